Source: an optimization exercise on an open RTL-to-GDS flow (aim: small area). Production flows keep margins and buffers that such runs may drop. At most, simulation tests tie the RTL to the original design; equivalence was not proved. Order is by start time. A run may have started before the one above it ended, and the first run may already hold edits. Some runs may be left out. An edit can pass the tests and still lose a function that they never use. No functional check of the RTL was part of runs 7 and 9. The clock cells of runs 5 to 9 come from the design's own scripts or RTL, not from TritonCTS. The clock port is modelled as an ideal driver, which makes a skipped or thinned clock tree look cheaper than it is; a real chip needs a root buffer or a tree. Power is estimated from default activity; no workload was simulated.

## design/flow/config.mk

```make
export PLATFORM = sky130hd
export DESIGN_NAME = remote_top
export DESIGN_NICKNAME = remote_top
export VERILOG_FILES = /design/flow/design.v
export SDC_FILE = /design/flow/constraint.sdc
export NUM_CORES = 4
export LEC_CHECK = 0
export CAP_MARGIN = 20
export CORE_MARGIN = 2
export CORE_UTILIZATION = 40
export SLEW_MARGIN = 20
```

## design/flow/constraint.sdc

```tcl
create_clock -name core_clock -period 20.0 [get_ports {CLOCK_50}]
set_input_delay 4.0000 -clock core_clock [delete_from_list [all_inputs] [get_ports {CLOCK_50}]]
set_output_delay 4.0000 -clock core_clock [all_outputs]
set_load 0.01 [all_outputs]
```

## design/flow/design.v

```verilog
`timescale 1ns/1ns
module clk_38k (	input logic clk_50,
						input logic reset,
						output logic clk_38);
	logic [11:0] counter;
	always_ff @(posedge clk_50)
	begin
		if (reset == 1'b1)
		begin
			counter <= 0;
			clk_38 <= 1;
		end
		else if (counter == 12'd440)
			begin
			clk_38 <= 0;
			counter <= counter + 1;
		end
		else if (counter == 12'd1319)
			begin
			clk_38 <= 1;
			counter <= 0;
		end
		else
			begin
			counter <= counter + 1;
		end
	end
endmodule
`timescale 1ns/1ns
module samsung_command (	input logic clk,
									input logic reset,
									input logic [3:0] KEY,
									output logic [31:0] command);
	logic pressed3;
	logic [22:0] counter3;
	always_ff @(posedge clk)
	begin
		if (reset)
			begin
			pressed3 <= 0;
			counter3 <= 22'd0;
			command <= 32'd0;
		end
		else if (~KEY[3])
			begin
			if (~pressed3)
				begin
				command <= 32'he0e040bf;								 
				pressed3 <= 1;
			end
			else
				begin
				counter3 <= 22'd0;
				command <= 32'd0;
			end
		end
		else
			begin
			if (counter3 == 22'd2_000_000)
				begin
				pressed3 <= 0;
				counter3 <= 22'd0;
			end
			else
				begin
				if (pressed3)
					begin
					counter3 <= counter3 + 1;
				end
			end
		end
	end		 
endmodule
`timescale 1ns/1ns
module samsung_protocol (	input logic clk,
									input logic reset,
									input logic [31:0] command_in,
									output logic ir_mod);
	typedef enum logic[3:0] {BEGIN, 
									LEADUP, 
									LEADDOWN,
									DATAUP,
									BITLOW,
									NEXTBIT,
									END} protocol_state_t;
	parameter leadup 		= 225000;
	parameter leaddown 	= 225000;
	parameter dataup		= 28000;
	parameter data0		= 28000;
	parameter data1		= 84500;
	parameter stop			= 28000;
	protocol_state_t state;
	logic [31:0] cmd;
	logic [31:0] counter;
	logic [31:0] stop_val;
	logic [5:0] num_shifts;
	always_ff@(posedge clk)
	begin
		if (reset)
			begin
			state <= BEGIN;
			cmd <= 0;
			counter <= 0;
			stop_val <= 0;
			num_shifts <= 0;
			ir_mod <= 0;
		end
		else case (state)
			BEGIN: begin
				if (command_in != 0)
					begin
						cmd <= command_in;
						counter <= 0;
						stop_val <= leadup;
						ir_mod <= 1;
						state <= LEADUP;
				end
			end
			LEADUP: begin
				if (counter == stop_val)
					begin
					counter <= 0;
					stop_val <= leaddown;
					ir_mod <= 0;
					state <= LEADDOWN;
				end
				else
					begin
					counter <= counter + 1;
				end
			end
			LEADDOWN: begin
				if (counter == stop_val)
					begin
					counter <= 0;
					stop_val <= dataup;
					ir_mod <= 1;
					state <= DATAUP;
				end
				else
					begin
					counter <= counter + 1;
				end
			end
			DATAUP: begin
				if (counter == stop_val)
					begin
					if (cmd[31] == 1)
						begin
						stop_val <= data1;
					end
					else
						begin
						stop_val <= data0;
					end
					counter <= 0;
					ir_mod <= 0;
					state <= BITLOW;
				end
				else
					begin
					counter <= counter + 1;
				end
			end
			BITLOW: begin
				if (counter == stop_val)
					begin
					cmd <= cmd << 1;
					num_shifts <= num_shifts + 1;
					state <= NEXTBIT;
				end
				else
					begin
					counter <= counter + 1;
				end
			end
			NEXTBIT: begin
				if (num_shifts == 32)
					begin
					stop_val <= stop;
					state <= END;
					num_shifts <= 0;
				end
				else
					begin
					stop_val <= dataup;
					state <= DATAUP;
				end
				counter <= 0;
				ir_mod <= 1;
			end
			END: begin
				if (counter == stop_val)
					begin
					state <= BEGIN;
					counter <= 0;
					ir_mod <= 0;
				end
				else
					begin
					counter <= counter + 1;
				end
			end			
		endcase
	end		 
endmodule
`timescale 1ns/1ns
module ir_drive (	input logic clk,
						input logic mod,
						output logic ir_val);
	always_comb
		begin
		ir_val = clk & mod;
	end
endmodule
`timescale 1ns/1ns
module remote_top (	input logic CLOCK_50,
							input logic reset,
							input logic [3:0] KEY,
							output logic IR_LED);
	logic clk_38, ir_mod;
	logic [31:0] command;
	clk_38k divider (	.clk_50(CLOCK_50), 
							.reset(reset), 
							.clk_38(clk_38));
	samsung_command key_to_cmd (	.clk(CLOCK_50), 
											.reset(reset), 
											.KEY(KEY), 
											.command(command));
	samsung_protocol prot (	.clk(CLOCK_50), 
									.reset(reset), 
									.command_in(command), 
									.ir_mod(ir_mod));
	ir_drive ir_drv (	.clk(clk_38), 
							.mod(ir_mod), 
							.ir_val(IR_LED));
endmodule
```

## design/flow/run.sh

```bash
#!/bin/bash
# synth_recipe.tcl (not shown) runs the flow's synth.tcl, then flattens the netlist and writes it again
# the make line also repeats each setting of config.mk as NAME=value (left out here)
make -C /OpenROAD-flow-scripts/flow DESIGN_CONFIG=/design/flow/config.mk WORK_HOME=/design/flow/orfs CLKGATE_MAP_FILE= SYNTH_SCRIPT=/design/flow/synth_recipe.tcl finish
```

==> results.cfg, run 1 <==
[outcome]
status = no timing/DRC/antenna violations

[clock_network]
cts_max_path_buffers = 2
cts_setup_buffers = 0
cts_buffers = 17
path_clk_slew_ns = 0.05
cts.htree.levels = 4
ctsHoldBuffers = 0
cts.repair.resized = 0
cts_tree = yes
cts-root-buf = clkbuf_16
clkSinkCount = 118
clkLatencyLatePin_ns = 0.42

[synthesis]
yosys.area.top_type_share_pct = 42.4
synthArstFlopShare_pct = 0
synth_edf_count = 0
avgSynthCellArea_um2 = 8.68
ys.flop_type = dfxtp_1
synthCells = 642
synth_top_area_cell = dfxtp_1
syn_area_um2 = 5570
synth_area_leaders = dfxtp_1 42%, nor2_1 4.4%, a22o_1 3.3%
ys_types = 63
seq_area_frac_synth_pct = 42.4
yosysWarnings = 4
syn_nets = 656
synth_seq_cells = 118
synth_common_cells = 118 x dfxtp_1, 66 x nor2_1, 47 x nand2_1
synth_most_common_cell = dfxtp_1

[pwr]
ir_drop_mv = 0.0662
p_per_area_nw_per_um2 = 115
leakagePower_nw = 2.23

[timing]
clock_skew_ns = 0.00959
fin_setup_tns_ns = 0
drv_slew = 0
setup_violations = 0
fin_hold_ws_ns = 0.453
fmax_mhz = 155
layout_setup_ws_ns = 13.54
rsz0062_at_grt = no
max_slew.worst_pin.slew_ns = 1.09
period_needed_ns = 6.46
period_share_pct = 32.3
relSlewSlack_pct = 27.1
hold_viol = 0

[detailed_routing]
vias_per_cell = 5.79
drt_first_pass_iters = 5
drtIter0Drc = 302
routed_wl_um = 12300
routed-via-count = 4786
ant_nets = 0
routedWlPerCell_um = 14.9
drc = 0

[floorplanning]
die_y_um = 122
ios = 7
dieArea_um2 = 14900
die_width_um = 122
initial_core_util_pct = 40.6
rows = 43
core_area_um2 = 13700

[final_layout]
final_util_pct = 46.0
drive_gt1_share_pct = 8.82
antenna_cells = 0
area_delta_synth_final_pct = 13.3
n_fill_cell = 1309
final_area_um2 = 6310
nNetsFinal = 648

[critical_path]
worstSetupEndpointType = flop
critPathLaunchType = primary input
critPathMaxFanout = 31
required_ns = 20.26
path_buf_inv = 3
max_stage_delay_ns = 0.78
crit_arrival_ns = 6.72
reg2reg_from = prot.counter[17]
cp_top_family = buffers and inverters
critPathKind = primary input to flop
cp_slowest_cell = o2111ai_1
rrSetupSlack_ns = 16.24
crit_chain = clkdlybuf4s50_1 -> buf_4 -> clkinv_1 -> o2111ai_1 -> nor2b_1 -> o21ai_0 -> o31ai_1
crit_start = reset

[grt]
antenna_found_initial = 0
grt_use_total_pct = 17.8
grt_pass1_vias = 4445
grt-ovfl-total = 0
grt_first_pass_wirelength_um = 21300
grt_max_degree = 32

[min_path]
hp-class = flop to flop
min-delay-start = divider.clk_38

[placed_design]
dpl-instance-area_um2 = 5690
dp_hpwl_um = 8070
place_congestion = 0.838
post-place-ws_ns = 13.08
io_buffers = 3

[job]
maxCapViolations = 0
## power by group
part	total (mW)	internal (mW)	switching, mW
registers	0.269	0.252	0.0169
logic	0.136	0.0446	0.0914
clock network	0.320	0.217	0.103
total	0.724	0.513	0.211
## metrics by stage
step           std cells  power (mW)
2_1_floorplan        642       0.386
3_3_place_gp         795       0.403
3_5_place_dp         795       0.407
4_1_cts              826       0.730
5_1_grt              826       0.764
6_report             826       0.724
## registers in the layout (all words and copies together) (netlist names)
name                 flops
prot.cmd                32
divider.clk_38           1
prot.stop_val            6
prot.num_shifts          6
prot.state               3
prot.counter            32
divider.counter         12
key_to_cmd.pressed3      1
key_to_cmd.counter3     23
prot.ir_mod              1
key_to_cmd.command       1
## logic make-up after synthesis
kind of cell    after synthesis  share of synthesized area, %
compound gates              165                          21.4
xor+xnor                     25                          3.93
fa+ha+maj                     8                          1.80
buf+inv                      53                          4.20
flops                       118                          42.4
mux                           6                          1.08
simple gates                267                          25.2
## metal layers
metal,track usage [%],up-vias,routed length [um]
met5,0,-,0
met4,7.47,0,197
met3,4.49,19,448
met2,28.2,81,5830
met1,23.1,2303,5830
li1,-,2383,-
## cells in the final DEF (no fill, tap or decap), types with 10 or more instances in the layout
| cell type | instances |
|---|---|
| a211o_1 | 11 |
| a21oi_1 | 36 |
| a22o_1 | 21 |
| and3_1 | 12 |
| and4_1 | 11 |
| clkbuf_16 | 17 |
| dfxtp_1 | 118 |
| inv_1 | 20 |
| nand2_1 | 47 |
| nand3_1 | 31 |
| nand4_1 | 19 |
| nor2_1 | 66 |
| nor3_1 | 21 |
| o21ai_0 | 28 |
| o221a_2 | 13 |
| xnor2_1 | 15 |
| xor2_1 | 10 |
## path summary, 6_finish.rpt
path	end	depth (start not counted)
worst min-delay path	divider.clk_38	1
worst min register to register	divider.clk_38	1
worst max-delay path	key_to_cmd.counter3[17]	7
worst max register to register	prot.counter[23]	6
## cell type report
cell class	instances	area (um2)	area share (%)
multi-input combinational	471	2980	47.1
sequential	118	2360	37.4
clock buffer	23	478	7.57
tap	180	225	3.57
clock inverter	8	146	2.32
inverter	21	78.8	1.25
timing repair buffer	5	45.0	0.714
==> run 2, diff against run 1 <==
==> design/flow/design.v (replaced) <==
`timescale 1ns/1ns
module clk_38k (input  logic clk_50,
                input  logic reset,
                output logic clk_38);
  logic [9:0] lfsr;
  wire term = (lfsr == 10'd92);
  always_ff @(posedge clk_50) begin
    if (reset) begin
      clk_38 <= 1'b1;
      lfsr   <= 10'd536;
    end else if (term) begin
      clk_38 <= ~clk_38;
      lfsr   <= clk_38 ? 10'd664 : 10'd536;
    end else begin
      lfsr   <= {lfsr[8:0], lfsr[9] ^ lfsr[6]};
    end
  end
endmodule
`timescale 1ns/1ns
module samsung_command (input  logic clk,
                        input  logic reset,
                        input  logic key3,
                        output logic cmd);
  logic pressed;
  logic [20:0] lfsr;
  wire term = (lfsr == 21'd2035581);
  always_ff @(posedge clk) begin
    if (!key3) lfsr <= 21'd1;
    else       lfsr <= {lfsr[19:0], lfsr[20] ^ lfsr[18]};
    if (reset) begin
      pressed <= 1'b0;
      cmd     <= 1'b0;
    end else if (!key3) begin
      pressed <= 1'b1;
      cmd     <= ~pressed;
    end else if (term) begin
      pressed <= 1'b0;
    end
  end
endmodule
`timescale 1ns/1ns
module samsung_protocol (input  logic clk,
                         input  logic reset,
                         input  logic cmd,
                         output logic ir_mod);
  localparam logic [31:0] PATTERN = 32'he0e040bf;
  logic busy, lead, stop;
  logic [4:0] idx;
  logic [17:0] lfsr;
  wire term = (lfsr == 18'd142358);
  wire bitv = PATTERN[~idx];
  always_ff @(posedge clk) begin
    lfsr <= {lfsr[16:0], lfsr[17] ^ lfsr[10]};
    if (reset) begin
      busy   <= 1'b0;
      ir_mod <= 1'b0;
    end else if (!busy) begin
      if (cmd) begin
        busy   <= 1'b1;
        ir_mod <= 1'b1;
        lead   <= 1'b1;
        stop   <= 1'b0;
        idx    <= 5'd0;
        lfsr   <= 18'd234266;
      end
    end else if (term) begin
      if (ir_mod) begin
        ir_mod <= 1'b0;
        if (stop) busy <= 1'b0;
        lfsr <= lead ? 18'd234266 : (bitv ? 18'd237336 : 18'd249230);
      end else begin
        ir_mod <= 1'b1;
        lfsr   <= 18'd236316;
        if (lead) lead <= 1'b0;
        else begin
          idx <= idx + 5'd1;
          if (&idx) stop <= 1'b1;
        end
      end
    end
  end
endmodule
`timescale 1ns/1ns
module ir_drive (input  logic clk,
                 input  logic mod,
                 output logic ir_val);
  assign ir_val = clk & mod;
endmodule
`timescale 1ns/1ns
module remote_top (input  logic       CLOCK_50,
                   input  logic       reset,
                   input  logic [3:0] KEY,
                   output logic       IR_LED);
  logic clk_38, cmd, ir_mod;
  clk_38k divider (.clk_50(CLOCK_50), .reset(reset), .clk_38(clk_38));
  samsung_command key_to_cmd (.clk(CLOCK_50), .reset(reset), .key3(KEY[3]), .cmd(cmd));
  samsung_protocol prot (.clk(CLOCK_50), .reset(reset), .cmd(cmd), .ir_mod(ir_mod));
  ir_drive ir_drv (.clk(clk_38), .mod(ir_mod), .ir_val(IR_LED));
endmodule
==> results.cfg, run 2 <==
[clock_network]
cts_buffers = 9
cts_max_path_buffers = 2
clkSinkCount = 61
path_clk_slew_ns = 0.07
cts.htree.levels = 3
clkLatencyLatePin_ns = 0.34
cts.repair.resized = 0
ctsHoldBuffers = 0
cts_tree = yes
cts_setup_buffers = 0
cts-root-buf = clkbuf_8

[timing]
drv_slew = 0
relSlewSlack_pct = 58.8
hold_viol = 0
period_needed_ns = 5.55
clock_skew_ns = 0.00885
fin_setup_tns_ns = 0
fmax_mhz = 180
rsz0062_at_grt = no
setup_violations = 0
max_slew.worst_pin.slew_ns = 0.613
period_share_pct = 27.8

[final_layout]
top_regs = key_to_cmd.lfsr (21), prot.lfsr (18), divider.lfsr (10)
largest_reg_flops = 21
area_delta_synth_final_pct = 12.1
final_cells = 288
n_fill_cell = 517
nNetsFinal = 222
final_util_pct = 45.7
drive_gt1_share_pct = 10.6
top_register = key_to_cmd.lfsr
final_cell_mix = 54 x dfxtp_1, 23 x and2_1, 13 x nor2_1
antenna_cells = 0
mostFrequentLayoutCell = dfxtp_1

[detailed_routing]
routed-via-count = 1388
ant_nets = 0
drt_first_pass_iters = 4
drtIter0Drc = 68
vias_per_cell = 4.82
routed_wl_um = 3620
routedWlPerCell_um = 12.6
drc = 0

[critical_path]
critPathMaxFanout = 10
critPathKind = flop to primary output
worstSetupEndpointType = primary output
cp_top_family = buffers and inverters
critPathLaunchType = flop
crit_chain = and2_1 -> clkdlybuf4s50_1
max_stage_delay_ns = 0.53
required_ns = 16.00
cp_slowest_cell = clkdlybuf4s50_1
crit_arrival_ns = 1.55
path_buf_inv = 1

[synthesis]
syn_area_um2 = 2220
yosys.area.top_type_share_pct = 48.8
synth_top_area_cell = dfxtp_1
synthCells = 205
synth_area_leaders = dfxtp_1 49%, edfxtp_1 9.5%, and2_1 6.5%
syn_nets = 216
synthArstFlopShare_pct = 0
ys.flop_type = dfxtp_1
yosysWarnings = 3
synth_edf_count = 7
avgSynthCellArea_um2 = 10.8
synth_seq_cells = 61
seq_area_frac_synth_pct = 58.2
synth_most_common_cell = dfxtp_1
ys_types = 46
synth_common_cells = 54 x dfxtp_1, 23 x and2_1, 13 x nor2_1

[grt]
grt-ovfl-total = 0
grt_max_degree = 27
grt_pass1_vias = 1393
grt_first_pass_wirelength_um = 6470
grt_use_total_pct = 14.2
antenna_found_initial = 0

[floorplanning]
dieArea_um2 = 6150
core_area_um2 = 5440
rows = 27
ios = 7
die_y_um = 78.5
die_width_um = 78.5
initial_core_util_pct = 40.8

[min_path]
hp-class = flop to flop

[placed_design]
dp.cells = 272
dp_hpwl_um = 2360
io_buffers = 3
place_congestion = 0.749

[pwr]
ir_drop_mv = 0.0527
leakagePower_nw = 0.958
power.total_uw = 279
p_per_area_nw_per_um2 = 112

[job]
maxCapViolations = 0

[outcome]
status = no timing/DRC/antenna violations
-- run 2: path summary, 6_finish.rpt --
path / end / slack [ns] / depth (start not counted) / from
worst max-delay path: IR_LED / 14.45 / 2 / prot.ir_mod
worst min-delay path: prot.lfsr[14] / 0.44 / 1 / prot.lfsr[13]
worst max register to register: prot.idx[1] / 17.70 / 4 / prot.lfsr[3]
worst min register to register: prot.lfsr[14] / 0.44 / 1 / prot.lfsr[13]
-- run 2: worst register-to-register path: stages, from the launching register on --
cell	delay [ns]
dfxtp_1	0.31
nand4b_1	0.16
or4_1	0.61
o31a_2	0.49
nor2_1	0.40
-- run 2: per-stage QoR --
step / hold slack [ns] / cell area [um2] / worst slack, ns
2_1_floorplan: 0.403 / 2220 / 15.00
3_3_place_gp: 0.420 / 2300 / 14.23
3_5_place_dp: 0.422 / 2300 / 14.22
4_1_cts: 0.446 / 2490 / 14.42
5_1_grt: 0.456 / 2490 / 14.38
6_report: 0.436 / 2490 / 14.45
-- run 2: layout make-up --
type | instances | area [um2] | share of cell area, %
Timing Repair Buffer | 4 | 37.5 | 1.51
Clock inverter | 6 | 47.5 | 1.91
Inverter | 7 | 26.3 | 1.06
Multi-Input combinational cell | 128 | 856 | 34.4
Sequential cell | 61 | 1290 | 51.9
Tap cell | 72 | 90.1 | 3.62
Clock buffer | 10 | 138 | 5.54
-- run 2: per-layer routing --
layer | GRT usage (%) | vias to the layer above | share of wire (%)
met2 | 19.9 | 14 | 41
met4 | 8.60 | 0 | 2.7
met3 | 6.55 | 12 | 4.2
li1 | - | 722 | -
met1 | 17.7 | 640 | 52
met5 | 0 | - | 0
-- run 2: cell families (layout without fill, tap and decap cells) --
kind of cell / count (synthesis) / after routing / synth area share, %
buf+inv: 16 / 27 / 3.16
flops: 61 / 61 / 58.2
fa+ha+maj: 5 / 5 / 2.82
mux: 1 / 1 / 0.451
simple gates: 89 / 89 / 23.8
compound gates: 28 / 28 / 9.59
xor+xnor: 5 / 5 / 1.98
-- run 2: power by group --
part	internal, mW	switching, mW
Combinational	0.0147	0.0112
Sequential	0.142	0.0108
Clock	0.0490	0.0508
==> run 3, diff against run 2 <==
--- a/design/flow/config.mk
+++ b/design/flow/config.mk
@@ -8,4 +8,7 @@
 export CAP_MARGIN = 20
 export CORE_MARGIN = 2
 export CORE_UTILIZATION = 40
+export CTS_BUF_LIST = sky130_fd_sc_hd__clkbuf_4
+export CTS_CLUSTER_DIAMETER = 200
+export CTS_CLUSTER_SIZE = 30
 export SLEW_MARGIN = 20
==> results.cfg, run 3 <==
[clock_network]
cts.repair.resized = 0
cts_max_path_buffers = 2
cts_buffers = 9
cts.htree.levels = 3
cts_setup_buffers = 0
path_clk_slew_ns = 0.10
ctsHoldBuffers = 0
clkLatencyLatePin_ns = 0.40
cts-root-buf = clkbuf_4
clkSinkCount = 61
cts_tree = yes

[synthesis]
yosys.area.top_type_share_pct = 48.8
synth_most_common_cell = dfxtp_1
synth_seq_cells = 61
synth_edf_count = 7
syn_area_um2 = 2220
seq_area_frac_synth_pct = 58.2
avgSynthCellArea_um2 = 10.8
synth_top_area_cell = dfxtp_1
yosysWarnings = 3
synthArstFlopShare_pct = 0
ys_types = 46
ys.flop_type = dfxtp_1
synthCells = 205
synth_common_cells = 54 x dfxtp_1, 23 x and2_1, 13 x nor2_1
syn_nets = 216
synth_area_leaders = dfxtp_1 49%, edfxtp_1 9.5%, and2_1 6.5%

[final_layout]
top_register = key_to_cmd.lfsr
nNetsFinal = 222
top_regs = key_to_cmd.lfsr (21), prot.lfsr (18), divider.lfsr (10)
final_cell_mix = 54 x dfxtp_1, 23 x and2_1, 13 x nor2_1
ff_latch_area_um2 = 1290
n_fill_cell = 527
drive_gt1_share_pct = 10.2
area_delta_synth_final_pct = 9.14
mostFrequentLayoutCell = dfxtp_1
multi_input_area_um2 = 856
largest_reg_flops = 21
antenna_cells = 0

[pwr]
p_per_area_nw_per_um2 = 104
ir_drop_mv = 0.0512
leakagePower_nw = 0.929

[critical_path]
critPathLaunchType = flop
path_buf_inv = 1
max_stage_delay_ns = 0.53
crit_start = prot.ir_mod
cp_slowest_cell = clkdlybuf4s50_1
rrSetupSlack_ns = 17.71
worstSetupEndpointType = primary output
crit_chain = and2_1 -> clkdlybuf4s50_1
critPathMaxFanout = 10
cp_top_family = buffers and inverters
required_ns = 16.00
reg2reg_from = prot.lfsr[3]
critPathKind = flop to primary output
crit_arrival_ns = 1.62

[placed_design]
place_congestion = 0.749
io_buffers = 3
dp_hpwl_um = 2360
post-place-ws_ns = 14.22

[timing]
hold_viol = 0
relSlewSlack_pct = 58.8
drv_slew = 0
period_share_pct = 28.1
fin_hold_ws_ns = 0.438
layout_setup_ws_ns = 14.38
clock_skew_ns = 0.0130
fmax_mhz = 178
period_needed_ns = 5.62
max_slew.worst_pin.slew_ns = 0.614
setup_violations = 0
fin_setup_tns_ns = 0
rsz0062_at_grt = no

[floorplanning]
core_area_um2 = 5440
rows = 27
dieArea_um2 = 6150
ios = 7
initial_core_util_pct = 40.8
die_y_um = 78.5
die_width_um = 78.5

[detailed_routing]
drtIter0Drc = 69
drc = 0
routedWlPerCell_um = 12.3
routed-via-count = 1384
drt_first_pass_iters = 4
vias_per_cell = 4.81
routed_wl_um = 3530
ant_nets = 0

[grt]
antenna_found_initial = 0
grt_use_total_pct = 13.8
grt_pass1_vias = 1374
grt-ovfl-total = 0
grt_max_degree = 27
grt_first_pass_wirelength_um = 6350

[outcome]
status = no timing/DRC/antenna violations

[min_path]
min-delay-start = prot.lfsr[13]
hp-class = flop to flop

[job]
maxCapViolations = 0
## run 3: final cells by class
| type | instances | area share, % |
|---|---|---|
| clock buffers | 9 | 2.79 |
| clock inverters | 7 | 2.12 |
| well taps | 72 | 3.72 |
| flip-flops and latches | 61 | 53.4 |
| multi-input cells | 128 | 35.4 |
| repair buffers | 4 | 1.55 |
| inverters | 7 | 1.09 |
## run 3: final timing paths
check,to,cells after the start
min,prot.lfsr[14],1
max,IR_LED,2
max reg2reg,prot.idx[4],4
min reg2reg,prot.lfsr[14],1
## run 3: cell families (layout without fill, tap and decap cells)
group                    after synthesis  in the layout  synth area share [%]
AND/OR/NAND/NOR                       89             89                  23.8
flip-flops                            61             61                  58.2
AO/OA/AOI/OAI                         28             28                  9.59
buffers and inverters                 16             27                  3.16
adder cells (fa/ha/maj)                5              5                  2.82
XOR/XNOR                               5              5                  1.98
multiplexers                           1              1                 0.451
## run 3: worst reg2reg max path, stage by stage (launching register included)
cell and delay, ns:
dfxtp_1 0.32, nand4b_1 0.16, or4_1 0.61, o31a_2 0.49, nor2_1 0.39
## run 3: where the power goes
group / internal [mW] / switching, mW / total, mW
Sequential: 0.142 / 0.0109 / 0.153
Combinational: 0.0147 / 0.0112 / 0.0258
Clock: 0.0259 / 0.0467 / 0.0726
Total: 0.183 / 0.0687 / 0.252
## run 3: per-stage QoR
stage	cells	utilization [%]	cell area (um2)	total power, mW
2_1_floorplan	205	-	2220	0.174
3_3_place_gp	272	42.3	2300	0.181
3_5_place_dp	272	42.3	2300	0.182
4_1_cts	288	44.5	2420	0.256
5_1_grt	288	44.5	2420	0.268
6_report	288	44.5	2420	0.252
## run 3: routing by layer
layer | share of wire [%] | global-route usage (%) | up-vias
li1 | - | - | 722
met1 | 53 | 17.5 | 642
met2 | 41 | 19.6 | 14
met3 | 4.8 | 6.55 | 6
met4 | 1.6 | 6.49 | 0
met5 | 0 | 0 | -
==> run 4, diff against run 3 <==
==> design/flow/flow/run.sh (new file) <==
#!/bin/bash
export CTS_ARGS="-sink_clustering_enable -repair_clock_nets -dont_use_dummy_load -buf_list {sky130_fd_sc_hd__clkbuf_4 sky130_fd_sc_hd__clkbuf_8} -sink_clustering_size 30 -sink_clustering_max_diameter 200"
export BUFFER_PORTS_ARGS="-buffer_cell sky130_fd_sc_hd__buf_1"
export RECOVER_POWER=100
bash standard.sh > standard.log 2>&1
==> design/flow/standard.sh (new file) <==
#!/bin/bash
# synth_recipe.tcl (not shown) runs the flow's synth.tcl, then flattens the netlist and writes it again
# the make line also repeats each setting of config.mk as NAME=value (left out here)
make -C /OpenROAD-flow-scripts/flow DESIGN_CONFIG=/design/flow/config.mk WORK_HOME=/design/flow/orfs CLKGATE_MAP_FILE= SYNTH_SCRIPT=/design/flow/synth_recipe.tcl "${@:-finish}"
--- a/design/flow/config.mk
+++ b/design/flow/config.mk
@@ -8,7 +8,4 @@
 export CAP_MARGIN = 20
 export CORE_MARGIN = 2
 export CORE_UTILIZATION = 40
-export CTS_BUF_LIST = sky130_fd_sc_hd__clkbuf_4
-export CTS_CLUSTER_DIAMETER = 200
-export CTS_CLUSTER_SIZE = 30
 export SLEW_MARGIN = 20
removed: design/flow/run.sh
==> results.cfg, run 4 <==
[final_layout]
final_cell_mix = 54 x dfxtp_1, 20 x and2_1, 13 x nor2_1
largest_reg_flops = 21
top_regs = key_to_cmd.lfsr (21), prot.lfsr (18), divider.lfsr (10)
area_delta_synth_final_pct = 8.13
ff_latch_area_um2 = 1290
final_area_um2 = 2400
antenna_cells = 0
drive_gt1_share_pct = 6.70
mostFrequentLayoutCell = dfxtp_1
top_register = key_to_cmd.lfsr
nNetsFinal = 222
multi_input_area_um2 = 851
n_fill_cell = 534

[timing]
period_needed_ns = 5.60
setup_violations = 0
period_share_pct = 28.0
hold_viol = 0
max_slew.worst_pin.slew_ns = 1.13
rsz0062_at_grt = no
drv_slew = 0
fmax_mhz = 179
clock_skew_ns = 0.0249
relSlewSlack_pct = 24.6
fin_setup_tns_ns = 0

[critical_path]
critPathKind = primary input to flop
worstSetupEndpointType = flop
reg2regPathDepth = 4
reg2reg_from = prot.lfsr[3]
critPathLaunchType = primary input
crit_arrival_ns = 5.84
required_ns = 20.24
crit_start = reset
critPathMaxFanout = 26
worst_r2r_endpoint = prot.idx[3]
rrSetupSlack_ns = 17.70

[pwr]
swShare_pct = 23.5
power.total_uw = 257
p_per_area_nw_per_um2 = 107
leakagePower_nw = 0.915
cell_internal_pwr_uw = 196
pwr-share-seq_pct = 59.8
p_switching_uw = 60.4
ir_drop_mv = 0.0503
p_comb_share_pct = 9.5
pwr-share-clk_pct = 30.7

[grt]
grt_first_pass_wirelength_um = 6330
grt-ovfl-total = 0
antenna_found_initial = 0
grt_max_degree = 27
grt_use_total_pct = 13.6
grt_pass1_vias = 1368

[detailed_routing]
drt_first_pass_iters = 4
drc = 0
routedWlPerCell_um = 12.7
routed_wl_um = 3570
vias_per_cell = 4.97
ant_nets = 0
drtIter0Drc = 62
routed-via-count = 1397

[clock_network]
path_clk_slew_ns = 0.05
cts_buffers = 9
ctsHoldBuffers = 0
clkSinkCount = 61
cts_tree = yes
cts_max_path_buffers = 2
cts-root-buf = clkbuf_8
cts.repair.resized = 0
cts_setup_buffers = 0
cts.htree.levels = 3
clkLatencyLatePin_ns = 0.34

[synthesis]
yosys.area.top_type_share_pct = 48.8
synth_seq_cells = 61
synth_common_cells = 54 x dfxtp_1, 23 x and2_1, 13 x nor2_1
avgSynthCellArea_um2 = 10.8
synth_top_area_cell = dfxtp_1
synth_area_leaders = dfxtp_1 49%, edfxtp_1 9.5%, and2_1 6.5%
syn_nets = 216
ys.flop_type = dfxtp_1
seq_area_frac_synth_pct = 58.2
syn_area_um2 = 2220
synth_edf_count = 7
ys_types = 46
synth_most_common_cell = dfxtp_1
synthCells = 205
yosysWarnings = 3
synthArstFlopShare_pct = 0

[min_path]
hold_depth = 1
min-delay-start = prot.lfsr[14]
holdPathEnd = prot.lfsr[15]
hp-class = flop to flop

[floorplanning]
ios = 7
die_y_um = 78.5
core_area_um2 = 5440
die_width_um = 78.5
initial_core_util_pct = 40.8
dieArea_um2 = 6150
rows = 27

[placed_design]
io_buffers = 3
dp_hpwl_um = 2310
dpl-instance-area_um2 = 2280
place_congestion = 0.754

[job]
maxCapViolations = 0

[outcome]
status = no timing/DRC/antenna violations
[run 4: cell count changes in the layout (fill, tap and decap cells not counted), moves of 2 or more]
cell             delta
clkinv_4            -3
clkdlybuf4s50_1     -3
clkbuf_8            +9
and2_0              +3
clkbuf_1            +2
clkbuf_4            -9
and2_1              -3
buf_1               +2
[run 4: kinds of logic (layout without fill, tap and decap cells)]
group                    Yosys count  after routing  synth area share, %
AND/OR/NAND/NOR                   89             89                 23.8
flip-flops                        61             61                 58.2
AO/OA/AOI/OAI                     28             28                 9.59
buffers and inverters             16             20                 3.16
adder cells (fa/ha/maj)            5              5                 2.82
XOR/XNOR                           5              5                 1.98
multiplexers                       1              1                0.451
[run 4: power groups by stage]
stage	sequential, mW	clock, mW	combinational, mW
3_5_place_dp	0.156	0	0.0249
3_3_place_gp	0.156	0	0.0245
6_report	0.154	0.0788	0.0244
4_1_cts	0.154	0.0830	0.0250
5_1_grt	0.156	0.0874	0.0277
2_1_floorplan	0.152	0	0.0221
[run 4: routing by layer]
layer / global-route usage [%] / vias up / share of wire [%]
li1: - / 717 / -
met1: 17.4 / 658 / 52
met2: 19.3 / 17 / 43
met3: 6.90 / 5 / 3.8
met4: 5.79 / 0 / 1.1
met5: 0 / - / 0
[run 4: worst max-delay path by stage]
stage | to | slack (ns) | cells past startpoint
2_1_floorplan | prot.idx[0] | 15.00 | 4
3_3_place_gp | prot.idx[0] | 14.54 | 5
3_5_place_dp | prot.idx[0] | 14.57 | 5
4_1_cts | IR_LED | 14.84 | 2
5_1_grt | prot.idx[3] | 14.19 | 5
6_report | prot.lfsr[2] | 14.40 | 6
[run 4: area by class of cell]
| cell class | instances | share of cell area [%] |
|---|---|---|
| Clock buffer | 9 | 5.17 |
| Inverter | 7 | 1.10 |
| Multi-Input combinational cell | 128 | 35.5 |
| Sequential cell | 61 | 53.9 |
| Tap cell | 72 | 3.76 |
| Timing Repair Buffer | 4 | 0.626 |
[run 4: critical path: stages]
cell and delay, ns:
buf_1 0.06, clkbuf_1 0.83, inv_1 0.40, nand3_1 0.28
nand2_1 0.07, mux2i_1 0.18
[run 4: stage by stage]
step,util (%),setup slack [ns],hold slack [ns],std cells
finish,44.1,14.40,0.436,281
global route,44.1,14.19,0.453,281
CTS,44.2,14.84,0.442,281
detailed placement,42.0,14.57,0.418,272
global placement,42.0,14.54,0.419,272
floorplan,-,15.00,0.403,205
==> run 5, diff against run 4 <==
==> design/flow/flow/run.sh (replaced) <==
#!/bin/bash
# The standard layout (standard.sh: ORFS from synthesis to finish) with:
#  - a flat clock tree (clock_tree.tcl, run before CTS): a few clkbuf_8 leaf
#    buffers fed from the clock port, instead of TritonCTS's H-tree and
#    dummy loads;
#  - single-drive port buffers;
#  - power recovery (downsizing of non-critical gates) after global routing.
# Each tool's output is in the ORFS logs under orfs/logs/; standard.sh's
# whole output is in standard.log here.
HERE=$(cd "$(dirname "$0")" && pwd)
export PRE_CTS_TCL="$HERE/clock_tree.tcl"
export BUFFER_PORTS_ARGS="-buffer_cell sky130_fd_sc_hd__buf_1"
export RECOVER_POWER=100
bash standard.sh > standard.log 2>&1
==> design/flow/flow/clock_tree.tcl (new file) <==
# Flat clock tree, used as PRE_CTS_TCL: the clock port drives a few leaf
# clock buffers, each driving the flip-flops of one region of the core,
# placed at the centroid of its flip-flops. The regions come from
# recursive bisection of the flip-flop positions at the median, along the
# longer side. The flow's own clock_tree_synthesis call is then made a
# no-op; the rest of the CTS step (detailed placement, timing repair,
# writing the results) runs as usual.

proc ct_bisect { sinks k } {
  if { $k <= 1 || [llength $sinks] < 2 } { return [list $sinks] }
  set xs [lmap e $sinks { lindex $e 0 }]
  set ys [lmap e $sinks { lindex $e 1 }]
  set w [expr {[tcl::mathfunc::max {*}$xs] - [tcl::mathfunc::min {*}$xs]}]
  set h [expr {[tcl::mathfunc::max {*}$ys] - [tcl::mathfunc::min {*}$ys]}]
  set idx [expr {$w >= $h ? 0 : 1}]
  set sorted [lsort -integer -index $idx $sinks]
  set k1 [expr {$k / 2}]
  set n1 [expr {[llength $sorted] * $k1 / $k}]
  return [concat [ct_bisect [lrange $sorted 0 [expr {$n1 - 1}]] $k1] \
                 [ct_bisect [lrange $sorted $n1 end] [expr {$k - $k1}]]]
}

proc build_clock_tree { K bufcell } {
  set block [ord::get_db_block]
  set master [[ord::get_db] findMaster $bufcell]
  set clk [$block findNet CLOCK_50]
  set sinks {}
  foreach it [$clk getITerms] {
    set loc [[$it getInst] getLocation]
    lappend sinks [list [lindex $loc 0] [lindex $loc 1] $it]
  }
  set k 0
  foreach grp [ct_bisect $sinks $K] {
    set net [odb::dbNet_create $block clknet_leaf_$k]
    $net setSigType CLOCK
    set sx 0; set sy 0
    foreach e $grp {
      set it [lindex $e 2]
      $it disconnect
      $it connect $net
      incr sx [lindex $e 0]; incr sy [lindex $e 1]
    }
    set m [llength $grp]
    set buf [odb::dbInst_create $block $master clkbuf_leaf_$k]
    [$buf findITerm A] connect $clk
    [$buf findITerm X] connect $net
    $buf setLocation [expr {$sx / $m}] [expr {$sy / $m}]
    $buf setPlacementStatus PLACED
    puts "clock_tree.tcl: clkbuf_leaf_$k ($bufcell) drives $m flip-flops"
    incr k
  }
}

source [file join [file dirname [info script]] clock_tree_params.tcl]
build_clock_tree $CT_LEAVES $CT_BUF
rename clock_tree_synthesis orig_clock_tree_synthesis
proc clock_tree_synthesis { args } { puts "clock tree already built by clock_tree.tcl" }
==> design/flow/flow/clock_tree_params.tcl (new file) <==
set CT_LEAVES 4
set CT_BUF sky130_fd_sc_hd__clkbuf_8
==> results.cfg, run 5 <==
[synthesis]
syn_nets = 216
synth_edf_count = 7
synth_common_cells = 54 x dfxtp_1, 23 x and2_1, 13 x nor2_1
synth_area_leaders = dfxtp_1 49%, edfxtp_1 9.5%, and2_1 6.5%
avgSynthCellArea_um2 = 10.8
synthArstFlopShare_pct = 0
synth_most_common_cell = dfxtp_1
ys.flop_type = dfxtp_1
ys_types = 46
synth_top_area_cell = dfxtp_1
yosys.area.top_type_share_pct = 48.8
synthCells = 205
seq_area_frac_synth_pct = 58.2
syn_area_um2 = 2220
yosysWarnings = 3
synth_seq_cells = 61

[floorplanning]
initial_core_util_pct = 40.8
core_area_um2 = 5440
die_width_um = 78.5
rows = 27
ios = 7
die_y_um = 78.5
dieArea_um2 = 6150

[detailed_routing]
drt_first_pass_iters = 4
vias_per_cell = 4.95
drtIter0Drc = 36
drc = 0
routedWlPerCell_um = 12.4
routed_wl_um = 3430
ant_nets = 0
routed-via-count = 1367

[pwr]
power.total_uw = 225
p_per_area_nw_per_um2 = 96.8
leakagePower_nw = 0.879
ir_drop_mv = 0.0529

[critical_path]
critPathLaunchType = primary input
cp_top_family = buffers and inverters
cp_slowest_cell = clkbuf_1
required_ns = 20.08
crit_arrival_ns = 5.82
critPathMaxFanout = 26
cp-endpoint = prot.lfsr[2]
crit_chain = buf_1 -> clkbuf_1 -> inv_1 -> nand3_1 -> nand2_1 -> mux2i_1
rrSetupSlack_ns = 17.69
worst_r2r_endpoint = prot.idx[1]
crit_start = reset
reg2regPathDepth = 4
cp_num_cells = 6
reg2reg_from = prot.lfsr[3]
max_stage_delay_ns = 0.82
path_buf_inv = 3
critPathKind = primary input to flop
worstSetupEndpointType = flop

[placed_design]
place_congestion = 0.754
dp.cells = 272
dp_hpwl_um = 2310
io_buffers = 3
post-place-ws_ns = 14.57

[clock_network]
path_clk_slew_ns = 0.10
ctsHoldBuffers = 0
clkLatencyLatePin_ns = 0.16
cts.repair.resized = 0
cts_setup_buffers = 0

[timing]
period_needed_ns = 5.74
period_share_pct = 28.7
relSlewSlack_pct = 25.6
layout_setup_ws_ns = 14.26
max_slew.worst_pin.slew_ns = 1.12
hold_viol = 0
setup_violations = 0
clock_skew_ns = 0.0126
rsz0062_at_grt = no
drv_slew = 0
fmax_mhz = 174
fin_setup_tns_ns = 0

[min_path]
hp-class = flop to flop
min-delay-start = prot.lfsr[14]

[final_layout]
area_delta_synth_final_pct = 5.02
final_cells = 276
mostFrequentLayoutCell = dfxtp_1
nNetsFinal = 217
largest_reg_flops = 21
top_regs = key_to_cmd.lfsr (21), prot.lfsr (18), divider.lfsr (10)
drive_gt1_share_pct = 4.41
final_cell_mix = 54 x dfxtp_1, 20 x and2_1, 13 x nor2_1
antenna_cells = 0
top_register = key_to_cmd.lfsr
final_util_pct = 42.8

[grt]
grt_use_total_pct = 11.7
grt_first_pass_wirelength_um = 6110
grt_pass1_vias = 1338
antenna_found_initial = 0
grt_max_degree = 27
grt-ovfl-total = 0

[outcome]
status = no timing/DRC/antenna violations

[job]
maxCapViolations = 0
[run 5: cell types whose count changed in the layout (fill, tap and decap cells not counted), sizes merged]
cell and change:
clkbuf -5
[run 5: where the power goes]
part | switching, mW | leakage, nW | internal (mW)
clock network | 0.0293 | 0.0288 | 0.0185
logic | 0.0103 | 0.340 | 0.0140
registers | 0.0111 | 0.511 | 0.142
total | 0.0507 | 0.879 | 0.175
[run 5: stage by stage]
stage	hold slack (ns)	cell area [um2]
2_1_floorplan	0.403	2220
5_1_grt	0.461	2330
4_1_cts	0.428	2340
3_5_place_dp	0.418	2280
3_3_place_gp	0.419	2280
6_report	0.444	2330
[run 5: layer usage]
layer	global-route usage [%]	vias up	wire, um
met5	0	-	0
met3	0.805	7	74
met4	2.11	0	76
met2	18.4	12	1410
met1	17.7	639	1860
li1	-	709	-
[run 5: cell type report]
cell class              instances  area, um2
fillers                       539       3110
flip-flops and latches         61       1290
multi-input cells             128        851
well taps                      72       90.1
plain buffers                   4       55.1
inverters                       7       26.3
repair buffers                  4       15.0
[run 5: cell families (layout without fill, tap and decap cells)]
logic type | Yosys count | count (layout) | share of synthesized area [%]
xor gates and xnor gates | 5 | 5 | 1.98
buffers and inverters | 16 | 15 | 3.16
and+or+nand+nor | 89 | 89 | 23.8
DFF | 61 | 61 | 58.2
muxes | 1 | 1 | 0.451
adders and majority gates | 5 | 5 | 2.82
AOI/OAI and AO/OA | 28 | 28 | 9.59
[run 5: worst min-delay path by stage]
stage,end,cells past startpoint
floorplan,prot.stop,0
global placement,prot.lfsr[4],1
detailed placement,divider.lfsr[3],1
CTS,prot.lfsr[4],1
global route,prot.lfsr[14],1
finish,prot.lfsr[15],1
[run 5: worst register-to-register path, stage by stage, from the launching register on]
cell      delay [ns]
dfxtp_1         0.32
nand4b_1        0.15
or4_1           0.60
o31a_2          0.49
nor2_1          0.39
==> run 6, diff against run 5 <==
==> design/flow/flow/clock_tree_params.tcl (replaced) <==
set CT_LEAVES 2
set CT_BUF sky130_fd_sc_hd__clkbuf_16
==> results.cfg, run 6 <==
[timing]
drv_slew = 0
fin_setup_tns_ns = 0
hold_viol = 0
period_needed_ns = 5.72
relSlewSlack_pct = 25.4
fmax_mhz = 175
clock_skew_ns = 0.00694
fin_hold_ws_ns = 0.452
setup_violations = 0
period_share_pct = 28.6
rsz0062_at_grt = no
max_slew.worst_pin.slew_ns = 1.12

[synthesis]
yosys.area.top_type_share_pct = 48.8
synth_top_area_cell = dfxtp_1
synth_seq_cells = 61
seq_area_frac_synth_pct = 58.2
synth_most_common_cell = dfxtp_1
avgSynthCellArea_um2 = 10.8
syn_area_um2 = 2220
synth_area_leaders = dfxtp_1 49%, edfxtp_1 9.5%, and2_1 6.5%
synthArstFlopShare_pct = 0
yosysWarnings = 3
ys.flop_type = dfxtp_1
ys_types = 46
synthCells = 205
syn_nets = 216
synth_edf_count = 7
synth_common_cells = 54 x dfxtp_1, 23 x and2_1, 13 x nor2_1

[final_layout]
largest_reg_flops = 21
final_cells = 274
final_cell_mix = 54 x dfxtp_1, 20 x and2_1, 13 x nor2_1
top_register = key_to_cmd.lfsr
nNetsFinal = 215
top_regs = key_to_cmd.lfsr (21), prot.lfsr (18), divider.lfsr (10)
n_fill_cell = 537
mostFrequentLayoutCell = dfxtp_1
final_area_um2 = 2320
drive_gt1_share_pct = 3.47
multi_input_area_um2 = 851
area_delta_synth_final_pct = 4.80
ff_latch_area_um2 = 1290
antenna_cells = 0

[clock_network]
cts_setup_buffers = 0
cts.repair.resized = 0
ctsHoldBuffers = 0
path_clk_slew_ns = 0.11
clkLatencyLatePin_ns = 0.17

[floorplanning]
ios = 7
die_y_um = 78.5
core_area_um2 = 5440
initial_core_util_pct = 40.8
die_width_um = 78.5
dieArea_um2 = 6150
rows = 27

[placed_design]
dp_hpwl_um = 2310
place_congestion = 0.754
dp.cells = 272
io_buffers = 3
dpl-instance-area_um2 = 2280

[grt]
antenna_found_initial = 0
grt-ovfl-total = 0
grt_pass1_vias = 1311
grt_first_pass_wirelength_um = 6000
grt_max_degree = 32
grt_use_total_pct = 11.5

[outcome]
status = no timing/DRC/antenna violations

[job]
maxCapViolations = 0

[detailed_routing]
drc = 0
routed-via-count = 1344
ant_nets = 0
routed_wl_um = 3360
drt_first_pass_iters = 4
vias_per_cell = 4.91
drtIter0Drc = 53
routedWlPerCell_um = 12.3

[critical_path]
worstSetupEndpointType = flop
crit_arrival_ns = 5.81
cp_slowest_cell = clkbuf_1
critPathLaunchType = primary input
critPathKind = primary input to flop
crit_chain = buf_1 -> clkbuf_1 -> inv_1 -> nand3_1 -> nand2_1 -> mux2i_1
required_ns = 20.09
max_stage_delay_ns = 0.82
critPathMaxFanout = 26

[pwr]
p_per_area_nw_per_um2 = 96.8
ir_drop_mv = 0.106
leakagePower_nw = 0.875

[min_path]
hp-class = flop to flop
run 6: cell counts after synthesis:
No cell type changed its count.
run 6: worst paths after layout:
check	slack [ns]	depth (start not counted)	to	from
max	14.28	6	prot.lfsr[2]	reset
min	0.45	1	prot.lfsr[4]	prot.lfsr[3]
max reg2reg	17.72	4	prot.idx[0]	prot.lfsr[3]
min reg2reg	0.45	1	prot.lfsr[4]	prot.lfsr[3]
run 6: per-layer routing:
metal	wire [um]	global-route usage (%)
met5	0	0
met4	42	1.23
met3	72	0.690
met2	1440	18.7
met1	1810	17.3
run 6: report_power, final:
group          total [mW]  internal (mW)  switching (mW)
combinational      0.0242         0.0140          0.0102
sequential          0.153          0.142          0.0111
clock              0.0474         0.0186          0.0288
total               0.225          0.175          0.0501
run 6: cell families (layout without fill, tap and decap cells):
group	count (synthesis)	in the layout	synth area share, %
adders and majority gates	5	5	2.82
DFF	61	61	58.2
AOI/OAI and AO/OA	28	28	9.59
muxes	1	1	0.451
and+or+nand+nor	89	89	23.8
xor gates and xnor gates	5	5	1.98
buffers and inverters	16	13	3.16
run 6: stage by stage:
step	total power, mW	setup WS (ns)	utilization [%]
6_report	0.225	14.28	42.7
2_1_floorplan	0.174	15.00	-
4_1_cts	0.218	14.57	42.9
3_3_place_gp	0.181	14.54	42.0
5_1_grt	0.237	14.06	42.7
3_5_place_dp	0.181	14.57	42.0
run 6: cell type report:
type                    instances  share of cell area, %
plain buffers                   2                   2.15
inverters                       7                   1.13
multi-input cells             128                   36.6
flip-flops and latches         61                   55.6
well taps                      72                   3.88
repair buffers                  4                  0.646
run 6: critical path, delay by kind of cell:
| family | cells | cell delay, ns |
|---|---|---|
| buffers and inverters | 3 | 1.27 |
| and+or+nand+nor | 2 | 0.35 |
| muxes | 1 | 0.17 |
==> run 7, diff against run 6 <==
==> design/flow/design.v (replaced) <==
`timescale 1ns/1ns
module clk_38k (input  logic clk_50,
                input  logic reset,
                output logic clk_38);
  localparam logic [9:0] LFSR_POL = 10'd682;
  logic [9:0] lfsr_q;
  wire  [9:0] lfsr = lfsr_q ^ LFSR_POL;
  wire term = (lfsr == 10'd414);
  always_ff @(posedge clk_50) begin
    if (reset) begin
      clk_38 <= 1'b1;
      lfsr_q <= (10'd341) ^ LFSR_POL;
    end else if (term) begin
      clk_38 <= ~clk_38;
      lfsr_q <= (clk_38 ? 10'd449 : 10'd341) ^ LFSR_POL;
    end else begin
      lfsr_q <= ({lfsr[8:0], lfsr[9] ^ lfsr[6]}) ^ LFSR_POL;
    end
  end
endmodule
`timescale 1ns/1ns
module samsung_command (input  logic clk,
                        input  logic reset,
                        input  logic key3,
                        output logic cmd);
  logic pressed;
  localparam logic [20:0] LFSR_POL = 21'd699050;
  logic [20:0] lfsr_q;
  wire  [20:0] lfsr = lfsr_q ^ LFSR_POL;
  wire term = (lfsr == 21'd851174);
  always_ff @(posedge clk) begin
    if (!key3) lfsr_q <= (21'd1398101) ^ LFSR_POL;
    else       lfsr_q <= ({lfsr[19:0], lfsr[20] ^ lfsr[18]}) ^ LFSR_POL;
    if (reset) begin
      pressed <= 1'b0;
      cmd     <= 1'b0;
    end else if (!key3) begin
      pressed <= 1'b1;
      cmd     <= ~pressed;
    end else if (term) begin
      pressed <= 1'b0;
    end
  end
endmodule
`timescale 1ns/1ns
module samsung_protocol (input  logic clk,
                             input  logic reset,
                             input  logic cmd,
                             output logic ir_mod);
      localparam logic [31:0] PATTERN = 32'he0e040bf;
      logic busy, lead, stop;
      logic [4:0] idx;
      wire bitv = PATTERN[~idx];
  localparam logic [17:0] LFSR_POL = 18'd174762;
  logic [17:0] lfsr_q;
  wire  [17:0] lfsr = lfsr_q ^ LFSR_POL;
  wire term = (lfsr == 18'd142358);
      always_ff @(posedge clk) begin
        lfsr_q <= ({lfsr[16:0], lfsr[17] ^ lfsr[10]}) ^ LFSR_POL;
        if (reset) begin
          busy   <= 1'b0;
          ir_mod <= 1'b0;
        end else if (!busy) begin
          if (cmd) begin
            busy   <= 1'b1;
            ir_mod <= 1'b1;
            lead   <= 1'b1;
            stop   <= 1'b0;
            idx    <= 5'd0;
            lfsr_q <= (18'd234266) ^ LFSR_POL;
          end
        end else if (term) begin
          if (ir_mod) begin
            ir_mod <= 1'b0;
            if (stop) busy <= 1'b0;
            lfsr_q <= (lead ? 18'd234266 : (bitv ? 18'd237336 : 18'd249230)) ^ LFSR_POL;
          end else begin
            ir_mod <= 1'b1;
            lfsr_q <= (18'd236316) ^ LFSR_POL;
            if (lead) lead <= 1'b0;
            else begin
              idx <= idx + 5'd1;
              if (&idx) stop <= 1'b1;
            end
          end
        end
      end
    endmodule
`timescale 1ns/1ns
module ir_drive (input  logic clk,
                 input  logic mod,
                 output logic ir_val);
  assign ir_val = clk & mod;
endmodule
`timescale 1ns/1ns
module remote_top (input  logic       CLOCK_50,
                   input  logic       reset,
                   input  logic [3:0] KEY,
                   output logic       IR_LED);
  logic clk_38, cmd, ir_mod;
  clk_38k divider (.clk_50(CLOCK_50), .reset(reset), .clk_38(clk_38));
  samsung_command key_to_cmd (.clk(CLOCK_50), .reset(reset), .key3(KEY[3]), .cmd(cmd));
  samsung_protocol prot (.clk(CLOCK_50), .reset(reset), .cmd(cmd), .ir_mod(ir_mod));
  ir_drive ir_drv (.clk(clk_38), .mod(ir_mod), .ir_val(IR_LED));
endmodule
==> design/flow/flow/clock_tree_params.tcl (replaced) <==
set CT_LEAVES 4
set CT_BUF sky130_fd_sc_hd__clkbuf_8
==> results.cfg, run 7 <==
[outcome]
status = no timing/DRC/antenna violations

[synthesis]
synth_top_area_cell = dfxtp_1
synth_top_family_by_area = simple AND/OR/NAND/NOR gates
seq_area_frac_synth_pct = 61.3
synth_compound_area_share_pct = 8.19
ys_types = 43
synth_seq_cells = 61
ys.flop_type = dfxtp_1
synthArstFlopShare_pct = 0
synthCells = 199
syn_area_um2 = 2110
synth_common_cells = 54 x dfxtp_1, 35 x nand2_1, 20 x nor2_1
synthAdderAreaFrac_pct = 2.97
synth_mux_area_share_pct = 0
synth_most_common_cell = dfxtp_1
synthSimpleGateAreaFrac_pct = 24.1
synth_edf_count = 7
yosysWarnings = 3
avgSynthCellArea_um2 = 10.6
synth_xor_xnor_area_share_pct = 1.66
synth_area_leaders = dfxtp_1 51%, edfxtp_1 10%, nand2_1 6.2%
syn_nets = 210
yosys.area.top_type_share_pct = 51.3

[pwr]
leakagePower_nw = 0.900
pwr-share-clk_pct = 20.8
swShare_pct = 23.1
p_per_area_nw_per_um2 = 103
cell_internal_pwr_uw = 175
pwr-share-seq_pct = 69.4
p_comb_share_pct = 9.8
p_switching_uw = 52.6
ir_drop_mv = 0.0489

[grt]
antenna_found_initial = 0
met3_usage_pct = 1.30
grt_max_degree = 25
use_met1_pct = 15.7
grt_use_total_pct = 11.0
grtUsageMet2_pct = 18.7
grt_pass1_vias = 1274
grt_first_pass_wirelength_um = 5550
top_usage_layer = met2
grt-ovfl-total = 0

[final_layout]
mostFrequentLayoutCell = dfxtp_1
area_delta_synth_final_pct = 5.58
top_register = key_to_cmd.lfsr_q
drive_gt1_share_pct = 5.47
n_fill_cell = 527
largest_reg_flops = 21
antenna_cells = 0
multi_input_area_um2 = 761
nNetsFinal = 214
ff_latch_area_um2 = 1290
top_regs = key_to_cmd.lfsr_q (21), prot.lfsr_q (18), divider.lfsr_q (10)
final_cell_mix = 54 x dfxtp_1, 36 x nand2_1, 20 x nor2_1
final_cells = 271
final_area_um2 = 2220

[floorplanning]
core_area_um2 = 5110
rows = 26
die_y_um = 76.6
die_width_um = 76.6
initial_core_util_pct = 41.3
ios = 7
dieArea_um2 = 5860

[timing]
period_share_pct = 28.0
fmax_mhz = 179
period_needed_ns = 5.59
rsz0062_at_grt = no
hold_viol = 0
fin_setup_tns_ns = 0
drv_slew = 0
relSlewSlack_pct = 39.1
setup_violations = 0
max_slew.worst_pin.slew_ns = 0.914
clock_skew_ns = 0.00793

[detailed_routing]
routedWlPerCell_um = 11.7
drt_first_pass_iters = 4
vias_per_cell = 4.72
drc = 0
routed_wl_um = 3180
routed-via-count = 1279
drtIter0Drc = 71
ant_nets = 0

[clock_network]
path_clk_slew_ns = 0.09
ctsHoldBuffers = 0
cts_setup_buffers = 0
clkLatencyLatePin_ns = 0.15
cts.repair.resized = 0

[critical_path]
required_ns = 19.85
max_stage_delay_ns = 0.43
path_buf_inv = 1
critPathKind = primary input to flop
cp_top_family = simple AND/OR/NAND/NOR gates
critPathMaxFanout = 13
critPathLaunchType = primary input
crit_arrival_ns = 5.44
worstSetupEndpointType = flop
crit_chain = clkbuf_1 -> nand2b_1 -> or3_1 -> nand2_1 -> o21a_1
cp_slowest_cell = or3_1

[placed_design]
place_congestion = 0.685
dp.cells = 267
io_buffers = 3
dp_hpwl_um = 2290
dpl-instance-area_um2 = 2190

[min_path]
hp-class = flop to flop

[job]
maxCapViolations = 0
-- run 7: kinds of logic (layout without fill, tap and decap cells) --
logic type / Yosys count / after routing
XOR/XNOR: 4 / 4
adder cells (fa/ha/maj): 5 / 5
flip-flops: 61 / 61
AO/OA/AOI/OAI: 26 / 26
buffers and inverters: 10 / 12
AND/OR/NAND/NOR: 93 / 93
-- run 7: area by class of cell --
class / instances / area share [%]
Sequential cell: 61 / 58.0
Multi-Input combinational cell: 128 / 34.2
Tap cell: 70 / 3.94
Buffer: 4 / 2.47
Inverter: 5 / 0.844
Timing Repair Buffer: 3 / 0.506
-- run 7: per-stage QoR --
step | power, mW | util (%) | hold slack, ns | setup slack (ns)
detailed placement | 0.184 | 42.8 | 0.366 | 14.35
floorplan | 0.177 | - | 0.353 | 14.80
global route | 0.241 | 43.6 | 0.400 | 14.26
CTS | 0.221 | 43.9 | 0.366 | 14.34
global placement | 0.184 | 42.8 | 0.360 | 14.35
finish | 0.228 | 43.6 | 0.384 | 14.41
-- run 7: power by group through the flow --
| stage | Sequential (mW) | Clock (mW) | Combinational, mW |
|---|---|---|---|
| global placement | 0.161 | 0 | 0.0225 |
| detailed placement | 0.161 | 0 | 0.0229 |
| CTS | 0.161 | 0.0367 | 0.0231 |
| global route | 0.161 | 0.0536 | 0.0264 |
| finish | 0.158 | 0.0473 | 0.0224 |
| floorplan | 0.157 | 0 | 0.0199 |
-- run 7: path summary, 6_finish.rpt --
kind	from	to	slack [ns]	cells past startpoint
max	reset	prot.idx[1]	14.41	5
max reg2reg	prot.lfsr_q[6]	prot.idx[1]	17.91	5
min reg2reg	divider.lfsr_q[2]	divider.lfsr_q[3]	0.38	1
min	divider.lfsr_q[2]	divider.lfsr_q[3]	0.38	1
-- run 7: layer usage --
metal	vias to the layer above	wire length (um)	share of wire [%]
met5	-	0	0
met4	0	46	1.4
met3	4	83	2.6
met2	7	1370	43
met1	586	1680	53
li1	682	-	-
==> run 8, diff against run 7 <==
--- a/design/flow/design.v
+++ b/design/flow/design.v
@@ -44,48 +44,47 @@
 endmodule
 `timescale 1ns/1ns
 module samsung_protocol (input  logic clk,
-                             input  logic reset,
-                             input  logic cmd,
-                             output logic ir_mod);
-      localparam logic [31:0] PATTERN = 32'he0e040bf;
-      logic busy, lead, stop;
-      logic [4:0] idx;
-      wire bitv = PATTERN[~idx];
+                         input  logic reset,
+                         input  logic cmd,
+                         output logic ir_mod);
+  localparam logic [31:0] PATTERN = 32'he0e040bf;
+  logic lead, stop;
+  logic [4:0] idx;
+  wire idle = stop & ~ir_mod;
+  wire bitv = PATTERN[~idx];
   localparam logic [17:0] LFSR_POL = 18'd174762;
   logic [17:0] lfsr_q;
   wire  [17:0] lfsr = lfsr_q ^ LFSR_POL;
   wire term = (lfsr == 18'd142358);
-      always_ff @(posedge clk) begin
-        lfsr_q <= ({lfsr[16:0], lfsr[17] ^ lfsr[10]}) ^ LFSR_POL;
-        if (reset) begin
-          busy   <= 1'b0;
-          ir_mod <= 1'b0;
-        end else if (!busy) begin
-          if (cmd) begin
-            busy   <= 1'b1;
-            ir_mod <= 1'b1;
-            lead   <= 1'b1;
-            stop   <= 1'b0;
-            idx    <= 5'd0;
-            lfsr_q <= (18'd234266) ^ LFSR_POL;
-          end
-        end else if (term) begin
-          if (ir_mod) begin
-            ir_mod <= 1'b0;
-            if (stop) busy <= 1'b0;
-            lfsr_q <= (lead ? 18'd234266 : (bitv ? 18'd237336 : 18'd249230)) ^ LFSR_POL;
-          end else begin
-            ir_mod <= 1'b1;
-            lfsr_q <= (18'd236316) ^ LFSR_POL;
-            if (lead) lead <= 1'b0;
-            else begin
-              idx <= idx + 5'd1;
-              if (&idx) stop <= 1'b1;
-            end
-          end
+  always_ff @(posedge clk) begin
+    lfsr_q <= ({lfsr[16:0], lfsr[17] ^ lfsr[10]}) ^ LFSR_POL;
+    if (reset) begin
+      stop   <= 1'b1;
+      ir_mod <= 1'b0;
+    end else if (idle) begin
+      if (cmd) begin
+        ir_mod <= 1'b1;
+        lead   <= 1'b1;
+        stop   <= 1'b0;
+        idx    <= 5'd0;
+        lfsr_q <= (18'd234266) ^ LFSR_POL;
+      end
+    end else if (term) begin
+      if (ir_mod) begin
+        ir_mod <= 1'b0;
+        lfsr_q <= (lead ? 18'd234266 : (bitv ? 18'd237336 : 18'd249230)) ^ LFSR_POL;
+      end else begin
+        ir_mod <= 1'b1;
+        lfsr_q <= (18'd236316) ^ LFSR_POL;
+        if (lead) lead <= 1'b0;
+        else begin
+          idx <= idx + 5'd1;
+          if (&idx) stop <= 1'b1;
         end
       end
-    endmodule
+    end
+  end
+endmodule
 `timescale 1ns/1ns
 module ir_drive (input  logic clk,
                  input  logic mod,
==> results.cfg, run 8 <==
[floorplanning]
initial_core_util_pct = 41.2
rows = 26
die_y_um = 76.3
die_width_um = 76.3
ios = 7
core_area_um2 = 5070
dieArea_um2 = 5820

[critical_path]
critPathLaunchType = primary input
required_ns = 20.04
critPathMaxFanout = 18
crit_arrival_ns = 5.48
worstSetupEndpointType = flop
critPathKind = primary input to flop

[grt]
grt_first_pass_wirelength_um = 6070
grt_max_degree = 25
antenna_found_initial = 0
grt_pass1_vias = 1349
grt_use_total_pct = 11.9
grt-ovfl-total = 0

[timing]
drv_slew = 0
setup_violations = 0
fmax_mhz = 184
period_needed_ns = 5.44
period_share_pct = 27.2
layout_setup_ws_ns = 14.56
fin_setup_tns_ns = 0
max_slew.worst_pin.slew_ns = 0.896
relSlewSlack_pct = 40.2
rsz0062_at_grt = no
hold_viol = 0
clock_skew_ns = 0.00699

[pwr]
p_per_area_nw_per_um2 = 103
ir_drop_mv = 0.0596
leakagePower_nw = 0.882
power.total_uw = 228

[min_path]
hp-class = flop to flop

[final_layout]
largest_reg_flops = 21
top_register = key_to_cmd.lfsr_q
top_regs = key_to_cmd.lfsr_q (21), prot.lfsr_q (18), divider.lfsr_q (10)
area_delta_synth_final_pct = 5.92
final_area_um2 = 2220
final_cell_mix = 54 x dfxtp_1, 35 x nand2_1, 18 x nor2_1
drive_gt1_share_pct = 5.00
nNetsFinal = 213
antenna_cells = 0
mostFrequentLayoutCell = dfxtp_1
final_util_pct = 43.7

[detailed_routing]
routed_wl_um = 3290
routedWlPerCell_um = 12.2
routed-via-count = 1308
drc = 0
drtIter0Drc = 75
drt_first_pass_iters = 4
ant_nets = 0
vias_per_cell = 4.84

[placed_design]
dp_hpwl_um = 2350
dpl-instance-area_um2 = 2170
post-place-ws_ns = 14.36
io_buffers = 3
place_congestion = 0.743

[synthesis]
synth_edf_count = 6
seq_area_frac_synth_pct = 60.3
yosys.area.top_type_share_pct = 51.7
synth_seq_cells = 60
ys_types = 39
syn_area_um2 = 2090
syn_nets = 210
synth_top_area_cell = dfxtp_1
synthArstFlopShare_pct = 0
synthCells = 199
ys.flop_type = dfxtp_1
synth_area_leaders = dfxtp_1 52%, edfxtp_1 8.6%, nand2_1 6.3%
synth_common_cells = 54 x dfxtp_1, 35 x nand2_1, 18 x nor2_1
avgSynthCellArea_um2 = 10.5
synth_most_common_cell = dfxtp_1
yosysWarnings = 3

[clock_network]
cts_setup_buffers = 0
ctsHoldBuffers = 0
cts.repair.resized = 0
clkLatencyLatePin_ns = 0.15
path_clk_slew_ns = 0.09

[job]
maxCapViolations = 0

[outcome]
status = no timing/DRC/antenna violations
## run 8: where the power goes
part	internal, mW	switching, mW
Clock	0.0185	0.0284
Combinational	0.0129	0.0119
Sequential	0.144	0.0128
Total	0.175	0.0531
## run 8: layout make-up
| class | count | area (um2) |
|---|---|---|
| fillers | 506 | 2860 |
| flip-flops and latches | 60 | 1260 |
| multi-input cells | 126 | 774 |
| well taps | 70 | 87.6 |
| plain buffers | 4 | 55.1 |
| inverters | 7 | 26.3 |
| repair buffers | 3 | 11.3 |
## run 8: per-layer routing
metal | routed length, um | track usage [%] | share of wire (%) | vias to the layer above
li1 | - | - | - | 681
met1 | 1720 | 17.3 | 52 | 612
met2 | 1410 | 19.6 | 43 | 11
met3 | 111 | 1.54 | 3.4 | 4
met4 | 47 | 1.45 | 1.4 | 0
met5 | 0 | 0 | 0 | -
## run 8: kinds of logic after synthesis
kind of cell | after synthesis | share of synthesized area [%]
AO/OA/AOI/OAI | 23 | 8.61
XOR/XNOR | 4 | 1.67
flip-flops | 60 | 60.3
buffers and inverters | 13 | 2.33
adder cells (fa/ha/maj) | 5 | 2.99
AND/OR/NAND/NOR | 94 | 24.1
## run 8: worst paths after layout
path / startpoint / end / slack (ns) / cells past startpoint
setup / recovery: reset / prot.lfsr_q[2] / 14.56 / 5
hold / removal: key_to_cmd.lfsr_q[0] / key_to_cmd.lfsr_q[1] / 0.39 / 1
setup reg to reg: prot.lfsr_q[6] / prot.idx[0] / 17.64 / 4
hold reg to reg: key_to_cmd.lfsr_q[0] / key_to_cmd.lfsr_q[1] / 0.39 / 1
## run 8: per-stage QoR
step | std cells | hold WS (ns)
2_1_floorplan | 199 | 0.353
3_3_place_gp | 266 | 0.362
3_5_place_dp | 266 | 0.366
4_1_cts | 270 | 0.366
5_1_grt | 270 | 0.407
6_report | 270 | 0.390
## run 8: critical path, cell delays in order
cell and delay (ns):
clkbuf_1 0.52, nor2_1 0.15, and2_0 0.29, a31o_1 0.33, o32ai_1 0.19
==> run 9, diff against run 8 <==
--- a/design/flow/design.v
+++ b/design/flow/design.v
@@ -5,14 +5,14 @@
   localparam logic [9:0] LFSR_POL = 10'd682;
   logic [9:0] lfsr_q;
   wire  [9:0] lfsr = lfsr_q ^ LFSR_POL;
-  wire term = (lfsr == 10'd414);
+  wire term = (lfsr == 10'd348);
   always_ff @(posedge clk_50) begin
     if (reset) begin
       clk_38 <= 1'b1;
-      lfsr_q <= (10'd341) ^ LFSR_POL;
+      lfsr_q <= (10'd366) ^ LFSR_POL;
     end else if (term) begin
       clk_38 <= ~clk_38;
-      lfsr_q <= (clk_38 ? 10'd449 : 10'd341) ^ LFSR_POL;
+      lfsr_q <= (clk_38 ? 10'd302 : 10'd366) ^ LFSR_POL;
     end else begin
       lfsr_q <= ({lfsr[8:0], lfsr[9] ^ lfsr[6]}) ^ LFSR_POL;
     end
@@ -55,7 +55,7 @@
   localparam logic [17:0] LFSR_POL = 18'd174762;
   logic [17:0] lfsr_q;
   wire  [17:0] lfsr = lfsr_q ^ LFSR_POL;
-  wire term = (lfsr == 18'd142358);
+  wire term = (lfsr == 18'd40275);
   always_ff @(posedge clk) begin
     lfsr_q <= ({lfsr[16:0], lfsr[17] ^ lfsr[10]}) ^ LFSR_POL;
     if (reset) begin
@@ -67,15 +67,15 @@
         lead   <= 1'b1;
         stop   <= 1'b0;
         idx    <= 5'd0;
-        lfsr_q <= (18'd234266) ^ LFSR_POL;
+        lfsr_q <= (18'd82292) ^ LFSR_POL;
       end
     end else if (term) begin
       if (ir_mod) begin
         ir_mod <= 1'b0;
-        lfsr_q <= (lead ? 18'd234266 : (bitv ? 18'd237336 : 18'd249230)) ^ LFSR_POL;
+        lfsr_q <= (lead ? 18'd82292 : (bitv ? 18'd71672 : 18'd506)) ^ LFSR_POL;
       end else begin
         ir_mod <= 1'b1;
-        lfsr_q <= (18'd236316) ^ LFSR_POL;
+        lfsr_q <= (18'd1012) ^ LFSR_POL;
         if (lead) lead <= 1'b0;
         else begin
           idx <= idx + 5'd1;
==> results.cfg, run 9 <==
[synthesis]
synth_edf_count = 6
synthArstFlopShare_pct = 0
syn_area_um2 = 2050
syn_nets = 210
avgSynthCellArea_um2 = 10.3
synth_seq_cells = 60
synth_common_cells = 54 x dfxtp_1, 39 x nand2_1, 19 x nor2_1
synth_area_leaders = dfxtp_1 53%, edfxtp_1 8.8%, nand2_1 7.1%
yosys.area.top_type_share_pct = 52.6
seq_area_frac_synth_pct = 61.4
synth_top_area_cell = dfxtp_1
synth_most_common_cell = dfxtp_1
synthCells = 200
yosysWarnings = 3
ys_types = 41
ys.flop_type = dfxtp_1

[floorplanning]
dieArea_um2 = 5730
ios = 7
core_area_um2 = 5040
initial_core_util_pct = 40.7
die_width_um = 75.7
die_y_um = 75.7
rows = 26

[grt]
grt_max_degree = 25
grt-ovfl-total = 0
grtUsageMet2_pct = 18.9
use_met1_pct = 18.5
grt_pass1_vias = 1253
grt_use_total_pct = 12.0
grt_first_pass_wirelength_um = 5600
antenna_found_initial = 0
met3_usage_pct = 0.794
top_usage_layer = met2

[detailed_routing]
routed_wl_um = 3190
ant_nets = 0
drt_first_pass_iters = 4
routedWlPerCell_um = 11.7
vias_per_cell = 4.89
drtIter0Drc = 89
drc = 0
routed-via-count = 1331

[critical_path]
max_stage_delay_ns = 0.47
crit_arrival_ns = 5.11
cp_slowest_cell = a221oi_1
critPathKind = primary input to flop
crit_start = reset
rrSetupSlack_ns = 17.55
critPathLaunchType = primary input
critPathMaxFanout = 15
crit_chain = clkbuf_1 -> or2_2 -> a221oi_1
reg2reg_from = prot.lfsr_q[15]
worstSetupEndpointType = flop
required_ns = 19.80

[final_layout]
multi_input_area_um2 = 734
ff_latch_area_um2 = 1260
top_regs = key_to_cmd.lfsr_q (21), prot.lfsr_q (18), divider.lfsr_q (10)
final_util_pct = 43.2
n_fill_cell = 488
area_delta_synth_final_pct = 5.91
largest_reg_flops = 21
mostFrequentLayoutCell = dfxtp_1
final_cell_mix = 54 x dfxtp_1, 39 x nand2_1, 19 x nor2_1
final_cells = 272
nNetsFinal = 214
antenna_cells = 0
top_register = key_to_cmd.lfsr_q
drive_gt1_share_pct = 3.47

[timing]
drv_slew = 0
max_slew.worst_pin.slew_ns = 0.894
fmax_mhz = 188
clock_skew_ns = 0.00625
setup_violations = 0
hold_viol = 0
period_needed_ns = 5.31
fin_setup_tns_ns = 0
period_share_pct = 26.6
relSlewSlack_pct = 40.4
rsz0062_at_grt = no

[clock_network]
clkLatencyLatePin_ns = 0.15
ctsHoldBuffers = 0
path_clk_slew_ns = 0.09
cts_setup_buffers = 0
cts.repair.resized = 0

[min_path]
hp-class = flop to flop
min-delay-start = prot.lfsr_q[16]

[pwr]
leakagePower_nw = 0.862
ir_drop_mv = 0.0562
p_per_area_nw_per_um2 = 111

[placed_design]
dp_hpwl_um = 2260
place_congestion = 0.848
dp.cells = 268
io_buffers = 3

[outcome]
status = no timing/DRC/antenna violations

[job]
maxCapViolations = 0
==> run 9: logic make-up (layout without fill, tap and decap cells) <==
logic type                 count (synthesis)  count (layout)  share of synthesized area (%)
and+or+nand+nor                           97              97                           23.8
buffers and inverters                     12              14                           2.19
adders and majority gates                  4               4                           2.44
DFF                                       60              60                           61.4
muxes                                      1               1                          0.487
AOI/OAI and AO/OA                         21              21                           7.61
xor gates and xnor gates                   5               5                           2.13
==> run 9: stage by stage <==
stage | power [mW] | setup WS (ns) | hold slack [ns] | cell area, um2
detailed placement | 0.200 | 14.60 | 0.365 | 2130
global route | 0.259 | 14.56 | 0.404 | 2180
global placement | 0.200 | 14.60 | 0.361 | 2130
floorplan | 0.189 | 15.11 | 0.353 | 2050
finish | 0.242 | 14.69 | 0.384 | 2180
CTS | 0.237 | 14.60 | 0.365 | 2190
==> run 9: worst paths after layout <==
check / to / cells past startpoint
worst max-delay path: prot.lead / 3
worst max register to register: prot.idx[4] / 5
worst min register to register: prot.lfsr_q[17] / 1
worst min-delay path: prot.lfsr_q[17] / 1
==> run 9: cell type report <==
| class | instances | share of cell area, % |
|---|---|---|
| repair buffers | 3 | 0.518 |
| flip-flops and latches | 60 | 58.0 |
| plain buffers | 4 | 2.53 |
| multi-input cells | 128 | 33.8 |
| well taps | 70 | 4.03 |
| inverters | 7 | 1.21 |
==> run 9: per-layer routing <==
metal  vias up  wire, um
met3         8        76
met1       629      1670
met2         8      1380
met5         -         0
li1        686         -
met4         0        64
==> run 9: critical path, delay by kind of cell <==
| family | cells | cell delay, ns |
|---|---|---|
| compound gates | 1 | 0.47 |
| buf+inv | 1 | 0.26 |
| simple gates | 1 | 0.38 |
==> run 9: report_power, final <==
part,switching (mW),internal (mW)
clock network,0.0280,0.0184
logic,0.0161,0.0152
registers,0.0177,0.147

re-timing with driven ports:
The results above use ideal ports. As a check the final layouts listed here were re-extracted and re-timed, cells and wires unchanged. Step 1, drivers: a clkbuf_16 drives CLOCK_50 and a buf_2 each remaining input, both assumed. Step 2 moves the port delays by t, midway between the first and last clock arrival at a register: inputs arrive t later, outputs are due t later. That takes back most of the time a late clock gives input paths. Slacks: ideal ports / drivers / drivers and shift; pairs: ideal ports / drivers.
| run | t, ns | slack for setup (ns) | worst setup path at the end | pins driven straight from the clock port |
|---|---|---|---|---|
| run 1 | 0.451 | 13.544 / 13.560 / 13.109 | input to register | 1 |
| run 2 | 0.367 | 14.446 / 14.417 / 14.237 | input to register | 1 |
| run 3 | 0.415 | 14.382 / 14.358 / 14.247 | input to register | 1 |
| run 4 | 0.354 | 14.398 / 14.405 / 14.051 | input to register | 1 |
| run 5 | 0.205 | 14.265 / 14.298 / 14.094 | input to register | 4 |
| run 6 | 0.210 | 14.284 / 14.308 / 14.098 | input to register | 2 |
| run 7 | 0.201 | 14.407 / 14.435 / 14.235 | input to register | 4 |
| run 8 | 0.203 | 14.563 / 14.578 / 14.375 | input to register | 4 |
| run 9 | 0.201 | 14.686 / 14.721 / 14.520 | input to register | 4 |
After both steps setup and hold are still met in every run listed. For run 1, which loses most, drivers alone change the setup slack by +0.016 ns; drivers and shift together by -0.435 ns.
